Context: an optimization exercise on an open-source flow, tuned for small area. The choices shown serve that exercise and are no tape-out recipe. Where RTL was checked, it was by simulation tests only, not by an equivalence proof against the original. Order is by start time. A run may have started before the one above it ended, and the first run may already hold edits. The series may have gaps, and a smaller design here may also do less where the tests do not look. Function not checked in run 2: the RTL went through the layout flow alone.

## design/flow/run.sh

```bash
#!/bin/bash
# synth_recipe.tcl (not shown) runs the flow's synth.tcl, then flattens the netlist and writes it again
# the make line also repeats each setting of config.mk as NAME=value (left out here)
make -C /OpenROAD-flow-scripts/flow DESIGN_CONFIG=/design/flow/config.mk WORK_HOME=/design/flow/orfs CLKGATE_MAP_FILE= SYNTH_SCRIPT=/design/flow/synth_recipe.tcl finish
```

## design/flow/config.mk

```make
export PLATFORM = sky130hd
export DESIGN_NAME = viterbi_decoder
export DESIGN_NICKNAME = viterbi_decoder
export VERILOG_FILES = /design/flow/design.v
export SDC_FILE = /design/flow/constraint.sdc
export NUM_CORES = 4
export LEC_CHECK = 0
export CAP_MARGIN = 20
export CORE_MARGIN = 2
export CORE_UTILIZATION = 40
export SLEW_MARGIN = 20
```

## design/flow/constraint.sdc

```tcl
create_clock -name core_clock -period 4.5 [get_ports {clk}]
set_input_delay 0.9000 -clock core_clock [delete_from_list [all_inputs] [get_ports {clk}]]
set_output_delay 0.9000 -clock core_clock [all_outputs]
set_load 0.01 [all_outputs]
```

## design/flow/design.v

```verilog
`timescale 1ns / 1ps
module ACS(
    input  logic       rst,
    input  logic       clk,
    input  logic       enable,
    input  logic [3:0] MB0,
    input  logic [3:0] MB1,
    input  logic [6:0] MN0,
    input  logic [6:0] MN1,
    output logic [6:0] MN_out,
    output logic       decision
    );
    logic [6:0] MN_0_new, MN_1_new;
    logic [6:0] next_MN;
    assign MN_0_new = MN0 + MB0;
    assign MN_1_new = MN1 + MB1;
    always_comb
    begin
        if(MN_0_new < MN_1_new) begin 
            decision = '0;
            next_MN = MN_0_new;
        end
        else begin
            decision = '1;
            next_MN = MN_1_new;
        end
    end
    always_ff @(posedge clk, posedge rst)
    begin
        if(rst)
            MN_out <= '0;
        else if (enable)
            MN_out <= next_MN;
    end
endmodule
`timescale 1ns / 1ps
module branch_metric_unit(
    input  logic       rst,
    input  logic       clk,
    input  logic       enable,
    input  logic [2:0] y1,
    input  logic [2:0] y2,
    output logic [3:0] MB00,
    output logic [3:0] MB01,
    output logic [3:0] MB10,
    output logic [3:0] MB11
    );
    logic [5:0] address;
    logic [3:0] rMB00, rMB01, rMB10, rMB11;
    assign address = {y2, y1};
    always_comb
    begin
        case (address)
            6'd0: begin rMB00 = 4'b0000; rMB01 = 4'b0111; rMB10 = 4'b0111; rMB11 = 4'b1001; end
            6'd1: begin rMB00 = 4'b0001; rMB01 = 4'b0111; rMB10 = 4'b0110; rMB11 = 4'b1001; end
            6'd2: begin rMB00 = 4'b0010; rMB01 = 4'b0111; rMB10 = 4'b0101; rMB11 = 4'b1000; end
            6'd3: begin rMB00 = 4'b0011; rMB01 = 4'b0111; rMB10 = 4'b0100; rMB11 = 4'b1000; end
            6'd4: begin rMB00 = 4'b0100; rMB01 = 4'b1000; rMB10 = 4'b0011; rMB11 = 4'b0111; end
            6'd5: begin rMB00 = 4'b0101; rMB01 = 4'b1000; rMB10 = 4'b0010; rMB11 = 4'b0111; end
            6'd6: begin rMB00 = 4'b0110; rMB01 = 4'b1001; rMB10 = 4'b0001; rMB11 = 4'b0111; end
            6'd7: begin rMB00 = 4'b0111; rMB01 = 4'b1001; rMB10 = 4'b0000; rMB11 = 4'b0111; end
            6'd8: begin rMB00 = 4'b0001; rMB01 = 4'b0110; rMB10 = 4'b0111; rMB11 = 4'b1001; end
            6'd9: begin rMB00 = 4'b0001; rMB01 = 4'b0110; rMB10 = 4'b0110; rMB11 = 4'b1000; end
            6'd10: begin rMB00 = 4'b0010; rMB01 = 4'b0110; rMB10 = 4'b0101; rMB11 = 4'b0111; end
            6'd11: begin rMB00 = 4'b0011; rMB01 = 4'b0110; rMB10 = 4'b0100; rMB11 = 4'b0111; end
            6'd12: begin rMB00 = 4'b0100; rMB01 = 4'b0111; rMB10 = 4'b0011; rMB11 = 4'b0110; end
            6'd13: begin rMB00 = 4'b0101; rMB01 = 4'b0111; rMB10 = 4'b0010; rMB11 = 4'b0110; end
            6'd14: begin rMB00 = 4'b0110; rMB01 = 4'b1000; rMB10 = 4'b0001; rMB11 = 4'b0110; end
            6'd15: begin rMB00 = 4'b0111; rMB01 = 4'b1001; rMB10 = 4'b0001; rMB11 = 4'b0110; end
            6'd16: begin rMB00 = 4'b0010; rMB01 = 4'b0101; rMB10 = 4'b0111; rMB11 = 4'b1000; end
            6'd17: begin rMB00 = 4'b0010; rMB01 = 4'b0101; rMB10 = 4'b0110; rMB11 = 4'b0111; end
            6'd18: begin rMB00 = 4'b0010; rMB01 = 4'b0101; rMB10 = 4'b0101; rMB11 = 4'b0111; end
            6'd19: begin rMB00 = 4'b0011; rMB01 = 4'b0101; rMB10 = 4'b0100; rMB11 = 4'b0110; end
            6'd20: begin rMB00 = 4'b0100; rMB01 = 4'b0110; rMB10 = 4'b0011; rMB11 = 4'b0101; end
            6'd21: begin rMB00 = 4'b0101; rMB01 = 4'b0111; rMB10 = 4'b0010; rMB11 = 4'b0101; end
            6'd22: begin rMB00 = 4'b0110; rMB01 = 4'b0111; rMB10 = 4'b0010; rMB11 = 4'b0101; end
            6'd23: begin rMB00 = 4'b0111; rMB01 = 4'b1000; rMB10 = 4'b0010; rMB11 = 4'b0101; end
            6'd24: begin rMB00 = 4'b0011; rMB01 = 4'b0100; rMB10 = 4'b0111; rMB11 = 4'b1000; end
            6'd25: begin rMB00 = 4'b0011; rMB01 = 4'b0100; rMB10 = 4'b0110; rMB11 = 4'b0111; end
            6'd26: begin rMB00 = 4'b0011; rMB01 = 4'b0100; rMB10 = 4'b0101; rMB11 = 4'b0110; end
            6'd27: begin rMB00 = 4'b0100; rMB01 = 4'b0101; rMB10 = 4'b0101; rMB11 = 4'b0101; end
            6'd28: begin rMB00 = 4'b0101; rMB01 = 4'b0101; rMB10 = 4'b0100; rMB11 = 4'b0101; end
            6'd29: begin rMB00 = 4'b0101; rMB01 = 4'b0110; rMB10 = 4'b0011; rMB11 = 4'b0100; end
            6'd30: begin rMB00 = 4'b0110; rMB01 = 4'b0111; rMB10 = 4'b0011; rMB11 = 4'b0100; end
            6'd31: begin rMB00 = 4'b0111; rMB01 = 4'b1000; rMB10 = 4'b0011; rMB11 = 4'b0100; end
            6'd32: begin rMB00 = 4'b0100; rMB01 = 4'b0011; rMB10 = 4'b1000; rMB11 = 4'b0111; end
            6'd33: begin rMB00 = 4'b0100; rMB01 = 4'b0011; rMB10 = 4'b0111; rMB11 = 4'b0110; end
            6'd34: begin rMB00 = 4'b0100; rMB01 = 4'b0011; rMB10 = 4'b0110; rMB11 = 4'b0101; end
            6'd35: begin rMB00 = 4'b0101; rMB01 = 4'b0100; rMB10 = 4'b0101; rMB11 = 4'b0101; end
            6'd36: begin rMB00 = 4'b0101; rMB01 = 4'b0101; rMB10 = 4'b0101; rMB11 = 4'b0100; end
            6'd37: begin rMB00 = 4'b0110; rMB01 = 4'b0101; rMB10 = 4'b0100; rMB11 = 4'b0011; end
            6'd38: begin rMB00 = 4'b0111; rMB01 = 4'b0110; rMB10 = 4'b0100; rMB11 = 4'b0011; end
            6'd39: begin rMB00 = 4'b1000; rMB01 = 4'b0111; rMB10 = 4'b0100; rMB11 = 4'b0011; end
            6'd40: begin rMB00 = 4'b0101; rMB01 = 4'b0010; rMB10 = 4'b1000; rMB11 = 4'b0111; end
            6'd41: begin rMB00 = 4'b0101; rMB01 = 4'b0010; rMB10 = 4'b0111; rMB11 = 4'b0110; end
            6'd42: begin rMB00 = 4'b0101; rMB01 = 4'b0010; rMB10 = 4'b0111; rMB11 = 4'b0101; end
            6'd43: begin rMB00 = 4'b0101; rMB01 = 4'b0011; rMB10 = 4'b0110; rMB11 = 4'b0100; end
            6'd44: begin rMB00 = 4'b0110; rMB01 = 4'b0100; rMB10 = 4'b0101; rMB11 = 4'b0011; end
            6'd45: begin rMB00 = 4'b0111; rMB01 = 4'b0101; rMB10 = 4'b0101; rMB11 = 4'b0010; end
            6'd46: begin rMB00 = 4'b0111; rMB01 = 4'b0110; rMB10 = 4'b0101; rMB11 = 4'b0010; end
            6'd47: begin rMB00 = 4'b1000; rMB01 = 4'b0111; rMB10 = 4'b0101; rMB11 = 4'b0010; end
            6'd48: begin rMB00 = 4'b0110; rMB01 = 4'b0001; rMB10 = 4'b1001; rMB11 = 4'b0111; end
            6'd49: begin rMB00 = 4'b0110; rMB01 = 4'b0001; rMB10 = 4'b1000; rMB11 = 4'b0110; end
            6'd50: begin rMB00 = 4'b0110; rMB01 = 4'b0010; rMB10 = 4'b0111; rMB11 = 4'b0101; end
            6'd51: begin rMB00 = 4'b0110; rMB01 = 4'b0011; rMB10 = 4'b0111; rMB11 = 4'b0100; end
            6'd52: begin rMB00 = 4'b0111; rMB01 = 4'b0100; rMB10 = 4'b0110; rMB11 = 4'b0011; end
            6'd53: begin rMB00 = 4'b0111; rMB01 = 4'b0101; rMB10 = 4'b0110; rMB11 = 4'b0010; end
            6'd54: begin rMB00 = 4'b1000; rMB01 = 4'b0110; rMB10 = 4'b0110; rMB11 = 4'b0001; end
            6'd55: begin rMB00 = 4'b1001; rMB01 = 4'b0111; rMB10 = 4'b0110; rMB11 = 4'b0001; end
            6'd56: begin rMB00 = 4'b0111; rMB01 = 4'b0000; rMB10 = 4'b1001; rMB11 = 4'b0111; end
            6'd57: begin rMB00 = 4'b0111; rMB01 = 4'b0001; rMB10 = 4'b1001; rMB11 = 4'b0110; end
            6'd58: begin rMB00 = 4'b0111; rMB01 = 4'b0010; rMB10 = 4'b1000; rMB11 = 4'b0101; end
            6'd59: begin rMB00 = 4'b0111; rMB01 = 4'b0011; rMB10 = 4'b1000; rMB11 = 4'b0100; end
            6'd60: begin rMB00 = 4'b1000; rMB01 = 4'b0100; rMB10 = 4'b0111; rMB11 = 4'b0011; end
            6'd61: begin rMB00 = 4'b1000; rMB01 = 4'b0101; rMB10 = 4'b0111; rMB11 = 4'b0010; end
            6'd62: begin rMB00 = 4'b1001; rMB01 = 4'b0110; rMB10 = 4'b0111; rMB11 = 4'b0001; end
            6'd63: begin rMB00 = 4'b1001; rMB01 = 4'b0111; rMB10 = 4'b0111; rMB11 = 4'b0000; end
            default: begin rMB00 = 4'b0000; rMB01 = 4'b0000; rMB10 = 4'b0000; rMB11 = 4'b0000; end
        endcase
    end
    always_ff @(posedge clk, posedge rst)
    begin
        if(rst) begin
            MB00 <= '0;
            MB01 <= '0;
            MB10 <= '0;
            MB11 <= '0;
        end
        else if (enable) begin
            MB00 <= rMB00;
            MB01 <= rMB01;
            MB10 <= rMB10;
            MB11 <= rMB11;
        end
    end
endmodule
`timescale 1ns / 1ps
module state_metric_unit(
    input logic rst,
    input logic clk,
    input logic enable,
    input logic [3:0] branch_metric0,
    input logic [3:0] branch_metric1,
    input logic [3:0] branch_metric2,
    input logic [3:0] branch_metric3,
    output logic [7:0] decision
    );
logic [6:0] state_metric_loopback0, state_metric_loopback1, state_metric_loopback2, state_metric_loopback3;
logic [6:0] state_metric_loopback4, state_metric_loopback5, state_metric_loopback6, state_metric_loopback7;
logic [6:0] state_metric_tmp0, state_metric_tmp1, state_metric_tmp2, state_metric_tmp3;
logic [6:0] state_metric_tmp4, state_metric_tmp5, state_metric_tmp6, state_metric_tmp7;
logic       clear_msb;
ACS acs0 (.rst(rst), .clk(clk), .enable(enable), .MB0(branch_metric0), .MB1(branch_metric3), .MN0(state_metric_loopback0), .MN1(state_metric_loopback1), .decision(decision[0]), .MN_out(state_metric_tmp0));
ACS acs1 (.rst(rst), .clk(clk), .enable(enable), .MB0(branch_metric1), .MB1(branch_metric2), .MN0(state_metric_loopback2), .MN1(state_metric_loopback3), .decision(decision[1]), .MN_out(state_metric_tmp1));
ACS acs2 (.rst(rst), .clk(clk), .enable(enable), .MB0(branch_metric2), .MB1(branch_metric1), .MN0(state_metric_loopback4), .MN1(state_metric_loopback5), .decision(decision[2]), .MN_out(state_metric_tmp2));
ACS acs3 (.rst(rst), .clk(clk), .enable(enable), .MB0(branch_metric3), .MB1(branch_metric0), .MN0(state_metric_loopback6), .MN1(state_metric_loopback7), .decision(decision[3]), .MN_out(state_metric_tmp3));
ACS acs4 (.rst(rst), .clk(clk), .enable(enable), .MB0(branch_metric3), .MB1(branch_metric0), .MN0(state_metric_loopback0), .MN1(state_metric_loopback1), .decision(decision[4]), .MN_out(state_metric_tmp4));
ACS acs5 (.rst(rst), .clk(clk), .enable(enable), .MB0(branch_metric2), .MB1(branch_metric1), .MN0(state_metric_loopback2), .MN1(state_metric_loopback3), .decision(decision[5]), .MN_out(state_metric_tmp5));
ACS acs6 (.rst(rst), .clk(clk), .enable(enable), .MB0(branch_metric1), .MB1(branch_metric2), .MN0(state_metric_loopback4), .MN1(state_metric_loopback5), .decision(decision[6]), .MN_out(state_metric_tmp6));
ACS acs7 (.rst(rst), .clk(clk), .enable(enable), .MB0(branch_metric0), .MB1(branch_metric3), .MN0(state_metric_loopback6), .MN1(state_metric_loopback7), .decision(decision[7]), .MN_out(state_metric_tmp7));
assign clear_msb = state_metric_tmp0[6] & state_metric_tmp1[6] & state_metric_tmp2[6] & state_metric_tmp3[6] &
                   state_metric_tmp4[6] & state_metric_tmp5[6] & state_metric_tmp6[6] & state_metric_tmp7[6];
assign state_metric_loopback0 = {state_metric_tmp0[6] & ~clear_msb, state_metric_tmp0[5:0]};
assign state_metric_loopback1 = {state_metric_tmp1[6] & ~clear_msb, state_metric_tmp1[5:0]};
assign state_metric_loopback2 = {state_metric_tmp2[6] & ~clear_msb, state_metric_tmp2[5:0]};
assign state_metric_loopback3 = {state_metric_tmp3[6] & ~clear_msb, state_metric_tmp3[5:0]};
assign state_metric_loopback4 = {state_metric_tmp4[6] & ~clear_msb, state_metric_tmp4[5:0]};
assign state_metric_loopback5 = {state_metric_tmp5[6] & ~clear_msb, state_metric_tmp5[5:0]};
assign state_metric_loopback6 = {state_metric_tmp6[6] & ~clear_msb, state_metric_tmp6[5:0]};
assign state_metric_loopback7 = {state_metric_tmp7[6] & ~clear_msb, state_metric_tmp7[5:0]};
endmodule
`timescale 1ns / 1ps
module survivor_path_stage
    (input  logic         rst,
     input  logic         clk,
     input  logic         enable,
     input  logic [7 : 0] data_in,
     input  logic [7 : 0] decision,
     output logic [7 : 0] data_out);
	logic [7:0] reg_data;
	always_ff @(posedge clk, posedge rst)
	begin
		if(rst)
			reg_data <= '0;
		else if(enable)
			reg_data <= data_in;
	end
	always_comb
	begin
		if(decision[0] == '0)
			data_out[0] = reg_data[0];
		else
			data_out[0] = reg_data[1];
		if(decision[1] == '0)
			data_out[1] = reg_data[2];
		else
			data_out[1] = reg_data[3];
		if(decision[2] == '0)
			data_out[2] = reg_data[4];
		else
			data_out[2] = reg_data[5];
		if(decision[3] == '0)
			data_out[3] = reg_data[6];
		else
			data_out[3] = reg_data[7];
		if(decision[4] == '0)
			data_out[4] = reg_data[0];
		else
			data_out[4] = reg_data[1];
		if(decision[5] == '0)
			data_out[5] = reg_data[2];
		else
			data_out[5] = reg_data[3];
		if(decision[6] == '0)
			data_out[6] = reg_data[4];
		else
			data_out[6] = reg_data[5];
		if(decision[7] == '0)
			data_out[7] = reg_data[6];
		else
			data_out[7] = reg_data[7];
	end
endmodule
`timescale 1ns / 1ps
module survivor_path
    (input  logic         rst,
     input  logic         clk,
     input  logic         enable,
     input  logic [7 : 0] data_in,
     output logic [7 : 0] data_out);
logic [7:0] st0_out, st1_out, st2_out, st3_out, st4_out, st5_out, st6_out, st7_out, st8_out, st9_out, st10_out, st11_out, st12_out, st13_out, st14_out, st15_out, st16_out, st17_out, st18_out, st19_out;
survivor_path_stage stage_0(.data_in(data_in),   .decision(data_in), .data_out(st0_out), .*);
survivor_path_stage stage_1(.data_in(st0_out),   .decision(data_in), .data_out(st1_out), .*);
survivor_path_stage stage_2(.data_in(st1_out),   .decision(data_in), .data_out(st2_out), .*);
survivor_path_stage stage_3(.data_in(st2_out),   .decision(data_in), .data_out(st3_out), .*);
survivor_path_stage stage_4(.data_in(st3_out),   .decision(data_in), .data_out(st4_out), .*);
survivor_path_stage stage_5(.data_in(st4_out),   .decision(data_in), .data_out(st5_out), .*);
survivor_path_stage stage_6(.data_in(st5_out),   .decision(data_in), .data_out(st6_out), .*);
survivor_path_stage stage_7(.data_in(st6_out),   .decision(data_in), .data_out(st7_out), .*);
survivor_path_stage stage_8(.data_in(st7_out),   .decision(data_in), .data_out(st8_out), .*);
survivor_path_stage stage_9(.data_in(st8_out),   .decision(data_in), .data_out(st9_out), .*);
survivor_path_stage stage_10(.data_in(st9_out),  .decision(data_in), .data_out(st10_out), .*);
survivor_path_stage stage_11(.data_in(st10_out), .decision(data_in), .data_out(st11_out), .*);
survivor_path_stage stage_12(.data_in(st11_out), .decision(data_in), .data_out(st12_out), .*);
survivor_path_stage stage_13(.data_in(st12_out), .decision(data_in), .data_out(st13_out), .*);
survivor_path_stage stage_14(.data_in(st13_out), .decision(data_in), .data_out(st14_out), .*);
survivor_path_stage stage_15(.data_in(st14_out), .decision(data_in), .data_out(st15_out), .*);
survivor_path_stage stage_16(.data_in(st15_out), .decision(data_in), .data_out(st16_out), .*);
survivor_path_stage stage_17(.data_in(st16_out), .decision(data_in), .data_out(st17_out), .*);
survivor_path_stage stage_18(.data_in(st17_out), .decision(data_in), .data_out(st18_out), .*);
survivor_path_stage stage_19(.data_in(st18_out), .decision(data_in), .data_out(data_out), .*);
endmodule
`timescale 1ns / 1ps
module viterbi_decoder(
    input  logic       rst,
    input  logic       clk,
    input  logic       enable,
    input  logic [2:0] y1,
    input  logic [2:0] y2,
    output logic       decoded_bit
    );
logic       enable_dly1, enable_dly2, enable_dly3, enable_dly4;
logic [3:0] MB00, MB01, MB10, MB11;
logic [7:0] decision, final_decision;
always_ff @(posedge clk, posedge rst)
begin
    if(rst) begin
        enable_dly1 <= 1'b0;
        enable_dly2 <= 1'b0;
        enable_dly3 <= 1'b0;
        enable_dly4 <= 1'b0;
    end
    else begin
        enable_dly1 <= enable;
        enable_dly2 <= enable_dly1;
        enable_dly3 <= enable_dly2;
        enable_dly4 <= enable_dly3;
    end
end
branch_metric_unit BMU (.rst(rst), .clk(clk), .enable(enable_dly2), .y1(y1), .y2(y2),
                        .MB00(MB00), .MB01(MB01), .MB10(MB10), .MB11(MB11));
state_metric_unit SMU (.rst(rst), .clk(clk), .enable(enable_dly3),
                       .branch_metric0(MB00), .branch_metric1(MB01),
                       .branch_metric2(MB10), .branch_metric3(MB11),
                       .decision(decision));
survivor_path survivor_path_unit (.rst(rst), .clk(clk), .enable(enable_dly3),
                                  .data_in(decision), .data_out(final_decision));
assign decoded_bit = final_decision[0];
endmodule
```

==> run notes, run 1 <==
* Fraction of layout instances using a drive strength above 1 at 8.12%
* Critical path launch point type: flip-flop
* Most frequent cells in the layout: dfrtp_1 (224), a21oi_1 (204), nor2_1 (185), mux2i_1 (145), ha_1 (116)
* Fraction of registers with async set/reset at 100%
* Post-Syn Area at 0.0147 mm^2
* Post-synth EDFFs at 0
* Post-synth top area share at 38.3%
* Crit share post-route at 96.7%
* Die height at 196 um
* Synth Area in Simple Gates at 12.7%
* Area delta synth->final at 11.2%
* Initial antenna violation count at 0
* DP Cell Count at 1957
* Antenna Nets Post-Route at 0
* RR Startpoint: BMU.MB01[0]
* Routability cong. at 0.865
* Core area at 0.0364 mm^2
* Status: finished clean
* Largest family of logic cells by synthesized area: compound AO/OA/AOI/OAI gates
* First-pass GRT wire length at 60300 um
* Worst-Margin Slew at 1.04 ns
* Yosys cell types at 61
* Clock slew at reported path FFs at 0.06 ns
* Worst EP required at 3.60 ns
* Total die area at 0.0383 mm^2
* Clock root cell: clkbuf_16
* Commonest non-fill, non-tap cell in the layout: dfrtp_1
* Worst R2R Setup Slack at 0.61 ns
* Vias per Instance at 5.57
* Synthesized flop and latch total at 225
* DRC at 0
* Largest cells by area after synthesis: dfrtp_1 (38%), ha_1 (10%), mux2i_1 (9.9%), a21oi_1 (7.1%), nor2_1 (4.7%)
* HPWL after DPL at 25900 um
* Antenna diode count at 0
* Min-Delay Endpoint: enable_dly2
* Post-synthesis mux area share at 11.0%
* Final Hold Viols at 0
* Ys Warns at 4
* Dominant synthesized flop cell: dfrtp_1
* Post-synthesis compound-gate area fraction at 16.9%
* Per-instance average area after synthesis at 9.58 um^2
* Initial DRC count at 717
* Die width at 196 um
* Top Ports at 10
* CP Max Fanout at 2
* Fin nets at 1663
* Worst skew pair latency at 0.57 ns
* Largest area contributor in the netlist: dfrtp_1
* Buffers on Ports at 9
* Largest net degree at the start of global routing at 113
* Initial core utilization at 40.4%
* Vias in the first global route at 11100
* Hold_sp: enable_dly1
* Vias at 11200
* Total track usage at 19.5%
* CTS Buffer Depth at 3
* FP Rows at 70
* R2r endpoint: survivor_path_unit.stage_5.reg_data[5]
* Cells after Synth at 1535
* Synth Area in XOR/XNOR at 4.76%
* Max transition margin at 30.4%
* Final max-slew violation count at 0
* CTS tree: built
* Hold Crit Class: flip-flop to flip-flop
* Drt wl/cell at 18.3 um
* Finished Layout Cells at 2008
* Max_cap viols at 0
* Seq/Total Area, Yosys at 38.3%
* R2r worst-path depth at 13
* Setup CP Type: flip-flop to primary output
* DR pass1 iterations at 5
* Final Skew at 0.0148 ns
* Synthesized net count at 1678
* Synth Area in Adders at 12.2%
* Maximum clock frequency at 230 MHz
* Final setup vio count at 0
* Crit path arrival time at 3.45 ns
* CTS buffer count at 27
* CP Capture Type: primary output
* CTS Sinks at 225
* Crit path time final at 4.35 ns
* # H-tree levels at 1
* Final WL at 36700 um
* GRT Residual Overflow at 0
* Min-Delay Path Depth at 0
[how the worst max path moves through the flow]
stage / start / to / slack (ns)
global route: BMU.MB11[0] / decoded_bit / -0.01
global placement: SMU.acs1.MN_out[0] / decoded_bit / 0.19
CTS: SMU.acs1.MN_out[0] / decoded_bit / 0.002
floorplan: rst / BMU.MB00[0] / 0.66
detailed placement: SMU.acs1.MN_out[0] / decoded_bit / 0.19
finish: BMU.MB11[0] / decoded_bit / 0.15
[routing by layer]
metal / vias to the layer above / wire length [um] / global-route usage [%]
met3: 44 / 1270 / 2.17
met5: - / 0 / 0
met1: 5455 / 17400 / 26.9
li1: 5505 / - / -
met4: 0 / 892 / 5.81
met2: 173 / 17200 / 32.4
[cells in the mapped netlist, drive strengths merged (16+ instances only)]
cell and instances:
nand2 72, a221o 33, clkbuf 48, xnor2 44, nor3 17, a21o 37, mux2i 145, xor2 36
o21ai 40, o221ai 24, nor2 187, dfrtp 225, nand4 21, fa 16, nand3 41, ha 118
nor2b 25, a21oi 213, inv 49, buf 42
[area by class of cell]
cell class	instances	area [um^2]
inverter	49	188
clock buffer	36	749
multi-input combinational	1171	8580
fill	3438	20100
sequential	225	5630
clock inverter	13	145
timing repair buffer	46	475
tap	468	586
[cell families (layout without fill, tap and decap cells)]
logic type                 Yosys count  count (layout)
AOI/OAI and AO/OA                  391             391
xor gates and xnor gates            80              80
adders and majority gates          134             134
buffers and inverters              139             144
DFF                                225             225
muxes                              158             158
and+or+nand+nor                    408             408
[worst max-delay path: stages (launching register included)]
cell and delay, ns:
dfrtp_1 0.38, ha_2 0.21, fa_2 0.40, a21o_1 0.18, a21oi_2 0.19, nor2_1 0.08
xor2_1 0.16, ha_1 0.36, a21oi_2 0.15, o21ai_2 0.08, a21oi_4 0.13, mux2_4 0.32
clkdlybuf4s15_1 0.25
[what timing repair did]
item	4_1_cts	5_1_grt
gates resized for setup	7	8
hold buffers	0	0
setup endpoints to repair	1	1
setup buffers	0	2
pin swaps	1	3
[through the flow]
step                      setup WS, ns  hold slack, ns  util (%)  TNS (ns)  instance area [um^2]
after detailed placement         0.190           0.385      42.3         0                 15400
final                            0.147           0.411      44.9         0                 16400
after global routing           -0.0110           0.419      44.9   -0.0110                 16400
after global placement           0.185           0.383      42.2         0                 15400
after CTS                      0.00176           0.410      44.8         0                 16300
after floorplan                  0.662           0.331         -         0                 14700
Power of run 1 is left out: the tool's default activity adds up to more than one toggle a clock period on the data nets, which glitch-free logic cannot reach.
==> run 2: changes to the inputs <==
==> design/flow/design.v (replaced) <==
`timescale 1ns / 1ps
module ACS(
    input  logic       rst,
    input  logic       clk,
    input  logic       enable,
    input  logic [5:0] cand0,
    input  logic [5:0] cand1,
    input  logic       add_pos,
    output logic [5:0] MN_out,
    output logic       decision
    );
    logic [5:0] r;
    logic       c;
    always_comb begin
        c = 1'b1;
        for (int i = 0; i < 6; i++) begin
            r[i] = cand0[i] ^ ~cand1[i] ^ c;
            c = (cand0[i] & ~cand1[i]) | (cand0[i] & c) | (~cand1[i] & c);
        end
    end
    assign decision = ~r[5] | ((r == 6'b100000) & add_pos);
    always_ff @(posedge clk, posedge rst)
    begin
        if (rst)
            MN_out <= '0;
        else if (enable)
            MN_out <= decision ? cand1 : cand0;
    end
endmodule
`timescale 1ns / 1ps
module branch_metric_unit(
    input  logic              rst,
    input  logic              clk,
    input  logic              enable,
    input  logic [2:0]        y1,
    input  logic [2:0]        y2,
    output logic signed [4:0] e,
    output logic signed [3:0] g,
    output logic signed [3:0] h,
    output logic              fneg
    );
    logic [5:0]        address;
    logic signed [4:0] e_n;
    logic signed [3:0] g_n, h_n;
    logic              fneg_n;
    assign address = {y2, y1};
    localparam logic [63:0] E0 = 64'h9a657ab5ad5ea659;
    localparam logic [63:0] E1 = 64'hb62ce99364c99234;
    localparam logic [63:0] E2 = 64'h8e1c1870e3c78e0c;
    localparam logic [63:0] E3 = 64'h7efcf8f0e0c08103;
    localparam logic [63:0] E4 = 64'hfefcf8f0e0c08000;
    localparam logic [63:0] G0 = 64'h651bc7efefc71b65;
    localparam logic [63:0] G1 = 64'h86e3f8ef003ff8e3;
    localparam logic [63:0] G2 = 64'hf8fcffef0000071f;
    localparam logic [63:0] G3 = 64'hffffffef00000000;
    localparam logic [63:0] H0 = 64'h3cbd99425abd7eff;
    localparam logic [63:0] H1 = 64'hf37377263694d555;
    localparam logic [63:0] H2 = 64'hf0f0f0e1f1733333;
    localparam logic [63:0] H3 = 64'hf0f0f0e0f0f0f0f0;
    localparam logic [63:0] FNEG0 = 64'h0080c0e0f0f8fcfe;
    assign e_n = {E4[address], E3[address], E2[address], E1[address], E0[address]};
    assign g_n = {G3[address], G2[address], G1[address], G0[address]};
    assign h_n = {H3[address], H2[address], H1[address], H0[address]};
    assign fneg_n = FNEG0[address];
    always_ff @(posedge clk)
    begin
        if (enable) begin
            e    <= e_n;
            g    <= g_n;
            h    <= h_n;
            fneg <= fneg_n;
        end
    end
endmodule
`timescale 1ns / 1ps
module state_metric_unit(
    input  logic              rst,
    input  logic              clk,
    input  logic              enable,
    input  logic signed [4:0] e,
    input  logic              fneg,
    input  logic signed [3:0] g,
    input  logic signed [3:0] h,
    output logic [7:0]        decision
    );
    function automatic logic [5:0] add6(input logic [5:0] a, input logic [5:0] b);
        logic       c;
        logic [5:0] s;
        c = 1'b0;
        for (int i = 0; i < 6; i++) begin
            s[i] = a[i] ^ b[i] ^ c;
            c = (a[i] & b[i]) | (a[i] & c) | (b[i] & c);
        end
        add6 = s;
    endfunction
    logic [5:0] M0, M1, M2, M3, M4, M5, M6, M7;
    logic [5:0] e6, g6, h6;
    logic [5:0] M0e, M1e, M6e, M7e;
    logic [5:0] M2g, M2h, M3g, M3h, M4g, M4h, M5g, M5h;
    logic [7:0] dec;
    logic [5:0] delta0;
    assign e6 = {e[4], e};
    assign g6 = {{2{g[3]}}, g};
    assign h6 = {{2{h[3]}}, h};
    assign M0e = add6(M0, e6);
    assign M1e = add6(M1, e6);
    assign M6e = add6(M6, e6);
    assign M7e = add6(M7, e6);
    assign M2g = add6(M2, g6);
    assign M2h = add6(M2, h6);
    assign M3g = add6(M3, g6);
    assign M3h = add6(M3, h6);
    assign M4g = add6(M4, g6);
    assign M4h = add6(M4, h6);
    assign M5g = add6(M5, g6);
    assign M5h = add6(M5, h6);
    ACS acs0 (.rst, .clk, .enable, .cand0(M0),  .cand1(M1e), .add_pos(e[4]),  .MN_out(M0), .decision(dec[0]));
    ACS acs1 (.rst, .clk, .enable, .cand0(M2g), .cand1(M3h), .add_pos(fneg),  .MN_out(M1), .decision(dec[1]));
    ACS acs2 (.rst, .clk, .enable, .cand0(M4h), .cand1(M5g), .add_pos(~fneg), .MN_out(M2), .decision(dec[2]));
    ACS acs3 (.rst, .clk, .enable, .cand0(M6e), .cand1(M7),  .add_pos(~e[4]), .MN_out(M3), .decision(dec[3]));
    ACS acs4 (.rst, .clk, .enable, .cand0(M0e), .cand1(M1),  .add_pos(~e[4]), .MN_out(M4), .decision(dec[4]));
    ACS acs5 (.rst, .clk, .enable, .cand0(M2h), .cand1(M3g), .add_pos(~fneg), .MN_out(M5), .decision(dec[5]));
    ACS acs6 (.rst, .clk, .enable, .cand0(M4g), .cand1(M5h), .add_pos(fneg),  .MN_out(M6), .decision(dec[6]));
    ACS acs7 (.rst, .clk, .enable, .cand0(M6),  .cand1(M7e), .add_pos(e[4]),  .MN_out(M7), .decision(dec[7]));
    assign delta0 = M0 - M1;
    assign decision = {dec[7:1], $signed(delta0) >= e};
endmodule
`timescale 1ns / 1ps
module survivor_path_stage
    (input  logic         rst,
     input  logic         clk,
     input  logic         hold,
     input  logic [7 : 0] take1,
     input  logic [7 : 0] take0,
     input  logic [7 : 0] data_in,
     output logic [7 : 0] reg_data);
    logic [7:0] next_data;
    always_comb
        for (int s = 0; s < 8; s++)
            next_data[s] = ~((take1[s] & data_in[2*(s%4)+1]) |
                             (take0[s] & data_in[2*(s%4)]) |
                             (hold & reg_data[s]));
    always_ff @(posedge clk)
    begin
        reg_data <= next_data;
    end
endmodule
`timescale 1ns / 1ps
module survivor_path
    (input  logic         rst,
     input  logic         clk,
     input  logic         enable,
     input  logic [7 : 0] data_in,
     output logic [7 : 0] data_out);
    logic       pol, hold;
    logic [7:0] take1, take0;
    logic [7:0] r0, stage0_next;
    logic [7:0] st [0:19];
    always_ff @(posedge clk, posedge rst)
    begin
        if (rst)
            pol <= 1'b0;
        else
            pol <= ~pol;
    end
    assign hold  = ~enable;
    assign take1 = {8{enable}} & data_in;
    assign take0 = {8{enable}} & ~data_in;
    assign stage0_next = ~(({8{enable}} & (data_in ^ {8{pol}})) | ({8{hold}} & r0));
    always_ff @(posedge clk)
    begin
        r0 <= stage0_next;
    end
    assign st[0] = r0;
    for (genvar k = 1; k < 20; k++) begin : stage
        survivor_path_stage u (.rst, .clk, .hold, .take1, .take0, .data_in(st[k-1]), .reg_data(st[k]));
    end
    always_comb
        for (int s = 0; s < 8; s++)
            data_out[s] = pol ^ (data_in[s] ? st[19][2*(s%4)+1] : st[19][2*(s%4)]);
endmodule
`timescale 1ns / 1ps
module viterbi_decoder(
    input  logic       rst,
    input  logic       clk,
    input  logic       enable,
    input  logic [2:0] y1,
    input  logic [2:0] y2,
    output logic       decoded_bit
    );
logic       enable_dly1, enable_dly2, enable_dly3;
logic signed [4:0] e;
logic              fneg;
logic signed [3:0] g, h;
logic [7:0] decision, final_decision;
always_ff @(posedge clk, posedge rst)
begin
    if(rst) begin
        enable_dly1 <= 1'b0;
        enable_dly2 <= 1'b0;
        enable_dly3 <= 1'b0;
    end
    else begin
        enable_dly1 <= enable;
        enable_dly2 <= enable_dly1;
        enable_dly3 <= enable_dly2;
    end
end
logic [4:0] advances;
logic       full;
assign full = (advances == 5'd20);
always_ff @(posedge clk, posedge rst)
begin
    if (rst)
        advances <= '0;
    else if (enable_dly3 && !full)
        advances <= advances + 5'd1;
end
branch_metric_unit BMU (.rst(rst), .clk(clk), .enable(enable_dly2), .y1(y1), .y2(y2),
                        .e(e), .g(g), .h(h), .fneg(fneg));
state_metric_unit SMU (.rst(rst), .clk(clk), .enable(enable_dly3),
                       .e(e), .g(g), .h(h), .fneg(fneg), .decision(decision));
survivor_path survivor_path_unit (.rst(rst), .clk(clk), .enable(enable_dly3),
                                  .data_in(decision), .data_out(final_decision));
assign decoded_bit = full & final_decision[0];
endmodule
--- a/design/flow/config.mk
+++ b/design/flow/config.mk
@@ -11 +11,2 @@
 export SLEW_MARGIN = 20
+export SYNTH_HIERARCHICAL = 1
==> run notes, run 2 <==
* Final Hold Viols at 0
* Fraction of layout instances using a drive strength above 1 at 16.9%
* DR WL met2 at 13700 um
* Placed cell areas at 0.0128 mm^2
* Post-Syn Area at 0.0122 mm^2
* Clock slew at reported path FFs at 0.06 ns
* CTS Buffer Depth at 3
* Initial DRC count at 1121
* Worst skew pair latency at 0.54 ns
* Vias at 9015
* Hold slack final at 0.356 ns
* Worst R2R Setup Slack at 0.14 ns
* Hold Crit Class: flip-flop to flip-flop
* Top Registers: survivor_path_unit.stage.u.reg_data x142, survivor_path_unit.r0 x8
* M1 WL at 14400 um
* CTS buffer count at 25
* Drt wl/cell at 20.7 um
* CP Max Fanout at 9
* Fin area at 0.0139 mm^2
* Crit path arrival time at 4.78 ns
* GRT Residual Overflow at 0
* R2r endpoint: survivor_path_unit.stage[1].u.reg_data[2]
* Setup TNS at 0 ns
* Worst EP required at 4.92 ns
* Setup CP Type: flip-flop to flip-flop
* Antenna Nets Post-Route at 0
* CTS Sinks at 221
* Max_cap viols at 0
* Core area at 0.0299 mm^2
* Crit path time final at 4.36 ns
* HPWL after DPL at 20500 um
* DR top layer: met4
* DR pass1 iterations at 8
* R2r worst-path depth at 12
* RR Startpoint: BMU.h[0]
* Area delta synth->final at 13.9%
* FP Rows at 63
* Total track usage at 19.2%
* Antenna diode count at 0
* CTS tree: built
* Final WL at 30600 um
* Final Skew at 0.0163 ns
* Vias in the first global route at 8890
* Buffers on Ports at 9
* Final setup vio count at 0
* Cells after Synth at 1031
* Critical path launch point type: flip-flop
* Hold_sp: enable_dly1
* Routability cong. at 0.872
* Die height at 179 um
* Top Ports at 10
* Total die area at 0.0319 mm^2
* Worst-Margin Slew at 1.07 ns
* RSZ-0062 raised after global routing: true
* CP Capture Type: flip-flop
* Status: finished clean
* Biggest register: survivor_path_unit.stage.u.reg_data
* Synthesized net count at 1168
* Crit share post-route at 96.9%
* Commonest non-fill, non-tap cell in the layout: dfxtp_1
* Max transition margin at 28.9%
* Vias per Instance at 6.10
* Initial antenna violation count at 0
* Final core occ at 46.5%
* Final max-slew violation count at 0
* Clock root cell: clkbuf_16
* Per-instance average area after synthesis at 11.8 um^2
* Die width at 179 um
* Min-Delay Endpoint: enable_dly2
* Largest net degree at the start of global routing at 111
* Min-Delay Path Depth at 0
* Maximum clock frequency at 229 MHz
* First-pass GRT wire length at 48700 um
* Initial core utilization at 40.8%
* Wire length on met3 at 1820 um
* # H-tree levels at 1
* Ys Warns at 14
* Largest register FFs at 142
* Most frequent cells in the layout: dfxtp_1 (150), a222oi_1 (142), fa_1 (77), inv_1 (73), dfrtp_1 (56)
* Hold_buf cts at 0
* DRC at 0
* Fin nets at 1205
run 2: repair_timing:
action | 4_1_cts | 5_1_grt
pin swaps | 0 | 20
gates resized for setup | 7 | 19
setup endpoints to repair | 18 | 76
gates cloned | 0 | 4
setup buffers | 0 | 13
run 2: worst max path at each step:
stage | start | endpoint | cells past startpoint
global placement | BMU.e[0] | survivor_path_unit.stage[14].u.reg_data[7] | 10
detailed placement | BMU.e[0] | survivor_path_unit.stage[14].u.reg_data[7] | 10
global route | BMU.h[0] | survivor_path_unit.stage[18].u.reg_data[2] | 12
finish | BMU.h[0] | survivor_path_unit.stage[1].u.reg_data[2] | 12
floorplan | BMU.g[0] | survivor_path_unit.stage[10].u.reg_data[1] | 12
CTS | SMU.acs0.MN_out[1] | decoded_bit | 13
run 2: metal layers:
metal  up-vias  track usage, %
met3        48            2.20
met1      4543            28.2
met4         0            5.35
met5         -               0
met2       294            29.8
li1       4130               -
run 2: through the flow:
step,worst slack (ns),instances
floorplan,0.169,1031
global placement,0.0242,1414
detailed placement,-0.0793,1414
CTS,0.0413,1460
global route,-0.0168,1477
finish,0.140,1477
run 2: cell type report:
cell class	count	area, um^2
fillers	2691	16000
multi-input cells	675	6760
flip-flops and latches	221	4850
clock buffers	37	772
repair buffers	69	634
well taps	390	488
inverters	76	288
clock inverters	9	98.8
run 2: worst max-delay path: stages, from the launching register on:
cell	delay, ns
edfxtp_1	0.49
ha_1	0.26
fa_1	0.38
fa_1	0.56
inv_1	0.10
fa_1	0.44
fa_1	0.39
fa_1	0.49
nand4_1	0.12
o21ai_2	0.26
nor2_1	0.13
buf_2	0.29
a222oi_1	0.31
Power of run 2 is left out for the same reason.
==> run 3: changes to the inputs <==
--- a/design/flow/design.v
+++ b/design/flow/design.v
@@ -46,20 +46,3 @@
     assign address = {y2, y1};
-    localparam logic [63:0] E0 = 64'h9a657ab5ad5ea659;
-    localparam logic [63:0] E1 = 64'hb62ce99364c99234;
-    localparam logic [63:0] E2 = 64'h8e1c1870e3c78e0c;
-    localparam logic [63:0] E3 = 64'h7efcf8f0e0c08103;
-    localparam logic [63:0] E4 = 64'hfefcf8f0e0c08000;
-    localparam logic [63:0] G0 = 64'h651bc7efefc71b65;
-    localparam logic [63:0] G1 = 64'h86e3f8ef003ff8e3;
-    localparam logic [63:0] G2 = 64'hf8fcffef0000071f;
-    localparam logic [63:0] G3 = 64'hffffffef00000000;
-    localparam logic [63:0] H0 = 64'h3cbd99425abd7eff;
-    localparam logic [63:0] H1 = 64'hf37377263694d555;
-    localparam logic [63:0] H2 = 64'hf0f0f0e1f1733333;
-    localparam logic [63:0] H3 = 64'hf0f0f0e0f0f0f0f0;
-    localparam logic [63:0] FNEG0 = 64'h0080c0e0f0f8fcfe;
-    assign e_n = {E4[address], E3[address], E2[address], E1[address], E0[address]};
-    assign g_n = {G3[address], G2[address], G1[address], G0[address]};
-    assign h_n = {H3[address], H2[address], H1[address], H0[address]};
-    assign fneg_n = FNEG0[address];
+    bm_table table_lookup (.address(address), .e_n(e_n), .g_n(g_n), .h_n(h_n), .fneg_n(fneg_n));
     always_ff @(posedge clk)
@@ -73,2 +56,159 @@
     end
+endmodule
+module bm_table(address, e_n, g_n, h_n, fneg_n);
+  input [5:0] address;
+  output [4:0] e_n;
+  output [3:0] g_n;
+  output [3:0] h_n;
+  output fneg_n;
+  wire _000_, _001_, _002_, _003_, _004_, _005_, _006_, _007_, _008_, _009_, _010_, _011_, _012_, _013_, _014_, _015_, _016_, _017_, _018_, _019_, _020_, _021_, _022_, _023_, _024_, _025_, _026_, _027_, _028_, _029_, _030_, _031_, _032_, _033_, _034_, _035_, _036_, _037_, _038_, _039_, _040_, _041_, _042_, _043_, _044_, _045_, _046_, _047_, _048_, _049_, _050_, _051_, _052_, _053_, _054_, _055_, _056_, _057_, _058_, _059_, _060_, _061_, _062_, _063_, _064_, _065_, _066_, _067_, _068_, _069_, _070_, _071_, _072_, _073_, _074_, _075_, _076_, _077_, _078_, _079_, _080_, _081_, _082_, _083_, _084_, _085_, _086_, _087_, _088_, _089_, _090_, _091_, _092_, _093_, _094_, _095_, _096_, _097_, _098_, _099_, _100_, _101_, _102_, _103_, _104_, _105_, _106_, _107_, _108_, _109_, _110_, _111_, _112_, _113_, _114_, _115_, _116_, _117_, _118_, _119_, _120_, _121_, _122_, _123_, _124_, _125_, _126_, _127_, _128_, _129_, _130_, _131_, _132_, _133_, _134_;
+  assign _061_ = address[0] & address[3];
+  assign _062_ = ~(address[4] | address[1]);
+  assign _063_ = _062_ | ~(_061_);
+  assign _064_ = address[2] & ~(address[5]);
+  assign _065_ = _063_ | ~(_064_);
+  assign _066_ = address[1] & ~(address[4]);
+  assign _067_ = ~_066_;
+  assign _068_ = ~(address[5] | address[2]);
+  assign _069_ = address[0] | ~(address[3]);
+  assign _070_ = _069_ | ~(_068_);
+  assign _071_ = _067_ & ~(_070_);
+  assign _072_ = _065_ & ~(_071_);
+  assign _073_ = address[4] & ~(address[3]);
+  assign _074_ = address[5] & address[1];
+  assign _075_ = address[5] & address[2];
+  assign _076_ = _075_ | _066_;
+  assign _077_ = _076_ & ~(_074_);
+  assign _078_ = ~(_077_ | _073_);
+  assign _079_ = address[4] & address[2];
+  assign _080_ = address[1] & ~(address[0]);
+  assign _081_ = address[0] & ~(address[1]);
+  assign _082_ = _079_ ? _080_ : _081_;
+  assign _083_ = _082_ & ~(_078_);
+  assign _084_ = _072_ & ~(_083_);
+  assign _085_ = ~(address[0] | address[3]);
+  assign _086_ = _085_ & ~(address[1]);
+  assign _087_ = address[2] & ~(_086_);
+  assign _088_ = _085_ | ~(address[1]);
+  assign _089_ = ~(_088_ & _087_);
+  assign _090_ = address[0] & ~(address[3]);
+  assign _091_ = address[2] | ~(address[1]);
+  assign _092_ = _091_ & ~(_090_);
+  assign _093_ = _067_ & ~(_092_);
+  assign _094_ = _062_ & ~(_069_);
+  assign _095_ = _066_ & _061_;
+  assign _096_ = ~address[5];
+  assign _097_ = _073_ | _096_;
+  assign _098_ = _097_ | _095_;
+  assign _099_ = _098_ | _094_;
+  assign _100_ = _099_ | _093_;
+  assign _101_ = _089_ & ~(_100_);
+  assign h_n[0] = _084_ & ~(_101_);
+  assign _102_ = address[5] & ~(address[1]);
+  assign _103_ = address[4] & ~(address[1]);
+  assign _104_ = _103_ & _061_;
+  assign _105_ = ~(address[4] | address[0]);
+  assign _106_ = _105_ ? address[3] : _102_;
+  assign _107_ = ~(_106_ | _104_);
+  assign _108_ = _107_ & _102_;
+  assign h_n[3] = address[2] & ~(_108_);
+  assign _109_ = address[5] & ~(address[2]);
+  assign _110_ = ~(_109_ | _064_);
+  assign _111_ = address[4] & address[1];
+  assign _112_ = _111_ | ~(_063_);
+  assign _113_ = _112_ & ~(_110_);
+  assign e_n[4] = _113_ | _075_;
+  assign _114_ = _068_ & ~(_062_);
+  assign _115_ = _075_ & ~(_111_);
+  assign _116_ = _115_ | _114_;
+  assign _117_ = _069_ & ~(_090_);
+  assign _118_ = ~(_103_ | _066_);
+  assign _119_ = _118_ | ~(_110_);
+  assign e_n[0] = _117_ ? _119_ : _116_;
+  assign _120_ = _074_ & _069_;
+  assign _121_ = address[4] & ~(_120_);
+  assign _122_ = ~(_121_ | _087_);
+  assign _123_ = _075_ & ~(_122_);
+  assign g_n[3] = _123_ | _109_;
+  assign _124_ = _085_ | _075_;
+  assign _125_ = _085_ & ~(_068_);
+  assign _126_ = _125_ | _118_;
+  assign _127_ = _124_ & ~(_126_);
+  assign _128_ = ~_061_;
+  assign _129_ = _118_ & ~(_110_);
+  assign _130_ = _061_ & ~(_114_);
+  assign _131_ = _129_ ? _128_ : _130_;
+  assign _132_ = _131_ | _127_;
+  assign _133_ = _116_ & ~(_117_);
+  assign _134_ = ~address[4];
+  assign _000_ = ~(address[1] | address[2]);
+  assign _001_ = _000_ | _134_;
+  assign _002_ = _133_ & ~(_001_);
+  assign _003_ = _002_ | _108_;
+  assign e_n[1] = _003_ | _132_;
+  assign _004_ = _073_ & ~(e_n[4]);
+  assign _005_ = _061_ | ~(_062_);
+  assign _006_ = _075_ & ~(_005_);
+  assign _007_ = _006_ | _113_;
+  assign _008_ = _087_ | ~(_121_);
+  assign _009_ = _007_ & ~(_008_);
+  assign _010_ = _087_ & ~(_121_);
+  assign _011_ = ~address[3];
+  assign _012_ = ~(_074_ & _134_);
+  assign _013_ = _000_ | _081_;
+  assign _014_ = _012_ & ~(_013_);
+  assign _015_ = _011_ & ~(_014_);
+  assign _016_ = _015_ | _095_;
+  assign _017_ = _016_ | _010_;
+  assign _018_ = _017_ | _009_;
+  assign g_n[1] = _018_ | _004_;
+  assign _019_ = _068_ & ~(_118_);
+  assign _020_ = _019_ | _007_;
+  assign _021_ = _061_ & ~(_129_);
+  assign _022_ = _116_ ? _085_ : _021_;
+  assign e_n[2] = _022_ | _020_;
+  assign _023_ = _090_ | _066_;
+  assign _024_ = _109_ | _103_;
+  assign _025_ = _023_ & ~(_024_);
+  assign fneg_n = _025_ | _064_;
+  assign _026_ = _000_ & _107_;
+  assign _027_ = _079_ | _062_;
+  assign _028_ = address[1] & ~(address[5]);
+  assign _029_ = _028_ & _090_;
+  assign _030_ = _029_ | address[5];
+  assign _031_ = _027_ & ~(_030_);
+  assign _032_ = _031_ | _123_;
+  assign h_n[2] = _032_ | _026_;
+  assign _033_ = ~(_028_ & _061_);
+  assign _034_ = ~(_122_ ^ _075_);
+  assign g_n[2] = _033_ & ~(_034_);
+  assign _035_ = _061_ | ~(_068_);
+  assign _036_ = ~(_113_ | _062_);
+  assign _037_ = _036_ | ~(_090_);
+  assign _038_ = _104_ | ~(address[2]);
+  assign _039_ = _012_ & ~(_038_);
+  assign _040_ = ~(_039_ | _113_);
+  assign _041_ = _037_ & ~(_040_);
+  assign _042_ = _035_ & ~(_041_);
+  assign _043_ = _011_ & ~(_074_);
+  assign _044_ = _043_ | _078_;
+  assign _045_ = address[1] | ~(address[2]);
+  assign _046_ = _045_ | _106_;
+  assign _047_ = _046_ & ~(address[0]);
+  assign _048_ = _084_ & ~(_047_);
+  assign _049_ = _044_ & ~(_048_);
+  assign g_n[0] = _049_ | _042_;
+  assign _050_ = _116_ | ~(_021_);
+  assign _051_ = _114_ | ~(_110_);
+  assign _052_ = _050_ & ~(_051_);
+  assign e_n[3] = _052_ | _007_;
+  assign _053_ = _080_ & ~(e_n[4]);
+  assign _054_ = _134_ & ~(_072_);
+  assign _055_ = _028_ ^ _090_;
+  assign _056_ = _079_ & ~(_055_);
+  assign _057_ = ~(_105_ & _096_);
+  assign _058_ = ~(_057_ & _107_);
+  assign _059_ = _058_ | _056_;
+  assign _060_ = _059_ | _054_;
+  assign h_n[1] = _060_ | _053_;
 endmodule
@@ -100,3 +240,3 @@
     logic [7:0] dec;
-    logic [5:0] delta0;
+    logic signed [5:0] delta0;
     assign e6 = {e[4], e};
@@ -125,3 +265,3 @@
     assign delta0 = M0 - M1;
-    assign decision = {dec[7:1], $signed(delta0) >= e};
+    assign decision = {dec[7:1], delta0 >= e};
 endmodule
==> run notes, run 3 <==
* Finished Layout Cells at 1393
* CP top delay family: adder cells
* Max_cap viols at 0
* Grt peak-use layer: met2
* Final Skew at 0.0127 ns
* Clock slew at reported path FFs at 0.06 ns
* Fin nets at 1131
* CP Max Fanout at 17
* Final setup vio count at 0
* CP Capture Type: flip-flop
* Largest net degree at the start of global routing at 126
* Area delta synth->final at 15.1%
* Crit path arrival time at 4.74 ns
* Grt met2 use at 29.0%
* Cell Chain, Critical Path: buf_4 > ha_1 > fa_1 > fa_2 > inv_1 > fa_1 > fa_1 > fa_1 > nand4_1 > o21ai_4 > buf_4 > and2_1 > buf_12 > a222oi_1
* Vias in the first global route at 8245
* Critical path launch point type: flip-flop
* Top Ports at 10
* Ys Warns at 14
* Cells after Synth at 941
* Cell at the slowest stage of the critical path: fa_2
* Die height at 175 um
* Fraction of layout instances using a drive strength above 1 at 17.7%
* Setup CP Type: flip-flop to flip-flop
* Clock root cell: clkbuf_16
* Min-Delay Path Depth at 0
* Initial core utilization at 40.7%
* CTS Buffer Depth at 3
* Per-instance average area after synthesis at 12.4 um^2
* Vias at 8446
* Fin area at 0.0134 mm^2
* CTS tree: built
* Max transition margin at 28.7%
* Most frequent cells in the layout: dfxtp_1 (150), a222oi_1 (142), inv_1 (76), fa_1 (71), dfrtp_1 (54)
* Die width at 175 um
* FP Rows at 62
* Worst-Margin Slew at 1.07 ns
* Top Registers: survivor_path_unit.stage.u.reg_data x142, survivor_path_unit.r0 x8
* First-pass GRT wire length at 46300 um
* CTS buffer count at 23
* Met3 global-route usage at 1.83%
* Synthesized net count at 1079
* HPWL after DPL at 19400 um
* Crit share post-route at 97.4%
* Buf+Inv Stages, Crit Path at 4
* Total track usage at 18.7%
* RR Startpoint: BMU.g[0]
* R2r worst-path depth at 14
* Worst skew pair latency at 0.53 ns
* R2r endpoint: survivor_path_unit.stage[12].u.reg_data[6]
* Met1 Resource Use GR at 28.2%
* Total die area at 0.0306 mm^2
* Hold_buf cts at 0
* DRC at 0
* Crit path time final at 4.39 ns
* Critical Path Max Stage Delay at 0.56 ns
* Status: finished clean
* Antenna diode count at 0
* Min-Delay Endpoint: enable_dly2
* Vias per Instance at 6.06
* Most frequent CP cell: fa_1
* Final Hold Viols at 0
* Routability cong. at 0.871
* Final WL at 29200 um
* Hold_sp: enable_dly1
* Initial antenna violation count at 0
* DP Cell Count at 1324
* Initial DRC count at 1226
* DR pass1 iterations at 10
* Commonest non-fill, non-tap cell in the layout: dfxtp_1
* Buffers on Ports at 9
* Placed cell areas at 0.0124 mm^2
* Hold slack final at 0.350 ns
* CTS Sinks at 221
* Hold Crit Class: flip-flop to flip-flop
* Post-Syn Area at 0.0117 mm^2
* Maximum clock frequency at 228 MHz
* # H-tree levels at 1
* Biggest register: survivor_path_unit.stage.u.reg_data
* Worst EP required at 4.85 ns
* Final max-slew violation count at 0
* Drt wl/cell at 21.0 um
* Antenna Nets Post-Route at 0
* Largest register FFs at 142
* Core area at 0.0287 mm^2
* GRT Residual Overflow at 0
* Worst R2R Setup Slack at 0.11 ns
==> run 3: worst register-to-register path: stages, from the launching register on <==
cell and delay [ns]:
edfxtp_1 0.42, buf_4 0.17, ha_1 0.20, fa_1 0.43, fa_2 0.56, inv_1 0.06, fa_1 0.44, fa_1 0.39
fa_1 0.50, nand4_1 0.21, o21ai_4 0.25, buf_4 0.14, and2_1 0.16, buf_12 0.16, a222oi_1 0.12
==> run 3: metal layers <==
metal	vias up	wire, um
li1	3839	-
met1	4266	13600
met2	303	13200
met3	38	1870
met4	0	548
met5	-	0
==> run 3: layout make-up <==
cell class / count / area (um^2)
clock buffers: 36 / 684
repair buffers: 72 / 702
well taps: 384 / 480
clock inverters: 5 / 70.1
flip-flops and latches: 221 / 4860
inverters: 77 / 292
multi-input cells: 598 / 6360
fillers: 2663 / 15300
==> run 3: stage by stage <==
stage	setup WS [ns]	setup TNS, ns	util, %
after floorplan	0.169	0	-
after global placement	0.116	0	43.1
after detailed placement	0.0894	0	43.1
after CTS	0.0217	0	45.8
after global routing	-0.0137	-0.0584	46.9
final	0.115	0	46.9
==> run 3: how the worst max path moves through the flow <==
| stage | from | to | cells after the start |
|---|---|---|---|
| after floorplan | BMU.g[0] | survivor_path_unit.stage[10].u.reg_data[1] | 12 |
| after global placement | BMU.h[0] | survivor_path_unit.stage[9].u.reg_data[2] | 12 |
| after detailed placement | BMU.g[0] | survivor_path_unit.stage[12].u.reg_data[6] | 12 |
| after CTS | SMU.acs0.MN_out[0] | decoded_bit | 15 |
| after global routing | BMU.g[0] | survivor_path_unit.stage[13].u.reg_data[6] | 14 |
| final | BMU.g[0] | survivor_path_unit.stage[12].u.reg_data[6] | 14 |
==> run 3: what timing repair did <==
action	in CTS	in global routing
cloned	0	8
resized for setup	6	39
endpoints found under the setup margin	1	62
pin swaps	1	19
buffers inserted	0	20
Power of run 3 is left out for the same reason.
==> run 4: changes to the inputs <==
--- a/design/flow/config.mk
+++ b/design/flow/config.mk
@@ -10,2 +10,4 @@
 export CORE_UTILIZATION = 40
+export CTS_BUF_LIST = sky130_fd_sc_hd__clkbuf_4 sky130_fd_sc_hd__clkbuf_8
+export CTS_CLUSTER_SIZE = 30
 export SLEW_MARGIN = 20
==> run notes, run 4 <==
* Critical Path Max Stage Delay at 0.56 ns
* Hold Crit Class: flip-flop to flip-flop
* DRC at 0
* Setup CP Type: flip-flop to flip-flop
* Placed cell areas at 0.0124 mm^2
* Worst-Margin Slew at 1.11 ns
* Min-Delay Path Depth at 0
* DP Cell Count at 1324
* Buffers on Ports at 9
* First-pass GRT wire length at 46500 um
* Antenna Nets Post-Route at 0
* Buf+Inv Stages, Crit Path at 4
* Initial antenna violation count at 0
* CP Capture Type: flip-flop
* Clock root cell: clkbuf_8
* Initial DRC count at 1229
* Final max-slew violation count at 0
* Largest register FFs at 142
* Commonest non-fill, non-tap cell in the layout: dfxtp_1
* Vias per Instance at 6.05
* Setup crit start: BMU.g[0]
* Fraction of layout instances using a drive strength above 1 at 20.8%
* Cell at the slowest stage of the critical path: fa_2
* Status: finished clean
* Top Ports at 10
* Initial core utilization at 40.7%
* HPWL after DPL at 19400 um
* Fin nets at 1148
* Total die area at 0.0306 mm^2
* Final WL at 30000 um
* # H-tree levels at 2
* Worst R2R Setup Slack at 0.10 ns
* Cells after Synth at 941
* Most frequent cells in the layout: dfxtp_1 (150), a222oi_1 (142), inv_1 (76), fa_1 (70), dfrtp_1 (54)
* Clock slew at reported path FFs at 0.06 ns
* Area delta synth->final at 15.9%
* Die height at 175 um
* Worst EP required at 4.85 ns
* CP top delay family: adder cells
* Cell Chain, Critical Path: buf_4 > ha_1 > fa_1 > fa_2 > inv_1 > fa_1 > fa_1 > fa_1 > nand4_1 > o21ai_4 > buf_4 > and2_1 > buf_12 > a222oi_1
* Crit path arrival time at 4.75 ns
* Vias at 8605
* Ys Warns at 14
* CP Max Fanout at 17
* Post-Syn Area at 0.0117 mm^2
* GRT Residual Overflow at 0
* RR Startpoint: BMU.g[0]
* Drt wl/cell at 21.1 um
* Largest net degree at the start of global routing at 126
* R2r worst-path depth at 14
* Final Hold Viols at 0
* Die width at 175 um
* R2r endpoint: survivor_path_unit.stage[1].u.reg_data[6]
* Core area at 0.0287 mm^2
* CTS tree: built
* Antenna diode count at 0
* Final core occ at 47.2%
* Final setup vio count at 0
* Vias in the first global route at 8356
* Worst skew pair latency at 0.55 ns
* Critical path launch point type: flip-flop
* Routability cong. at 0.871
* Total track usage at 18.9%
* Top Registers: survivor_path_unit.stage.u.reg_data x142, survivor_path_unit.r0 x8
* Crit path time final at 4.40 ns
* Per-instance average area after synthesis at 12.4 um^2
* Fin area at 0.0135 mm^2
* Setup TNS at 0 ns
* Max_cap viols at 0
* Setup crit end: survivor_path_unit.stage[1].u.reg_data[6]
* DR pass1 iterations at 11
* CTS Buffer Depth at 3
* Most frequent CP cell: fa_1
* Cell depth of the worst setup path at 14
* Maximum clock frequency at 227 MHz
* Crit share post-route at 97.7%
* CTS buffer count at 38
* Max transition margin at 26.2%
* CTS Sinks at 221
* Synthesized net count at 1079
* Finished Layout Cells at 1422
* Biggest register: survivor_path_unit.stage.u.reg_data
* FP Rows at 62
* Final Skew at 0.0182 ns
* Hold_buf cts at 0
## run 4: cell count changes in the layout (fill, tap and decap cells not counted), sizes merged
cell,delta
buf,+1
clkdlybuf4s15,-1
clkinv,+3
inv,+2
clkbuf,+27
bufinv,-1
clkinvlp,-2
## run 4: repair_timing
item / in CTS / in global routing
pin swaps: 1 / 23
setup endpoints to repair: 1 / 74
setup buffers: 1 / 19
gates resized for setup: 6 / 46
cloned: 0 / 10
## run 4: cell type report
| type | count | area [um^2] |
|---|---|---|
| clock buffers | 61 | 739 |
| multi-input cells | 598 | 6370 |
| flip-flops and latches | 221 | 4860 |
| fillers | 2669 | 15200 |
| inverters | 77 | 292 |
| repair buffers | 74 | 749 |
| well taps | 384 | 480 |
| clock inverters | 7 | 50.0 |
## run 4: per-layer routing
metal	up-vias	part of all wire (%)	GRT usage, %
li1	3889	-	-
met1	4314	46	28.1
met2	358	45	28.8
met3	44	7.3	2.42
met4	0	2.2	5.73
met5	-	0	0
## run 4: worst min path at each step
stage | startpoint | endpoint | slack, ns
after global routing | enable_dly1 | enable_dly2 | 0.36
after CTS | enable_dly1 | enable_dly2 | 0.35
after detailed placement | enable_dly1 | enable_dly2 | 0.34
final | enable_dly1 | enable_dly2 | 0.35
after floorplan | enable_dly1 | enable_dly2 | 0.33
after global placement | enable_dly1 | enable_dly2 | 0.33
## run 4: per-stage QoR
stage               setup slack [ns]  hold WS, ns
global placement               0.116        0.333
CTS                           0.0255        0.353
finish                         0.104        0.348
detailed placement            0.0894        0.340
floorplan                      0.169        0.331
global route                 -0.0284        0.364
Power of run 4 is left out for the same reason.
==> run 5: changes to the inputs <==
--- a/design/flow/design.v
+++ b/design/flow/design.v
@@ -9,2 +9,3 @@
     output logic [5:0] MN_out,
+    output logic [5:0] MN_out_n,
     output logic       decision
@@ -21,2 +22,16 @@
     assign decision = ~r[5] | ((r == 6'b100000) & add_pos);
+    metric_register state_metric (.rst, .clk, .take1(enable & decision), .take0(enable & ~decision),
+                                  .hold(~enable), .cand1, .cand0, .MN(MN_out), .MN_n(MN_out_n));
+endmodule
+module metric_register(
+    input  logic       rst,
+    input  logic       clk,
+    input  logic       take1,
+    input  logic       take0,
+    input  logic       hold,
+    input  logic [5:0] cand1,
+    input  logic [5:0] cand0,
+    output logic [5:0] MN,
+    output logic [5:0] MN_n
+    );
     always_ff @(posedge clk, posedge rst)
@@ -24,6 +39,17 @@
         if (rst)
-            MN_out <= '0;
-        else if (enable)
-            MN_out <= decision ? cand1 : cand0;
+            MN_n <= '0;
+        else
+            MN_n <= ~(({6{take1}} & cand1) | ({6{take0}} & cand0) | ({6{hold}} & MN));
     end
+    assign MN = ~MN_n;
+endmodule
+module decision_pair0(
+    input  logic [5:0]        M0_n,
+    input  logic [5:0]        M1_n,
+    input  logic signed [4:0] e,
+    output logic              decision
+    );
+    logic signed [5:0] delta;
+    assign delta = M1_n - M0_n;
+    assign decision = (delta >= e);
 endmodule
@@ -223,3 +249,4 @@
     input  logic signed [3:0] h,
-    output logic [7:0]        decision
+    output logic [7:0]        decision,
+    output logic              decision0_out
     );
@@ -236,2 +263,3 @@
     logic [5:0] M0, M1, M2, M3, M4, M5, M6, M7;
+    logic [5:0] M0_n, M1_n;
     logic [5:0] e6, g6, h6;
@@ -239,4 +267,4 @@
     logic [5:0] M2g, M2h, M3g, M3h, M4g, M4h, M5g, M5h;
-    logic [7:0] dec;
-    logic signed [5:0] delta0;
+    logic [7:1] dec;
+    logic       d0;
     assign e6 = {e[4], e};
@@ -256,12 +284,14 @@
     assign M5h = add6(M5, h6);
-    ACS acs0 (.rst, .clk, .enable, .cand0(M0),  .cand1(M1e), .add_pos(e[4]),  .MN_out(M0), .decision(dec[0]));
-    ACS acs1 (.rst, .clk, .enable, .cand0(M2g), .cand1(M3h), .add_pos(fneg),  .MN_out(M1), .decision(dec[1]));
-    ACS acs2 (.rst, .clk, .enable, .cand0(M4h), .cand1(M5g), .add_pos(~fneg), .MN_out(M2), .decision(dec[2]));
-    ACS acs3 (.rst, .clk, .enable, .cand0(M6e), .cand1(M7),  .add_pos(~e[4]), .MN_out(M3), .decision(dec[3]));
-    ACS acs4 (.rst, .clk, .enable, .cand0(M0e), .cand1(M1),  .add_pos(~e[4]), .MN_out(M4), .decision(dec[4]));
-    ACS acs5 (.rst, .clk, .enable, .cand0(M2h), .cand1(M3g), .add_pos(~fneg), .MN_out(M5), .decision(dec[5]));
-    ACS acs6 (.rst, .clk, .enable, .cand0(M4g), .cand1(M5h), .add_pos(fneg),  .MN_out(M6), .decision(dec[6]));
-    ACS acs7 (.rst, .clk, .enable, .cand0(M6),  .cand1(M7e), .add_pos(e[4]),  .MN_out(M7), .decision(dec[7]));
-    assign delta0 = M0 - M1;
-    assign decision = {dec[7:1], delta0 >= e};
+    decision_pair0 dp0     (.M0_n, .M1_n, .e, .decision(d0));
+    assign decision0_out = d0;
+    metric_register acs0 (.rst, .clk, .take1(enable & d0), .take0(enable & ~d0), .hold(~enable),
+                          .cand1(M1e), .cand0(M0), .MN(M0), .MN_n(M0_n));
+    ACS acs1 (.rst, .clk, .enable, .cand0(M2g), .cand1(M3h), .add_pos(fneg),  .MN_out(M1), .MN_out_n(M1_n), .decision(dec[1]));
+    ACS acs2 (.rst, .clk, .enable, .cand0(M4h), .cand1(M5g), .add_pos(~fneg), .MN_out(M2), .MN_out_n(), .decision(dec[2]));
+    ACS acs3 (.rst, .clk, .enable, .cand0(M6e), .cand1(M7),  .add_pos(~e[4]), .MN_out(M3), .MN_out_n(), .decision(dec[3]));
+    ACS acs4 (.rst, .clk, .enable, .cand0(M0e), .cand1(M1),  .add_pos(~e[4]), .MN_out(M4), .MN_out_n(), .decision(dec[4]));
+    ACS acs5 (.rst, .clk, .enable, .cand0(M2h), .cand1(M3g), .add_pos(~fneg), .MN_out(M5), .MN_out_n(), .decision(dec[5]));
+    ACS acs6 (.rst, .clk, .enable, .cand0(M4g), .cand1(M5h), .add_pos(fneg),  .MN_out(M6), .MN_out_n(), .decision(dec[6]));
+    ACS acs7 (.rst, .clk, .enable, .cand0(M6),  .cand1(M7e), .add_pos(e[4]),  .MN_out(M7), .MN_out_n(), .decision(dec[7]));
+    assign decision = {dec[7:1], d0};
 endmodule
@@ -292,4 +322,6 @@
      input  logic         enable,
+     input  logic         full,
      input  logic [7 : 0] data_in,
-     output logic [7 : 0] data_out);
+     output logic         out0,
+     output logic         out1);
     logic       pol, hold;
@@ -317,5 +349,4 @@
     end
-    always_comb
-        for (int s = 0; s < 8; s++)
-            data_out[s] = pol ^ (data_in[s] ? st[19][2*(s%4)+1] : st[19][2*(s%4)]);
+    assign out0 = full & (pol ^ st[19][0]);
+    assign out1 = full & (pol ^ st[19][1]);
 endmodule
@@ -334,3 +365,4 @@
 logic signed [3:0] g, h;
-logic [7:0] decision, final_decision;
+logic [7:0] decision;
+logic       decision0_out, out0, out1;
 always_ff @(posedge clk, posedge rst)
@@ -361,6 +393,7 @@
 state_metric_unit SMU (.rst(rst), .clk(clk), .enable(enable_dly3),
-                       .e(e), .g(g), .h(h), .fneg(fneg), .decision(decision));
-survivor_path survivor_path_unit (.rst(rst), .clk(clk), .enable(enable_dly3),
-                                  .data_in(decision), .data_out(final_decision));
-assign decoded_bit = full & final_decision[0];
+                       .e(e), .g(g), .h(h), .fneg(fneg), .decision(decision),
+                       .decision0_out(decision0_out));
+survivor_path survivor_path_unit (.rst(rst), .clk(clk), .enable(enable_dly3), .full(full),
+                                  .data_in(decision), .out0(out0), .out1(out1));
+assign decoded_bit = decision0_out ? out1 : out0;
 endmodule
--- a/design/flow/config.mk
+++ b/design/flow/config.mk
@@ -10,4 +10,2 @@
 export CORE_UTILIZATION = 40
-export CTS_BUF_LIST = sky130_fd_sc_hd__clkbuf_4 sky130_fd_sc_hd__clkbuf_8
-export CTS_CLUSTER_SIZE = 30
 export SLEW_MARGIN = 20
==> run notes, run 5 <==
* Status: finished clean
* Setup crit start: BMU.h[0]
* Clock root cell: clkbuf_16
* Antenna diode count at 0
* R2r worst-path depth at 13
* R2r endpoint: survivor_path_unit.stage[13].u.reg_data[5]
* DR WL met2 at 12300 um
* Buf+Inv Stages, Crit Path at 3
* Setup CP Type: flip-flop to flip-flop
* Top Ports at 10
* Area delta synth->final at 12.3%
* Die height at 172 um
* Buffers on Ports at 9
* Fin area at 0.0126 mm^2
* RSZ-0062 raised after global routing: true
* Critical Path Max Stage Delay at 0.53 ns
* Critical path launch point type: flip-flop
* M1 WL at 12600 um
* Per-instance average area after synthesis at 12.5 um^2
* Final WL at 27300 um
* Cell Chain, Critical Path: buf_4 > ha_1 > fa_1 > fa_1 > fa_1 > fa_1 > inv_1 > fa_1 > nand4_1 > o21ai_2 > nor2_1 > buf_4 > a222oi_1
* Final core occ at 45.5%
* Filler cell count at 2509
* Vias in the first global route at 7914
* Antenna Nets Post-Route at 0
* Commonest non-fill, non-tap cell in the layout: a222oi_1
* HPWL after DPL at 18800 um
* Top Registers: survivor_path_unit.stage.u.reg_data x142, survivor_path_unit.r0 x8
* Final Hold Viols at 0
* Final max-slew violation count at 0
* Synthesized net count at 1034
* Worst R2R Setup Slack at 0.19 ns
* CP Capture Type: flip-flop
* CTS Sinks at 221
* Worst skew pair latency at 0.53 ns
* GRT Residual Overflow at 0
* Final Skew at 0.0148 ns
* CTS buffer count at 24
* Clock slew at reported path FFs at 0.06 ns
* Largest register FFs at 142
* CTS Buffer Depth at 3
* Wire length on met3 at 1930 um
* Core area at 0.0277 mm^2
* Maximum clock frequency at 232 MHz
* Cell at the slowest stage of the critical path: fa_1
* Fraction of layout instances using a drive strength above 1 at 8.66%
* # H-tree levels at 1
* Vias at 8011
* Most frequent cells in the layout: a222oi_1 (190), dfxtp_1 (150), inv_1 (127), fa_1 (77), dfrtp_1 (57)
* Initial DRC count at 1413
* Total die area at 0.0295 mm^2
* Total track usage at 19.1%
* RR Startpoint: BMU.h[0]
* Placed cell areas at 0.0118 mm^2
* Largest net degree at the start of global routing at 104
* DR top layer: met4
* CP Max Fanout at 17
* Hold Crit Class: flip-flop to flip-flop
* Hold_buf cts at 0
* Cell depth of the worst setup path at 13
* Initial antenna violation count at 0
* Setup crit end: survivor_path_unit.stage[13].u.reg_data[5]
* Routability cong. at 0.898
* First-pass GRT wire length at 44600 um
* Area of the multi-input gates at 0.00576 mm^2
* Worst EP required at 4.91 ns
* Biggest register: survivor_path_unit.stage.u.reg_data
* Vias per Instance at 6.05
* Cells after Synth at 901
* DRC at 0
* Final setup vio count at 0
* Most frequent CP cell: fa_1
* FP Rows at 61
* Post-Syn Area at 0.0112 mm^2
* Crit path arrival time at 4.73 ns
* Crit share post-route at 95.9%
* DR pass1 iterations at 10
* CP top delay family: adder cells
* Ys Warns at 15
* CTS tree: built
* Crit path time final at 4.31 ns
* Max transition margin at 32.3%
* Drt wl/cell at 20.6 um
* Initial core utilization at 40.6%
* Register area at 0.00485 mm^2
* Die width at 172 um
* Worst-Margin Slew at 1.02 ns
* Fin nets at 1063
* Max_cap viols at 0
run 5: per-layer routing:
layer,track usage [%],vias up
li1,-,3632
met4,4.53,0
met3,2.78,30
met1,28.4,4010
met2,29.3,339
met5,0,-
run 5: layout make-up:
cell class	count	area share [%]
clock buffers	37	5.88
clock inverters	6	0.357
repair buffers	31	2.07
inverters	129	3.86
multi-input cells	523	45.7
flip-flops and latches	221	38.4
well taps	378	3.75
run 5: per-stage QoR:
step	hold slack [ns]	TNS, ns	std cells	setup slack (ns)
floorplan	0.331	0	901	0.390
global placement	0.334	-0.243	1281	-0.0196
detailed placement	0.344	-0.890	1281	-0.0632
CTS	0.357	0	1324	0.0157
global route	0.373	-0.0111	1325	-0.0111
finish	0.356	0	1325	0.186
run 5: worst min path at each step:
stage	from	endpoint	cells past startpoint
after detailed placement	enable_dly1	enable_dly2	0
final	enable_dly1	enable_dly2	0
after global placement	enable_dly1	enable_dly2	0
after floorplan	enable_dly1	enable_dly2	0
after CTS	enable_dly1	enable_dly2	0
after global routing	enable_dly1	enable_dly2	0
run 5: repair_timing:
item	in CTS	in global routing
buffers inserted	0	1
resized for setup	2	6
cloned	0	0
setup endpoints to repair	19	25
run 5: worst reg2reg max path, delay by kind of cell, from the launching register on:
family / cells / cell delay, ns
buf+inv: 3 / 0.52
simple gates: 2 / 0.20
compound gates: 2 / 0.59
fa+ha+maj: 6 / 2.44
flops: 1 / 0.47
Power of run 5 is left out for the same reason.
==> run 6: changes to the inputs <==
--- a/design/flow/design.v
+++ b/design/flow/design.v
@@ -88,153 +88,141 @@
   output [3:0] h_n;
-  output fneg_n;
-  wire _000_, _001_, _002_, _003_, _004_, _005_, _006_, _007_, _008_, _009_, _010_, _011_, _012_, _013_, _014_, _015_, _016_, _017_, _018_, _019_, _020_, _021_, _022_, _023_, _024_, _025_, _026_, _027_, _028_, _029_, _030_, _031_, _032_, _033_, _034_, _035_, _036_, _037_, _038_, _039_, _040_, _041_, _042_, _043_, _044_, _045_, _046_, _047_, _048_, _049_, _050_, _051_, _052_, _053_, _054_, _055_, _056_, _057_, _058_, _059_, _060_, _061_, _062_, _063_, _064_, _065_, _066_, _067_, _068_, _069_, _070_, _071_, _072_, _073_, _074_, _075_, _076_, _077_, _078_, _079_, _080_, _081_, _082_, _083_, _084_, _085_, _086_, _087_, _088_, _089_, _090_, _091_, _092_, _093_, _094_, _095_, _096_, _097_, _098_, _099_, _100_, _101_, _102_, _103_, _104_, _105_, _106_, _107_, _108_, _109_, _110_, _111_, _112_, _113_, _114_, _115_, _116_, _117_, _118_, _119_, _120_, _121_, _122_, _123_, _124_, _125_, _126_, _127_, _128_, _129_, _130_, _131_, _132_, _133_, _134_;
-  assign _061_ = address[0] & address[3];
-  assign _062_ = ~(address[4] | address[1]);
-  assign _063_ = _062_ | ~(_061_);
-  assign _064_ = address[2] & ~(address[5]);
-  assign _065_ = _063_ | ~(_064_);
-  assign _066_ = address[1] & ~(address[4]);
-  assign _067_ = ~_066_;
-  assign _068_ = ~(address[5] | address[2]);
-  assign _069_ = address[0] | ~(address[3]);
-  assign _070_ = _069_ | ~(_068_);
-  assign _071_ = _067_ & ~(_070_);
-  assign _072_ = _065_ & ~(_071_);
-  assign _073_ = address[4] & ~(address[3]);
-  assign _074_ = address[5] & address[1];
-  assign _075_ = address[5] & address[2];
-  assign _076_ = _075_ | _066_;
-  assign _077_ = _076_ & ~(_074_);
-  assign _078_ = ~(_077_ | _073_);
-  assign _079_ = address[4] & address[2];
-  assign _080_ = address[1] & ~(address[0]);
-  assign _081_ = address[0] & ~(address[1]);
-  assign _082_ = _079_ ? _080_ : _081_;
-  assign _083_ = _082_ & ~(_078_);
-  assign _084_ = _072_ & ~(_083_);
-  assign _085_ = ~(address[0] | address[3]);
-  assign _086_ = _085_ & ~(address[1]);
-  assign _087_ = address[2] & ~(_086_);
-  assign _088_ = _085_ | ~(address[1]);
-  assign _089_ = ~(_088_ & _087_);
-  assign _090_ = address[0] & ~(address[3]);
-  assign _091_ = address[2] | ~(address[1]);
-  assign _092_ = _091_ & ~(_090_);
-  assign _093_ = _067_ & ~(_092_);
-  assign _094_ = _062_ & ~(_069_);
-  assign _095_ = _066_ & _061_;
-  assign _096_ = ~address[5];
-  assign _097_ = _073_ | _096_;
-  assign _098_ = _097_ | _095_;
-  assign _099_ = _098_ | _094_;
-  assign _100_ = _099_ | _093_;
-  assign _101_ = _089_ & ~(_100_);
-  assign h_n[0] = _084_ & ~(_101_);
-  assign _102_ = address[5] & ~(address[1]);
-  assign _103_ = address[4] & ~(address[1]);
-  assign _104_ = _103_ & _061_;
-  assign _105_ = ~(address[4] | address[0]);
-  assign _106_ = _105_ ? address[3] : _102_;
-  assign _107_ = ~(_106_ | _104_);
-  assign _108_ = _107_ & _102_;
-  assign h_n[3] = address[2] & ~(_108_);
-  assign _109_ = address[5] & ~(address[2]);
-  assign _110_ = ~(_109_ | _064_);
-  assign _111_ = address[4] & address[1];
-  assign _112_ = _111_ | ~(_063_);
-  assign _113_ = _112_ & ~(_110_);
-  assign e_n[4] = _113_ | _075_;
-  assign _114_ = _068_ & ~(_062_);
-  assign _115_ = _075_ & ~(_111_);
-  assign _116_ = _115_ | _114_;
-  assign _117_ = _069_ & ~(_090_);
-  assign _118_ = ~(_103_ | _066_);
-  assign _119_ = _118_ | ~(_110_);
-  assign e_n[0] = _117_ ? _119_ : _116_;
-  assign _120_ = _074_ & _069_;
-  assign _121_ = address[4] & ~(_120_);
-  assign _122_ = ~(_121_ | _087_);
-  assign _123_ = _075_ & ~(_122_);
-  assign g_n[3] = _123_ | _109_;
-  assign _124_ = _085_ | _075_;
-  assign _125_ = _085_ & ~(_068_);
-  assign _126_ = _125_ | _118_;
-  assign _127_ = _124_ & ~(_126_);
-  assign _128_ = ~_061_;
-  assign _129_ = _118_ & ~(_110_);
-  assign _130_ = _061_ & ~(_114_);
-  assign _131_ = _129_ ? _128_ : _130_;
-  assign _132_ = _131_ | _127_;
-  assign _133_ = _116_ & ~(_117_);
-  assign _134_ = ~address[4];
-  assign _000_ = ~(address[1] | address[2]);
-  assign _001_ = _000_ | _134_;
-  assign _002_ = _133_ & ~(_001_);
-  assign _003_ = _002_ | _108_;
-  assign e_n[1] = _003_ | _132_;
-  assign _004_ = _073_ & ~(e_n[4]);
-  assign _005_ = _061_ | ~(_062_);
-  assign _006_ = _075_ & ~(_005_);
-  assign _007_ = _006_ | _113_;
-  assign _008_ = _087_ | ~(_121_);
-  assign _009_ = _007_ & ~(_008_);
-  assign _010_ = _087_ & ~(_121_);
-  assign _011_ = ~address[3];
-  assign _012_ = ~(_074_ & _134_);
-  assign _013_ = _000_ | _081_;
-  assign _014_ = _012_ & ~(_013_);
-  assign _015_ = _011_ & ~(_014_);
-  assign _016_ = _015_ | _095_;
-  assign _017_ = _016_ | _010_;
-  assign _018_ = _017_ | _009_;
-  assign g_n[1] = _018_ | _004_;
-  assign _019_ = _068_ & ~(_118_);
-  assign _020_ = _019_ | _007_;
-  assign _021_ = _061_ & ~(_129_);
-  assign _022_ = _116_ ? _085_ : _021_;
-  assign e_n[2] = _022_ | _020_;
-  assign _023_ = _090_ | _066_;
-  assign _024_ = _109_ | _103_;
-  assign _025_ = _023_ & ~(_024_);
-  assign fneg_n = _025_ | _064_;
-  assign _026_ = _000_ & _107_;
-  assign _027_ = _079_ | _062_;
-  assign _028_ = address[1] & ~(address[5]);
-  assign _029_ = _028_ & _090_;
-  assign _030_ = _029_ | address[5];
-  assign _031_ = _027_ & ~(_030_);
-  assign _032_ = _031_ | _123_;
-  assign h_n[2] = _032_ | _026_;
-  assign _033_ = ~(_028_ & _061_);
-  assign _034_ = ~(_122_ ^ _075_);
-  assign g_n[2] = _033_ & ~(_034_);
-  assign _035_ = _061_ | ~(_068_);
-  assign _036_ = ~(_113_ | _062_);
-  assign _037_ = _036_ | ~(_090_);
-  assign _038_ = _104_ | ~(address[2]);
-  assign _039_ = _012_ & ~(_038_);
-  assign _040_ = ~(_039_ | _113_);
-  assign _041_ = _037_ & ~(_040_);
-  assign _042_ = _035_ & ~(_041_);
-  assign _043_ = _011_ & ~(_074_);
-  assign _044_ = _043_ | _078_;
-  assign _045_ = address[1] | ~(address[2]);
-  assign _046_ = _045_ | _106_;
-  assign _047_ = _046_ & ~(address[0]);
-  assign _048_ = _084_ & ~(_047_);
-  assign _049_ = _044_ & ~(_048_);
-  assign g_n[0] = _049_ | _042_;
-  assign _050_ = _116_ | ~(_021_);
-  assign _051_ = _114_ | ~(_110_);
-  assign _052_ = _050_ & ~(_051_);
-  assign e_n[3] = _052_ | _007_;
-  assign _053_ = _080_ & ~(e_n[4]);
-  assign _054_ = _134_ & ~(_072_);
-  assign _055_ = _028_ ^ _090_;
-  assign _056_ = _079_ & ~(_055_);
-  assign _057_ = ~(_105_ & _096_);
-  assign _058_ = ~(_057_ & _107_);
-  assign _059_ = _058_ | _056_;
-  assign _060_ = _059_ | _054_;
-  assign h_n[1] = _060_ | _053_;
+  output [0:0] fneg_n;
+  wire _000_, _001_, _002_, _003_, _004_, _005_, _006_, _007_, _008_, _009_, _010_, _011_, _012_, _013_, _014_, _015_, _016_, _017_, _018_, _019_, _020_, _021_, _022_, _023_, _024_, _025_, _026_, _027_, _028_, _029_, _030_, _031_, _032_, _033_, _034_, _035_, _036_, _037_, _038_, _039_, _040_, _041_, _042_, _043_, _044_, _045_, _046_, _047_, _048_, _049_, _050_, _051_, _052_, _053_, _054_, _055_, _056_, _057_, _058_, _059_, _060_, _061_, _062_, _063_, _064_, _065_, _066_, _067_, _068_, _069_, _070_, _071_, _072_, _073_, _074_, _075_, _076_, _077_, _078_, _079_, _080_, _081_, _082_, _083_, _084_, _085_, _086_, _087_, _088_, _089_, _090_, _091_, _092_, _093_, _094_, _095_, _096_, _097_, _098_, _099_, _100_, _101_, _102_, _103_, _104_, _105_, _106_, _107_, _108_, _109_, _110_, _111_, _112_, _113_, _114_, _115_, _116_, _117_, _118_, _119_, _120_, _121_, _122_;
+  assign _051_ = address[0] & address[3];
+  assign _052_ = address[4] ^ address[3];
+  assign _053_ = address[0] & ~(_052_);
+  assign _054_ = _053_ | address[1];
+  assign _055_ = address[0] & ~(address[3]);
+  assign _056_ = address[4] & ~(_055_);
+  assign _057_ = _054_ & ~(_056_);
+  assign _058_ = ~(address[0] | address[3]);
+  assign _059_ = ~(address[5] | address[2]);
+  assign _060_ = _059_ & ~(_058_);
+  assign _061_ = _057_ | ~(_060_);
+  assign _062_ = address[5] & address[2];
+  assign _063_ = ~(address[4] | address[1]);
+  assign _064_ = address[4] & address[1];
+  assign _065_ = ~(_064_ | _063_);
+  assign _066_ = ~(_065_ | _051_);
+  assign _067_ = ~(_066_ | _058_);
+  assign _068_ = _062_ & ~(_067_);
+  assign _069_ = ~address[5];
+  assign _070_ = address[4] | ~(address[1]);
+  assign _071_ = _070_ | _069_;
+  assign _072_ = ~(_071_ | _068_);
+  assign _073_ = _061_ & ~(_072_);
+  assign _074_ = ~(_073_ | _051_);
+  assign _075_ = address[2] & ~(_051_);
+  assign _076_ = _063_ | address[5];
+  assign _077_ = _076_ | _075_;
+  assign _078_ = address[2] & ~(_077_);
+  assign _079_ = ~address[2];
+  assign _080_ = _064_ & ~(_079_);
+  assign _081_ = _063_ & ~(_069_);
+  assign _082_ = _081_ | _080_;
+  assign _083_ = ~(_058_ | _051_);
+  assign _084_ = _082_ & ~(_083_);
+  assign _085_ = _084_ | _078_;
+  assign _086_ = ~(_085_ | _074_);
+  assign _087_ = _062_ & ~(_052_);
+  assign _088_ = _087_ & ~(_065_);
+  assign _089_ = address[3] & ~(address[0]);
+  assign _090_ = address[1] & ~(_089_);
+  assign _091_ = ~address[4];
+  assign _092_ = address[2] | ~(address[5]);
+  assign _093_ = _092_ | _091_;
+  assign _094_ = ~(_093_ | _090_);
+  assign _095_ = _094_ & _067_;
+  assign _096_ = _095_ | _088_;
+  assign h_n[0] = _086_ & ~(_096_);
+  assign _097_ = _088_ & _058_;
+  assign h_n[3] = address[2] & ~(_097_);
+  assign _098_ = ~(_064_ & _060_);
+  assign _099_ = ~(_062_ | _059_);
+  assign _100_ = _098_ & ~(_099_);
+  assign _101_ = _064_ ? _060_ : _077_;
+  assign _102_ = _059_ ? _051_ : _058_;
+  assign _103_ = _065_ & ~(_083_);
+  assign _104_ = _102_ ? _063_ : _103_;
+  assign _105_ = _081_ | address[2];
+  assign _106_ = _104_ & ~(_105_);
+  assign _107_ = _101_ & ~(_106_);
+  assign e_n[2] = ~(_107_ ^ _068_);
+  assign _108_ = e_n[2] & ~(_100_);
+  assign e_n[4] = _108_ | _062_;
+  assign _109_ = ~_083_;
+  assign _110_ = ~_103_;
+  assign _111_ = _079_ ? _063_ : _064_;
+  assign _112_ = _111_ | _099_;
+  assign e_n[0] = _112_ ? _109_ : _110_;
+  assign g_n[3] = address[5] & ~(_097_);
+  assign _113_ = _067_ & _062_;
+  assign _114_ = _066_ & ~(_100_);
+  assign _115_ = _114_ | _104_;
+  assign e_n[1] = _115_ | _113_;
+  assign _116_ = address[3] & ~(address[4]);
+  assign _117_ = _062_ | _116_;
+  assign _118_ = ~(_117_ & _090_);
+  assign _119_ = address[2] & ~(address[4]);
+  assign _120_ = _119_ & ~(_104_);
+  assign _121_ = _118_ & ~(_120_);
+  assign _122_ = ~address[1];
+  assign _000_ = address[4] & ~(address[5]);
+  assign _001_ = _000_ | _122_;
+  assign _002_ = _071_ & ~(_001_);
+  assign _003_ = ~(address[0] | address[2]);
+  assign _004_ = _003_ & ~(_002_);
+  assign _005_ = _094_ & ~(_004_);
+  assign _006_ = ~(_000_ | address[0]);
+  assign _007_ = _122_ & ~(_006_);
+  assign _008_ = _007_ | _079_;
+  assign _009_ = _002_ | address[3];
+  assign _010_ = _008_ & ~(_009_);
+  assign _011_ = _010_ | _005_;
+  assign _012_ = _121_ & ~(_011_);
+  assign g_n[1] = ~_012_;
+  assign _013_ = ~(_099_ | _057_);
+  assign fneg_n = _092_ & ~(_013_);
+  assign _014_ = address[5] | ~(address[1]);
+  assign _015_ = _014_ | _056_;
+  assign _016_ = ~(address[1] | address[2]);
+  assign _017_ = _069_ & ~(_051_);
+  assign _018_ = address[5] & ~(_058_);
+  assign _019_ = _091_ & ~(_018_);
+  assign _020_ = ~(_019_ | _017_);
+  assign _021_ = _020_ | ~(_016_);
+  assign _022_ = _021_ & ~(h_n[3]);
+  assign h_n[2] = _015_ & ~(_022_);
+  assign _023_ = _121_ | address[5];
+  assign _024_ = _000_ | _094_;
+  assign _025_ = _024_ | _097_;
+  assign g_n[2] = _023_ & ~(_025_);
+  assign _026_ = _013_ | _063_;
+  assign _027_ = e_n[0] | _079_;
+  assign _028_ = _026_ & ~(_027_);
+  assign _029_ = _063_ & ~(address[2]);
+  assign _030_ = _029_ & ~(_083_);
+  assign _031_ = _058_ & ~(_014_);
+  assign _032_ = _055_ & ~(_092_);
+  assign _033_ = _032_ | _031_;
+  assign _034_ = _033_ | _030_;
+  assign _035_ = _034_ | _004_;
+  assign _036_ = _035_ | _028_;
+  assign _037_ = _054_ & ~(_002_);
+  assign _038_ = _079_ & ~(_012_);
+  assign _039_ = _038_ ^ _037_;
+  assign g_n[0] = _039_ | _036_;
+  assign _040_ = _107_ | _068_;
+  assign e_n[3] = _100_ ? _040_ : e_n[2];
+  assign _041_ = _103_ & ~(_086_);
+  assign _042_ = ~(_016_ & address[4]);
+  assign _043_ = address[5] & ~(_116_);
+  assign _044_ = ~(_043_ | address[0]);
+  assign _045_ = ~(_044_ & _042_);
+  assign _046_ = _080_ ? _015_ : _045_;
+  assign _047_ = _020_ & ~(address[1]);
+  assign _048_ = _062_ & _056_;
+  assign _049_ = ~(_048_ | _047_);
+  assign _050_ = ~(_049_ & _046_);
+  assign h_n[1] = _050_ | _041_;
 endmodule
--- a/design/flow/config.mk
+++ b/design/flow/config.mk
@@ -10,2 +10,4 @@
 export CORE_UTILIZATION = 40
+export CTS_CLUSTER_DIAMETER = 100
+export CTS_CLUSTER_SIZE = 30
 export SLEW_MARGIN = 20
==> run notes, run 6 <==
* Status: finished clean
* CTS tree: built
* DP Cell Count at 1278
* Grt peak-use layer: met2
* Commonest non-fill, non-tap cell in the layout: a222oi_1
* Antenna Nets Post-Route at 0
* Register area at 0.00485 mm^2
* Max transition margin at 30.7%
* Final Hold Viols at 0
* Clock root cell: clkbuf_16
* Hold Crit Class: flip-flop to flip-flop
* Initial core utilization at 40.5%
* Fin area at 0.0123 mm^2
* Met3 global-route usage at 2.67%
* Crit share post-route at 97.3%
* Fraction of layout instances using a drive strength above 1 at 7.75%
* RSZ-0062 raised after global routing: true
* CP Max Fanout at 6
* Setup CP Type: flip-flop to flip-flop
* Finished Layout Cells at 1307
* Top Registers: survivor_path_unit.stage.u.reg_data x142, survivor_path_unit.r0 x8
* CTS Buffer Depth at 3
* Clock slew at reported path FFs at 0.11 ns
* Vias in the first global route at 7822
* FP Rows at 61
* Routability cong. at 0.900
* Maximum clock frequency at 228 MHz
* Largest register FFs at 142
* Initial DRC count at 1289
* Final Skew at 0.0282 ns
* Placement Setup Slack at 0.0125 ns
* GRT Residual Overflow at 0
* Vias per Instance at 6.09
* Area of the multi-input gates at 0.00574 mm^2
* Antenna diode count at 0
* CTS buffer count at 12
* Setup TNS at 0 ns
* Area delta synth->final at 9.71%
* Most frequent cells in the layout: a222oi_1 (191), dfxtp_1 (150), inv_1 (127), fa_1 (77), dfrtp_1 (57)
* Top Ports at 10
* Drt wl/cell at 20.8 um
* Initial antenna violation count at 0
* Post-route setup slack at 0.122 ns
* Fin nets at 1056
* Core area at 0.0277 mm^2
* Ys Warns at 15
* Filler cell count at 2560
* Worst EP required at 4.85 ns
* Total die area at 0.0294 mm^2
* Final setup vio count at 0
* CP Capture Type: flip-flop
* Largest net degree at the start of global routing at 108
* Buffers on Ports at 9
* Crit path time final at 4.38 ns
* HPWL after DPL at 18900 um
* Crit path arrival time at 4.73 ns
* First-pass GRT wire length at 43700 um
* DR pass1 iterations at 8
* Die height at 171 um
* Die width at 171 um
* Synthesized net count at 1027
* Met1 Resource Use GR at 27.6%
* # H-tree levels at 1
* Per-instance average area after synthesis at 12.5 um^2
* Final max-slew violation count at 0
* Biggest register: survivor_path_unit.stage.u.reg_data
* Worst skew pair latency at 0.49 ns
* Vias at 7960
* DRC at 0
* Cells after Synth at 897
* Critical path launch point type: flip-flop
* Worst-Margin Slew at 1.04 ns
* Final WL at 27200 um
* Grt met2 use at 29.1%
* Post-Syn Area at 0.0112 mm^2
* Total track usage at 18.7%
* Max_cap viols at 0
* CTS Sinks at 221
* Placed cell areas at 0.0118 mm^2
## run 6: final cells by class
class,instances,area share [%]
well taps,378,3.84
multi-input cells,519,46.6
inverters,129,3.95
clock buffers,14,2.67
clock inverters,3,0.468
repair buffers,43,3.06
flip-flops and latches,221,39.4
## run 6: repair_timing
item	in CTS	in global routing
pin swaps	0	5
endpoints found under the setup margin	14	17
gates cloned	0	1
setup buffers	0	11
resized for setup	2	9
hold buffers	0	0
## run 6: final timing paths
| kind | from | end | slack, ns | cells after the start |
|---|---|---|---|---|
| worst max-delay path | BMU.e[0] | SMU.acs3.state_metric.MN_n[2] | 0.12 | 13 |
| worst min-delay path | enable_dly1 | enable_dly2 | 0.36 | 0 |
| worst max register to register | BMU.e[0] | SMU.acs3.state_metric.MN_n[2] | 0.12 | 13 |
| worst min register to register | enable_dly1 | enable_dly2 | 0.36 | 0 |
| max in group asynchronous | rst | advances[3] | 3.04 | 2 |
| min in group asynchronous | rst | survivor_path_unit.pol | 1.01 | 2 |
## run 6: critical path: stages (launching register included)
cell and delay [ns]:
edfxtp_1 0.49, buf_4 0.20, ha_1 0.20, fa_1 0.50, inv_1 0.07, fa_1 0.45, fa_1 0.43, fa_1 0.40
fa_1 0.47, nand4_1 0.14, o21ai_2 0.09, buf_4 0.15, and2_1 0.22, a222oi_1 0.41
## run 6: per-stage QoR
stage	utilization [%]	hold slack, ns
6_report	44.4	0.358
5_1_grt	44.4	0.381
4_1_cts	44.0	0.361
3_5_place_dp	42.6	0.337
3_3_place_gp	42.6	0.331
2_1_floorplan	-	0.331
## run 6: per-layer routing
layer / vias to the layer above / wire length [um]
li1: 3586 / -
met1: 4059 / 12800
met2: 282 / 12200
met3: 33 / 1680
met4: 0 / 458
met5: - / 0
Power of run 6 is left out for the same reason.
==> run 7: changes to the inputs <==
--- a/design/flow/config.mk
+++ b/design/flow/config.mk
@@ -8,2 +8,3 @@
 export CAP_MARGIN = 20
+export CELL_PAD_IN_SITES_DETAIL_PLACEMENT = 1
 export CORE_MARGIN = 2
@@ -12,2 +13,3 @@
 export CTS_CLUSTER_SIZE = 30
+export PLACE_DENSITY = 0.5
 export SLEW_MARGIN = 20
==> run notes, run 7 <==
* Post-Syn Area at 0.0112 mm^2
* Routability cong. at 0.863
* Die width at 171 um
* DRC at 0
* Hold Crit Class: flip-flop to flip-flop
* CP Capture Type: flip-flop
* Total track usage at 21.2%
* Crit path time final at 4.30 ns
* Initial DRC count at 1287
* CTS buffer count at 12
* Critical path launch point type: flip-flop
* Biggest register: survivor_path_unit.stage.u.reg_data
* Vias in the first global route at 8187
* Initial core utilization at 40.5%
* Final WL at 30600 um
* # H-tree levels at 1
* Final Skew at 0.0352 ns
* CP Max Fanout at 5
* Fin nets at 1054
* Max transition margin at 30.8%
* Final max-slew violation count at 0
* Vias per Instance at 6.11
* Largest net degree at the start of global routing at 104
* Commonest non-fill, non-tap cell in the layout: a222oi_1
* Antenna Nets Post-Route at 0
* DR pass1 iterations at 9
* DP Cell Count at 1279
* Top Ports at 10
* CTS tree: built
* Worst EP required at 4.87 ns
* Per-instance average area after synthesis at 12.5 um^2
* Setup CP Type: flip-flop to flip-flop
* FP Rows at 61
* Maximum clock frequency at 233 MHz
* Final Hold Viols at 0
* Drt wl/cell at 23.4 um
* Worst-Margin Slew at 1.04 ns
* Status: finished clean
* Die height at 171 um
* CTS Sinks at 221
* Finished Layout Cells at 1307
* Vias at 7987
* Crit path arrival time at 4.67 ns
* CTS Buffer Depth at 3
* Cells after Synth at 897
* GRT Residual Overflow at 0
* Buffers on Ports at 9
* Synthesized net count at 1027
* Ys Warns at 15
* First-pass GRT wire length at 48500 um
* Final setup vio count at 0
* Setup TNS at 0 ns
* Area delta synth->final at 10.1%
* HPWL after DPL at 21300 um
* Initial antenna violation count at 0
* Crit share post-route at 95.5%
* Clock slew at reported path FFs at 0.11 ns
* Filler cell count at 2844
* Total die area at 0.0294 mm^2
* Worst skew pair latency at 0.50 ns
* Top Registers: survivor_path_unit.stage.u.reg_data x142, survivor_path_unit.r0 x8
* Core area at 0.0277 mm^2
* Fraction of layout instances using a drive strength above 1 at 8.19%
* Clock root cell: clkbuf_16
* Most frequent cells in the layout: a222oi_1 (191), dfxtp_1 (150), inv_1 (127), fa_1 (75), dfrtp_1 (57)
* Largest register FFs at 142
* Max_cap viols at 0
## run 7: changes by cell type in the layout (fill, tap and decap cells not counted), sizes merged
cell,change
buf,-2
clkbuf,+1
clkinv,-1
diode,+1
dlygate4sd2,+1
dlymetal6s2s,-1
inv,+1
## run 7: repair_timing
item,CTS,global route
hold endpoints to repair,0,0
cloned,0,4
hold buffers,0,0
endpoints found under the setup margin,1,45
buffers inserted,0,5
resized for setup,3,23
pin swaps,0,10
## run 7: path summary, 6_finish.rpt
path | to | from | cells past startpoint | slack (ns)
setup / recovery | survivor_path_unit.stage[4].u.reg_data[2] | BMU.h[0] | 12 | 0.20
setup reg to reg | survivor_path_unit.stage[4].u.reg_data[2] | BMU.h[0] | 12 | 0.20
min in group asynchronous | survivor_path_unit.pol | rst | 2 | 1.11
hold / removal | enable_dly2 | enable_dly1 | 0 | 0.35
max in group asynchronous | enable_dly1 | rst | 2 | 2.88
hold reg to reg | enable_dly2 | enable_dly1 | 0 | 0.35
## run 7: area by class of cell
cell class	instances	area (um^2)	area share, %
Sequential cell	221	4850	39.3
Clock inverter	3	56.3	0.456
Tap cell	378	473	3.83
Inverter	129	487	3.94
Antenna cell	1	2.50	0.0203
Clock buffer	15	343	2.77
Multi-Input combinational cell	519	5760	46.6
Timing Repair Buffer	41	385	3.12
## run 7: metrics by stage
stage               area, um^2  utilization, %  hold WS [ns]  worst slack (ns)
global route             12400            44.6         0.361           -0.0214
detailed placement       11800            42.7         0.336             0.140
floorplan                11200               -         0.331             0.390
CTS                      12200            44.1         0.355             0.127
finish                   12400            44.6         0.351             0.202
global placement         11800            42.7         0.332             0.199
## run 7: metal layers
metal / GRT usage, % / vias to the layer above / wire length (um)
met5: 0 / - / 0
met4: 2.84 / 0 / 296
met3: 2.02 / 21 / 1370
met2: 32.3 / 198 / 13600
met1: 33.3 / 4161 / 15400
li1: - / 3607 / -
## run 7: worst max-delay path, stage by stage, from the launching register on
cell      delay (ns)
edfxtp_1        0.50
ha_2            0.24
fa_1            0.43
fa_1            0.43
fa_1            0.43
fa_1            0.53
inv_1           0.06
fa_1            0.54
nand4_1         0.16
o21ai_4         0.24
nor2_2          0.11
buf_6           0.22
a222oi_1        0.31
Power of run 7 is left out for the same reason.
==> run 8: changes to the inputs <==
--- a/design/flow/config.mk
+++ b/design/flow/config.mk
@@ -7,4 +7,3 @@
 export LEC_CHECK = 0
-export CAP_MARGIN = 20
-export CELL_PAD_IN_SITES_DETAIL_PLACEMENT = 1
+export CAP_MARGIN = 5
 export CORE_MARGIN = 2
@@ -13,4 +12,3 @@
 export CTS_CLUSTER_SIZE = 30
-export PLACE_DENSITY = 0.5
-export SLEW_MARGIN = 20
+export SLEW_MARGIN = 5
 export SYNTH_HIERARCHICAL = 1
==> run notes, run 8 <==
* Status: finished clean
* RSZ-0062 raised after global routing: true
* Final max-slew violation count at 0
* Largest register FFs at 142
* Drt wl/cell at 20.8 um
* Most frequent cells in the layout: a222oi_1 (191), dfxtp_1 (150), inv_1 (127), fa_1 (77), dfrtp_1 (57)
* Synthesized net count at 1027
* First-pass GRT wire length at 43700 um
* Vias in the first global route at 7822
* # H-tree levels at 1
* Final WL at 27200 um
* Per-instance average area after synthesis at 12.5 um^2
* Cells after Synth at 897
* Crit path arrival time at 4.73 ns
* Filler cell count at 2560
* Min-Delay Path Depth at 0
* Placed cell areas at 0.0118 mm^2
* Setup CP Type: flip-flop to flip-flop
* Final core occ at 44.4%
* Setup crit end: SMU.acs3.state_metric.MN_n[2]
* Buffers on Ports at 9
* Vias at 7960
* CTS buffer count at 12
* DRC at 0
* CP Capture Type: flip-flop
* Worst EP required at 4.85 ns
* Worst skew pair latency at 0.49 ns
* Hold_buf cts at 0
* Area delta synth->final at 9.71%
* Fin nets at 1056
* Fraction of layout instances using a drive strength above 1 at 7.75%
* Critical path launch point type: flip-flop
* Antenna diode count at 0
* Commonest non-fill, non-tap cell in the layout: a222oi_1
* Hold Crit Class: flip-flop to flip-flop
* GRT Residual Overflow at 0
* CTS tree: built
* Crit path time final at 4.38 ns
* Initial antenna violation count at 0
* Largest net degree at the start of global routing at 108
* CTS Buffer Depth at 3
* Fin area at 0.0123 mm^2
* Clock root cell: clkbuf_16
* Worst R2R Setup Slack at 0.12 ns
* Initial DRC count at 1289
* Core area at 0.0277 mm^2
* HPWL after DPL at 18900 um
* Max transition margin at 30.7%
* Die height at 171 um
* Final setup vio count at 0
* R2r endpoint: SMU.acs3.state_metric.MN_n[2]
* R2r worst-path depth at 13
* Total die area at 0.0294 mm^2
* Initial core utilization at 40.5%
* FP Rows at 61
* Hold slack final at 0.358 ns
* Total track usage at 18.7%
* Die width at 171 um
* DR pass1 iterations at 8
* Max_cap viols at 0
* Top Ports at 10
* Routability cong. at 0.900
* RR Startpoint: BMU.e[0]
* Setup crit start: BMU.e[0]
* Biggest register: survivor_path_unit.stage.u.reg_data
* Clock slew at reported path FFs at 0.11 ns
* Final Hold Viols at 0
* Post-Syn Area at 0.0112 mm^2
* Crit share post-route at 97.3%
* Ys Warns at 15
* Worst-Margin Slew at 1.04 ns
* Maximum clock frequency at 228 MHz
* Top Registers: survivor_path_unit.stage.u.reg_data x142, survivor_path_unit.r0 x8
* CP Max Fanout at 6
* Final Skew at 0.0282 ns
* CTS Sinks at 221
* Antenna Nets Post-Route at 0
* Vias per Instance at 6.09
run 8: per-layer routing:
layer	track usage [%]	vias up	part of all wire, %
met3	2.67	33	6.2
li1	-	3586	-
met2	29.1	282	45
met1	27.6	4059	47
met5	0	-	0
met4	4.31	0	1.7
run 8: stage by stage:
stage	TNS (ns)	worst slack [ns]	std cells
6_report	0	0.122	1307
5_1_grt	-0.452	-0.0745	1307
4_1_cts	0	0.0116	1295
3_5_place_dp	0	0.0125	1278
3_3_place_gp	0	0.0557	1278
2_1_floorplan	0	0.390	897
run 8: cell type report:
type / instances / area [um^2] / share of cell area (%)
multi-input cells: 519 / 5740 / 46.6
flip-flops and latches: 221 / 4850 / 39.4
inverters: 129 / 487 / 3.95
well taps: 378 / 473 / 3.84
repair buffers: 43 / 377 / 3.06
clock buffers: 14 / 329 / 2.67
clock inverters: 3 / 57.6 / 0.468
run 8: how the worst min path moves through the flow:
stage	startpoint	to	slack, ns
2_1_floorplan	enable_dly1	enable_dly2	0.33
3_3_place_gp	enable_dly1	enable_dly2	0.33
3_5_place_dp	enable_dly1	enable_dly2	0.34
4_1_cts	enable_dly1	enable_dly2	0.36
5_1_grt	enable_dly1	enable_dly2	0.38
6_report	enable_dly1	enable_dly2	0.36
run 8: repair_timing:
| item | in CTS | in global routing |
|---|---|---|
| setup buffers | 0 | 11 |
| gates cloned | 0 | 1 |
| endpoints found under the setup margin | 14 | 17 |
| resized for setup | 2 | 9 |
| pin swaps | 0 | 5 |
run 8: worst max-delay path, stage by stage (launching register included):
cell      delay [ns]
edfxtp_1        0.49
buf_4           0.20
ha_1            0.20
fa_1            0.50
inv_1           0.07
fa_1            0.45
fa_1            0.43
fa_1            0.40
fa_1            0.47
nand4_1         0.14
o21ai_2         0.09
buf_4           0.15
and2_1          0.22
a222oi_1        0.41
Power of run 8 is left out for the same reason.
==> run 9: changes to the inputs <==
--- a/design/flow/design.v
+++ b/design/flow/design.v
@@ -73,5 +73,11 @@
     bm_table table_lookup (.address(address), .e_n(e_n), .g_n(g_n), .h_n(h_n), .fneg_n(fneg_n));
-    always_ff @(posedge clk)
+    always_ff @(posedge clk, posedge rst)
     begin
-        if (enable) begin
+        if (rst) begin
+            e    <= '0;
+            g    <= '0;
+            h    <= '0;
+            fneg <= 1'b0;
+        end
+        else if (enable) begin
             e    <= e_n;
@@ -300,5 +306,8 @@
                              (hold & reg_data[s]));
-    always_ff @(posedge clk)
+    always_ff @(posedge clk, posedge rst)
     begin
-        reg_data <= next_data;
+        if (rst)
+            reg_data <= '0;
+        else
+            reg_data <= next_data;
     end
@@ -310,3 +319,2 @@
      input  logic         enable,
-     input  logic         full,
      input  logic [7 : 0] data_in,
@@ -329,5 +337,8 @@
     assign stage0_next = ~(({8{enable}} & (data_in ^ {8{pol}})) | ({8{hold}} & r0));
-    always_ff @(posedge clk)
+    always_ff @(posedge clk, posedge rst)
     begin
-        r0 <= stage0_next;
+        if (rst)
+            r0 <= '0;
+        else
+            r0 <= stage0_next;
     end
@@ -337,4 +348,4 @@
     end
-    assign out0 = full & (pol ^ st[19][0]);
-    assign out1 = full & (pol ^ st[19][1]);
+    assign out0 = pol ^ st[19][0];
+    assign out1 = pol ^ st[19][1];
 endmodule
@@ -368,12 +379,2 @@
 end
-logic [4:0] advances;
-logic       full;
-assign full = (advances == 5'd20);
-always_ff @(posedge clk, posedge rst)
-begin
-    if (rst)
-        advances <= '0;
-    else if (enable_dly3 && !full)
-        advances <= advances + 5'd1;
-end
 branch_metric_unit BMU (.rst(rst), .clk(clk), .enable(enable_dly2), .y1(y1), .y2(y2),
@@ -383,3 +384,3 @@
                        .decision0_out(decision0_out));
-survivor_path survivor_path_unit (.rst(rst), .clk(clk), .enable(enable_dly3), .full(full),
+survivor_path survivor_path_unit (.rst(rst), .clk(clk), .enable(enable_dly3),
                                   .data_in(decision), .out0(out0), .out1(out1));
--- a/design/flow/config.mk
+++ b/design/flow/config.mk
@@ -7,3 +7,3 @@
 export LEC_CHECK = 0
-export CAP_MARGIN = 5
+export CAP_MARGIN = 20
 export CORE_MARGIN = 2
@@ -12,3 +12,3 @@
 export CTS_CLUSTER_SIZE = 30
-export SLEW_MARGIN = 5
+export SLEW_MARGIN = 20
 export SYNTH_HIERARCHICAL = 1
==> run notes, run 9 <==
* Vias per Instance at 6.24
* Largest register FFs at 142
* Max_cap viols at 0
* FP Rows at 63
* Hold_sp: enable_dly1
* RSZ-0062 raised after global routing: false
* Most frequent CP cell: fa_1
* Final Skew at 0.0208 ns
* Status: finished clean
* Crit path time final at 4.33 ns
* Fin nets at 1054
* Setup TNS at 0 ns
* CTS Buffer Depth at 3
* Placement Setup Slack at 0.0250 ns
* Fraction of layout instances using a drive strength above 1 at 7.87%
* R2r worst-path depth at 13
* Hold Crit Class: flip-flop to flip-flop
* Setup crit start: BMU.g[0]
* R2r endpoint: survivor_path_unit.stage[7].u.reg_data[6]
* Per-instance average area after synthesis at 13.2 um^2
* Area delta synth->final at 6.90%
* Clock slew at reported path FFs at 0.11 ns
* # H-tree levels at 1
* Ys Warns at 15
* Post-route setup slack at 0.170 ns
* Crit share post-route at 96.2%
* Die width at 177 um
* Clock root cell: clkbuf_16
* CP Max Fanout at 17
* Cell at the slowest stage of the critical path: fa_1
* Final max-slew violation count at 0
* Initial core utilization at 40.5%
* Antenna Nets Post-Route at 0
* Total track usage at 19.6%
* CP Capture Type: flip-flop
* Largest net degree at the start of global routing at 110
* Biggest register: survivor_path_unit.stage.u.reg_data
* Worst R2R Setup Slack at 0.17 ns
* Cell Chain, Critical Path: ha_1 > fa_1 > fa_1 > fa_1 > fa_1 > inv_1 > fa_1 > nand4_1 > o21ai_2 > buf_4 > nor2_1 > buf_4 > a222oi_1
* Final Hold Viols at 0
* Worst EP required at 4.85 ns
* CTS tree: built
* Total die area at 0.0313 mm^2
* Crit path arrival time at 4.68 ns
* Cells after Synth at 907
* Critical Path Max Stage Delay at 0.55 ns
* Initial antenna violation count at 0
* CTS buffer count at 11
* Worst-Margin Slew at 1.10 ns
* Final setup vio count at 0
* RR Startpoint: BMU.g[0]
* Commonest non-fill, non-tap cell in the layout: dfrtp_1
* Post-Syn Area at 0.0120 mm^2
* Synthesized net count at 1035
* DR pass1 iterations at 9
* Top Registers: survivor_path_unit.stage.u.reg_data x142, survivor_path_unit.r0 x8
* Buffers on Ports at 9
* Setup CP Type: flip-flop to flip-flop
* Routability cong. at 0.896
* Maximum clock frequency at 231 MHz
* Die height at 177 um
* First-pass GRT wire length at 48100 um
* GRT Residual Overflow at 0
* Worst skew pair latency at 0.48 ns
* Final WL at 29800 um
* Fin area at 0.0128 mm^2
* Antenna diode count at 0
* HPWL after DPL at 20900 um
* Critical path launch point type: flip-flop
* DRC at 0
* Initial DRC count at 1413
* Top Ports at 10
* Setup crit end: survivor_path_unit.stage[7].u.reg_data[6]
* CTS Sinks at 216
* Core area at 0.0296 mm^2
* Vias at 8229
* Placed cell areas at 0.0125 mm^2
* Final core occ at 43.3%
* Most frequent cells in the layout: dfrtp_1 (215), a222oi_1 (191), inv_1 (145), fa_1 (77), ha_1 (42)
* Max transition margin at 26.4%
* Drt wl/cell at 22.6 um
* Vias in the first global route at 8232
[run 9: area by class of cell]
cell class / count / area, um^2
sequential: 216 / 5410
timing repair buffer: 34 / 297
inverter: 146 / 551
clock inverter: 3 / 25.0
fill: 2697 / 16800
tap: 390 / 488
clock buffer: 12 / 289
multi-input combinational: 517 / 5740
[run 9: through the flow]
step                std cells  hold slack [ns]
CTS                      1318            0.371
finish                   1318            0.364
global route             1318            0.392
detailed placement       1303            0.346
floorplan                 907            0.331
global placement         1303            0.338
[run 9: worst min-delay path by stage]
stage	to	slack, ns	cells past startpoint
finish	enable_dly2	0.36	0
global route	enable_dly2	0.39	0
CTS	enable_dly2	0.37	0
detailed placement	enable_dly2	0.35	0
global placement	enable_dly2	0.34	0
floorplan	enable_dly2	0.33	0
[run 9: routing by layer]
layer	GRT usage, %	vias up	part of all wire (%)
met5	0	-	0
met4	4.65	0	2.2
met3	2.88	42	7.8
met2	29.4	387	45
met1	29.8	4219	45
li1	-	3581	-
[run 9: timing repair]
action                     4_1_cts  5_1_grt
resized for setup                0        8
setup endpoints to repair        0       37
setup buffers                    0        0
hold buffers                     0        0
[run 9: worst max-delay path, delay by kind of cell (launching register included)]
| family | cells | cell delay (ns) |
|---|---|---|
| flip-flops | 1 | 0.47 |
| adder cells (fa/ha/maj) | 6 | 2.61 |
| buffers and inverters | 3 | 0.47 |
| AND/OR/NAND/NOR | 2 | 0.15 |
| AO/OA/AOI/OAI | 2 | 0.51 |
Power of run 9 is left out for the same reason.
==> run 10: changes to the inputs <==
--- a/design/flow/design.v
+++ b/design/flow/design.v
@@ -73,11 +73,5 @@
     bm_table table_lookup (.address(address), .e_n(e_n), .g_n(g_n), .h_n(h_n), .fneg_n(fneg_n));
-    always_ff @(posedge clk, posedge rst)
+    always_ff @(posedge clk)
     begin
-        if (rst) begin
-            e    <= '0;
-            g    <= '0;
-            h    <= '0;
-            fneg <= 1'b0;
-        end
-        else if (enable) begin
+        if (enable) begin
             e    <= e_n;
@@ -306,8 +300,5 @@
                              (hold & reg_data[s]));
-    always_ff @(posedge clk, posedge rst)
+    always_ff @(posedge clk)
     begin
-        if (rst)
-            reg_data <= '0;
-        else
-            reg_data <= next_data;
+        reg_data <= next_data;
     end
@@ -319,2 +310,3 @@
      input  logic         enable,
+     input  logic         full,
      input  logic [7 : 0] data_in,
@@ -337,8 +329,5 @@
     assign stage0_next = ~(({8{enable}} & (data_in ^ {8{pol}})) | ({8{hold}} & r0));
-    always_ff @(posedge clk, posedge rst)
+    always_ff @(posedge clk)
     begin
-        if (rst)
-            r0 <= '0;
-        else
-            r0 <= stage0_next;
+        r0 <= stage0_next;
     end
@@ -348,4 +337,4 @@
     end
-    assign out0 = pol ^ st[19][0];
-    assign out1 = pol ^ st[19][1];
+    assign out0 = full & (pol ^ st[19][0]);
+    assign out1 = full & (pol ^ st[19][1]);
 endmodule
@@ -379,2 +368,12 @@
 end
+logic [4:0] advances;
+logic       full;
+assign full = (advances == 5'd20);
+always_ff @(posedge clk, posedge rst)
+begin
+    if (rst)
+        advances <= '0;
+    else if (enable_dly3 && !full)
+        advances <= advances + 5'd1;
+end
 branch_metric_unit BMU (.rst(rst), .clk(clk), .enable(enable_dly2), .y1(y1), .y2(y2),
@@ -384,3 +383,3 @@
                        .decision0_out(decision0_out));
-survivor_path survivor_path_unit (.rst(rst), .clk(clk), .enable(enable_dly3),
+survivor_path survivor_path_unit (.rst(rst), .clk(clk), .enable(enable_dly3), .full(full),
                                   .data_in(decision), .out0(out0), .out1(out1));
--- a/design/flow/config.mk
+++ b/design/flow/config.mk
@@ -9,3 +9,3 @@
 export CORE_MARGIN = 2
-export CORE_UTILIZATION = 40
+export CORE_UTILIZATION = 55
 export CTS_CLUSTER_DIAMETER = 100
==> run notes, run 10 <==
* Initial antenna violation count at 0
* Per-instance average area after synthesis at 12.5 um^2
* Register area at 0.00485 mm^2
* Area of the multi-input gates at 0.00576 mm^2
* CP Max Fanout at 17
* Antenna diode count at 0
* Ys Warns at 15
* Fin nets at 1053
* Vias per Instance at 6.74
* Worst-Margin Slew at 1.05 ns
* CP Capture Type: flip-flop
* Most frequent CP cell: fa_1
* Hold Crit Class: flip-flop to flip-flop
* Largest net degree at the start of global routing at 108
* Max transition margin at 29.7%
* Vias at 8066
* Setup TNS at 0 ns
* Area delta synth->final at 7.96%
* CTS tree: built
* Crit path time final at 4.39 ns
* Worst skew pair latency at 0.48 ns
* Cells after Synth at 897
* Initial DRC count at 1616
* Buf+Inv Stages, Crit Path at 3
* Final Hold Viols at 0
* Total track usage at 26.5%
* Top Registers: survivor_path_unit.stage.u.reg_data x142, survivor_path_unit.r0 x8
* Status: finished clean
* DRC at 0
* Critical path launch point type: flip-flop
* Cell at the slowest stage of the critical path: fa_1
* Buffers on Ports at 9
* Max_cap viols at 0
* Die height at 147 um
* Hold_buf cts at 0
* Biggest register: survivor_path_unit.stage.u.reg_data
* Final Skew at 0.0209 ns
* Commonest non-fill, non-tap cell in the layout: a222oi_1
* Drt wl/cell at 23.8 um
* GRT Residual Overflow at 0
* Antenna Nets Post-Route at 0
* CP top delay family: adder cells
* Die width at 147 um
* DR pass1 iterations at 14
* Total die area at 0.0216 mm^2
* First-pass GRT wire length at 45300 um
* Cell Chain, Critical Path: buf_4 > ha_1 > fa_1 > fa_1 > fa_1 > fa_1 > inv_1 > fa_1 > nand4_1 > o21ai_2 > nor2_1 > buf_4 > a222oi_1
* Critical Path Max Stage Delay at 0.54 ns
* Largest register FFs at 142
* HPWL after DPL at 20200 um
* Fraction of layout instances using a drive strength above 1 at 7.77%
* # H-tree levels at 1
* Vias in the first global route at 8121
* Initial core utilization at 55.8%
* CTS Sinks at 221
* Clock slew at reported path FFs at 0.11 ns
* Final WL at 28400 um
* Filler cell count at 1651
* Clock root cell: clkbuf_16
* Core area at 0.0201 mm^2
* CTS buffer count at 11
* Setup CP Type: flip-flop to flip-flop
* Routability cong. at 0.902
* FP Rows at 52
* Synthesized net count at 1027
* Top Ports at 10
* Final setup vio count at 0
* RSZ-0062 raised after global routing: true
* Post-Syn Area at 0.0112 mm^2
* Worst EP required at 4.86 ns
* Maximum clock frequency at 228 MHz
* Crit path arrival time at 4.75 ns
* Most frequent cells in the layout: a222oi_1 (191), dfxtp_1 (150), inv_1 (127), fa_1 (76), dfrtp_1 (57)
* CTS Buffer Depth at 3
* Crit share post-route at 97.6%
* Final max-slew violation count at 0
## run 10: cell count changes in the layout (fill, tap and decap cells not counted), sizes merged, moves of 7 or more
cell,delta
mux2,-13
inv,-17
dfrtp,-159
dfxtp,+150
edfxtp,+14
buf,+7
## run 10: layer usage
layer	track usage (%)	vias up	wire length, um
met2	41.0	411	13000
met1	38.7	4032	12300
met4	5.92	0	437
met5	0	-	0
met3	5.84	32	2690
li1	-	3591	-
## run 10: area by class of cell
class                      instances  area share, %
clock buffer                      14           2.37
clock inverter                     3          0.227
inverter                         129           4.02
multi-input combinational        519           47.5
sequential                       221           40.0
tap                              270           2.79
timing repair buffer              41           3.03
## run 10: repair_timing
item,in CTS,in global routing
gates resized for setup,2,15
pin swaps,0,13
endpoints found under the setup margin,1,36
setup buffers,0,6
gates cloned,0,2
## run 10: worst reg2reg max path: stages (launching register included)
cell and delay [ns]:
edfxtp_1 0.46, buf_4 0.16, ha_1 0.20, fa_1 0.38, fa_1 0.39, fa_1 0.42, fa_1 0.54, inv_1 0.07
fa_1 0.54, nand4_1 0.14, o21ai_2 0.26, nor2_1 0.07, buf_4 0.27, a222oi_1 0.35
## run 10: worst paths after layout
| kind | slack [ns] | end | cells past startpoint | startpoint |
|---|---|---|---|---|
| max | 0.11 | survivor_path_unit.stage[17].u.reg_data[5] | 13 | BMU.h[0] |
| min | 0.36 | enable_dly2 | 0 | enable_dly1 |
| max reg2reg | 0.11 | survivor_path_unit.stage[17].u.reg_data[5] | 13 | BMU.h[0] |
| min reg2reg | 0.36 | enable_dly2 | 0 | enable_dly1 |
| max in group asynchronous | 2.94 | advances[4] | 2 | rst |
| min in group asynchronous | 1.09 | survivor_path_unit.pol | 2 | rst |
## run 10: metrics by stage
| stage | std cells | util, % | worst slack [ns] | hold WS (ns) | area, um^2 |
|---|---|---|---|---|---|
| floorplan | 897 | - | 0.390 | 0.331 | 11200 |
| global route | 1197 | 60.2 | -0.0343 | 0.373 | 12100 |
| finish | 1197 | 60.2 | 0.109 | 0.363 | 12100 |
| detailed placement | 1172 | 58.1 | 0.135 | 0.342 | 11700 |
| CTS | 1189 | 59.7 | 0.0250 | 0.367 | 12000 |
| global placement | 1172 | 58.1 | 0.171 | 0.337 | 11700 |
Power of run 10 is left out for the same reason.
==> run 11: changes to the inputs <==
--- a/design/flow/config.mk
+++ b/design/flow/config.mk
@@ -9,3 +9,3 @@
 export CORE_MARGIN = 2
-export CORE_UTILIZATION = 55
+export CORE_UTILIZATION = 65
 export CTS_CLUSTER_DIAMETER = 100
==> run notes, run 11 <==
* Status: finished clean
* Clock root cell: clkbuf_16
* Antenna Nets Post-Route at 0
* Fraction of layout instances using a drive strength above 1 at 7.49%
* Largest net degree at the start of global routing at 90
* Routability cong. at 0.918
* Top Ports at 10
* Setup TNS at 0 ns
* Die height at 135 um
* Maximum clock frequency at 232 MHz
* Final max-slew violation count at 0
* M1 WL at 11500 um
* GRT Residual Overflow at 0
* Vias per Instance at 7.14
* Antenna diode count at 0
* Wire length on met3 at 2910 um
* Biggest register: survivor_path_unit.stage.u.reg_data
* Ys Warns at 15
* Final Skew at 0.0260 ns
* RR Startpoint: BMU.g[0]
* Crit path arrival time at 4.67 ns
* Initial antenna violation count at 0
* Final Hold Viols at 0
* Cells after Synth at 897
* Hold_sp: enable_dly1
* Finished Layout Cells at 1146
* Per-instance average area after synthesis at 12.5 um^2
* Total die area at 0.0183 mm^2
* Top Registers: survivor_path_unit.stage.u.reg_data x142, survivor_path_unit.r0 x8
* Synthesized net count at 1027
* Register area at 0.00485 mm^2
* Setup crit start: BMU.g[0]
* Final WL at 27900 um
* HPWL after DPL at 20000 um
* Hold_buf cts at 0
* CTS Buffer Depth at 3
* Worst skew pair latency at 0.48 ns
* First-pass GRT wire length at 45200 um
* CP Capture Type: flip-flop
* Core area at 0.0171 mm^2
* Commonest non-fill, non-tap cell in the layout: a222oi_1
* Buf+Inv Stages, Crit Path at 3
* Total track usage at 31.5%
* Crit path time final at 4.32 ns
* CP Max Fanout at 17
* Filler cell count at 1244
* Max_cap viols at 0
* Worst-Margin Slew at 0.866 ns
* Most frequent cells in the layout: a222oi_1 (191), dfxtp_1 (150), inv_1 (127), fa_1 (72), dfrtp_1 (57)
* Crit share post-route at 95.9%
* Worst EP required at 4.86 ns
* Placed cell areas at 0.0116 mm^2
* Cell at the slowest stage of the critical path: fa_1
* DR WL met2 at 12900 um
* Fin nets at 1048
* Vias in the first global route at 8175
* Post-route setup slack at 0.183 ns
* Drt wl/cell at 24.3 um
* CTS Sinks at 221
* Area delta synth->final at 7.10%
* Placement Setup Slack at 0.0464 ns
* Post-Syn Area at 0.0112 mm^2
* Area of the multi-input gates at 0.00576 mm^2
* Most frequent CP cell: fa_1
* DP Cell Count at 1128
* FP Rows at 48
* RSZ-0062 raised after global routing: false
* DR top layer: met4
* Critical path launch point type: flip-flop
* Vias at 8188
* Final setup vio count at 0
* DR pass1 iterations at 11
* CTS tree: built
* CP top delay family: adder cells
* Largest register FFs at 142
* Clock slew at reported path FFs at 0.11 ns
* Hold Crit Class: flip-flop to flip-flop
* Buffers on Ports at 9
* Critical Path Max Stage Delay at 0.54 ns
* Die width at 135 um
* Fin area at 0.0120 mm^2
* Initial core utilization at 65.8%
* DRC at 0
* Max transition margin at 42.3%
* Cell Chain, Critical Path: ha_1 > fa_1 > fa_1 > fa_1 > fa_1 > inv_1 > fa_1 > xor3_1 > o21ai_2 > buf_4 > and2_1 > buf_4 > a222oi_1
* CTS buffer count at 11
* # H-tree levels at 1
* Initial DRC count at 1493
* Setup CP Type: flip-flop to flip-flop
-- run 11: cell count changes in the layout (fill, tap and decap cells not counted), moves of 2 or more --
cell     change
o21ai_2      +2
o21ai_4      -2
buf_6        -2
buf_4        -2
nor2_4       +2
nor2_1       -3
fa_1         -4
fa_2         +4
-- run 11: metal layers --
layer	vias up	track usage, %
met5	-	0
met2	501	49.2
met3	38	5.95
met4	0	6.66
met1	4069	46.7
li1	3580	-
-- run 11: repair_timing --
| action | in CTS | in global routing |
|---|---|---|
| gates resized for setup | 1 | 14 |
| pin swaps | 0 | 7 |
| setup buffers | 0 | 2 |
| setup endpoints to repair | 1 | 76 |
-- run 11: final timing paths --
check / to / slack [ns] / depth (start not counted)
max: survivor_path_unit.stage[4].u.reg_data[6] / 0.18 / 13
min: enable_dly2 / 0.36 / 0
max reg2reg: survivor_path_unit.stage[4].u.reg_data[6] / 0.18 / 13
min reg2reg: enable_dly2 / 0.36 / 0
max in group asynchronous: enable_dly2 / 3.01 / 2
min in group asynchronous: survivor_path_unit.pol / 1.01 / 2
-- run 11: worst reg2reg max path: cells and delay by family (launching register included) --
family	cells	cell delay (ns)
compound gates	2	0.47
buf+inv	3	0.42
fa+ha+maj	6	2.50
xor+xnor	1	0.22
simple gates	1	0.13
flops	1	0.47
-- run 11: through the flow --
stage / hold WS (ns) / utilization [%]
finish: 0.356 / 70.4
global route: 0.379 / 70.4
CTS: 0.356 / 70.1
detailed placement: 0.335 / 68.3
global placement: 0.335 / 68.2
floorplan: 0.331 / -
-- run 11: final cells by class --
| cell class | count | area share [%] |
|---|---|---|
| multi-input cells | 519 | 48.0 |
| flip-flops and latches | 221 | 40.4 |
| inverters | 129 | 4.05 |
| repair buffers | 36 | 2.70 |
| clock buffers | 15 | 2.42 |
| well taps | 225 | 2.34 |
| clock inverters | 1 | 0.167 |
Power of run 11 is left out for the same reason.
==> run 12: changes to the inputs <==
--- a/design/flow/design.v
+++ b/design/flow/design.v
@@ -73,5 +73,11 @@
     bm_table table_lookup (.address(address), .e_n(e_n), .g_n(g_n), .h_n(h_n), .fneg_n(fneg_n));
-    always_ff @(posedge clk)
+    always_ff @(posedge clk, posedge rst)
     begin
-        if (enable) begin
+        if (rst) begin
+            e    <= '0;
+            g    <= '0;
+            h    <= '0;
+            fneg <= 1'b0;
+        end
+        else if (enable) begin
             e    <= e_n;
@@ -300,5 +306,8 @@
                              (hold & reg_data[s]));
-    always_ff @(posedge clk)
+    always_ff @(posedge clk, posedge rst)
     begin
-        reg_data <= next_data;
+        if (rst)
+            reg_data <= '0;
+        else
+            reg_data <= next_data;
     end
@@ -310,3 +319,2 @@
      input  logic         enable,
-     input  logic         full,
      input  logic [7 : 0] data_in,
@@ -329,5 +337,8 @@
     assign stage0_next = ~(({8{enable}} & (data_in ^ {8{pol}})) | ({8{hold}} & r0));
-    always_ff @(posedge clk)
+    always_ff @(posedge clk, posedge rst)
     begin
-        r0 <= stage0_next;
+        if (rst)
+            r0 <= '0;
+        else
+            r0 <= stage0_next;
     end
@@ -337,4 +348,4 @@
     end
-    assign out0 = full & (pol ^ st[19][0]);
-    assign out1 = full & (pol ^ st[19][1]);
+    assign out0 = pol ^ st[19][0];
+    assign out1 = pol ^ st[19][1];
 endmodule
@@ -368,12 +379,2 @@
 end
-logic [4:0] advances;
-logic       full;
-assign full = (advances == 5'd20);
-always_ff @(posedge clk, posedge rst)
-begin
-    if (rst)
-        advances <= '0;
-    else if (enable_dly3 && !full)
-        advances <= advances + 5'd1;
-end
 branch_metric_unit BMU (.rst(rst), .clk(clk), .enable(enable_dly2), .y1(y1), .y2(y2),
@@ -383,3 +384,3 @@
                        .decision0_out(decision0_out));
-survivor_path survivor_path_unit (.rst(rst), .clk(clk), .enable(enable_dly3), .full(full),
+survivor_path survivor_path_unit (.rst(rst), .clk(clk), .enable(enable_dly3),
                                   .data_in(decision), .out0(out0), .out1(out1));
--- a/design/flow/config.mk
+++ b/design/flow/config.mk
@@ -9,3 +9,3 @@
 export CORE_MARGIN = 2
-export CORE_UTILIZATION = 65
+export CORE_UTILIZATION = 55
 export CTS_CLUSTER_DIAMETER = 100
==> run notes, run 12 <==
* Largest register FFs at 142
* Hold slack final at 0.365 ns
* Cell at the slowest stage of the critical path: fa_1
* CTS Buffer Depth at 3
* RR Startpoint: BMU.g[0]
* R2r worst-path depth at 12
* Max transition margin at 34.6%
* Area delta synth->final at 5.83%
* Buffers on Ports at 9
* Vias in the first global route at 8891
* Largest net degree at the start of global routing at 100
* GRT Residual Overflow at 0
* Synthesized net count at 1035
* Biggest register: survivor_path_unit.stage.u.reg_data
* # H-tree levels at 1
* Routability cong. at 0.877
* Worst skew pair latency at 0.48 ns
* R2r endpoint: survivor_path_unit.stage[4].u.reg_data[6]
* First-pass GRT wire length at 50500 um
* Postcts setup bufs at 0
* Setup CP Type: flip-flop to flip-flop
* Min-Delay Endpoint: enable_dly2
* Critical Path Max Stage Delay at 0.56 ns
* Filler cell count at 1725
* Final Hold Viols at 0
* Worst EP required at 4.85 ns
* Total track usage at 28.8%
* Final WL at 31700 um
* HPWL after DPL at 21900 um
* Commonest non-fill, non-tap cell in the layout: dfrtp_1
* Post-Syn Area at 0.0120 mm^2
* CTS tree: built
* Fin nets at 1054
* DRC at 0
* Final Skew at 0.0205 ns
* CP Max Fanout at 17
* Critical path launch point type: flip-flop
* CTS Sinks at 216
* Fraction of layout instances using a drive strength above 1 at 7.55%
* Hold_sp: enable_dly1
* Core area at 0.0212 mm^2
* Antenna Nets Post-Route at 0
* Area of the multi-input gates at 0.00573 mm^2
* Clock root cell: clkbuf_16
* Max_cap viols at 0
* Top Registers: survivor_path_unit.stage.u.reg_data x142, survivor_path_unit.r0 x8
* CP Capture Type: flip-flop
* Crit path time final at 4.30 ns
* Die width at 152 um
* Maximum clock frequency at 233 MHz
* Cell Chain, Critical Path: ha_1 > fa_1 > fa_1 > fa_1 > fa_1 > inv_1 > fa_1 > nand4_1 > o21ai_2 > nor2_1 > buf_4 > a222oi_1
* RSZ-0062 raised after global routing: false
* Initial core utilization at 56.4%
* Most frequent cells in the layout: dfrtp_1 (215), a222oi_1 (191), inv_1 (145), fa_1 (76), ha_1 (42)
* Register area at 0.00541 mm^2
* Antenna diode count at 0
* Worst-Margin Slew at 0.981 ns
* Cells after Synth at 907
* Vias at 8574
* Final max-slew violation count at 0
* Top Ports at 10
* Initial antenna violation count at 1
* Most frequent CP cell: fa_1
* Worst R2R Setup Slack at 0.20 ns
* Min-Delay Path Depth at 0
* Per-instance average area after synthesis at 13.2 um^2
* Post-route setup slack at 0.203 ns
* Final setup vio count at 0
* Clock slew at reported path FFs at 0.12 ns
* Hold Crit Class: flip-flop to flip-flop
* Crit share post-route at 95.5%
* CTS buffer count at 11
* Placement Setup Slack at -0.0298 ns
* Total die area at 0.0230 mm^2
* Drt wl/cell at 26.4 um
* Initial DRC count at 1633
* Die height at 152 um
* Status: finished clean
* DR pass1 iterations at 12
* FP Rows at 53
* Vias per Instance at 7.13
* Crit path arrival time at 4.65 ns
* Ys Warns at 15
* Setup TNS at 0 ns
==> run 12: routing by layer <==
metal / vias to the layer above / GRT usage (%) / wire, um
met5: - / 0 / 0
met4: 0 / 6.81 / 571
met3: 53 / 7.10 / 3490
met2: 537 / 43.8 / 14200
met1: 4401 / 42.5 / 13400
li1: 3583 / - / -
==> run 12: worst max-delay path by stage <==
stage	from	to	slack (ns)
after CTS	SMU.acs1.state_metric.MN_n[0]	decoded_bit	0.1
after detailed placement	BMU.h[0]	survivor_path_unit.stage[1].u.reg_data[2]	-0.03
after floorplan	BMU.h[0]	survivor_path_unit.stage[10].u.reg_data[2]	0.41
final	BMU.g[0]	survivor_path_unit.stage[4].u.reg_data[6]	0.20
after global routing	BMU.g[0]	survivor_path_unit.stage[4].u.reg_data[1]	0.0003
after global placement	BMU.h[0]	survivor_path_unit.stage[18].u.reg_data[2]	0.09
==> run 12: timing repair <==
item / CTS / global route
cloned: 0 / 0
endpoints found under the setup margin: 18 / 19
hold endpoints to repair: 0 / 0
hold buffers: 0 / 0
pin swaps: 0 / 2
resized for setup: 1 / 4
==> run 12: worst max-delay path, delay by kind of cell, from the launching register on <==
kind	cells	cell delay (ns)
adder cells (fa/ha/maj)	6	2.64
AO/OA/AOI/OAI	2	0.55
flip-flops	1	0.47
buffers and inverters	2	0.33
AND/OR/NAND/NOR	2	0.18
==> run 12: final cells by class <==
cell class	count	share of cell area (%)
Clock inverter	2	0.217
Tap cell	275	2.72
Inverter	146	4.35
Timing Repair Buffer	34	2.54
Multi-Input combinational cell	517	45.2
Sequential cell	216	42.7
Clock buffer	12	2.28
==> run 12: metrics by stage <==
step | utilization (%) | cell area (um^2) | std cells
floorplan | - | 12000 | 907
global placement | 58.1 | 12300 | 1188
detailed placement | 58.1 | 12300 | 1188
CTS | 59.6 | 12700 | 1202
global route | 59.7 | 12700 | 1202
finish | 59.7 | 12700 | 1202
Power of run 12 is left out for the same reason.

==> port drivers added, routing unchanged <==
Ports are ideal in the flow. The routed layouts listed here were re-timed in OpenROAD.
Step 1, drivers: a clkbuf_16 drives clk and a buf_2 each remaining input, both assumed.
Step 2 also shifts input and output timing later by t, the mid clock arrival at the registers, as if the neighbouring blocks saw the same clock.
Slacks: no drivers / after step 1 / after step 2; pairs: no drivers / after step 1.
| run | shift t [ns] | setup WS [ns] | hold WS [ns] | pins driven straight from the clock port |
|---|---|---|---|---|
| run 1 | 0.611 | 0.147 / 0.095 / 0.609 | 0.411 / 0.411 / 0.411 | 1 |
| run 2 | 0.581 | 0.140 / 0.127 / 0.140 | 0.356 / 0.356 / 0.356 | 1 |
| run 3 | 0.569 | 0.115 / 0.098 / 0.115 | 0.350 / 0.350 / 0.350 | 1 |
| run 4 | 0.579 | 0.104 / 0.104 / 0.104 | 0.348 / 0.348 / 0.348 | 1 |
| run 5 | 0.565 | 0.186 / 0.186 / 0.186 | 0.356 / 0.356 / 0.356 | 1 |
| run 6 | 0.520 | 0.122 / 0.122 / 0.122 | 0.358 / 0.358 / 0.358 | 1 |
| run 7 | 0.528 | 0.202 / 0.202 / 0.202 | 0.351 / 0.351 / 0.351 | 1 |
| run 8 | 0.520 | 0.122 / 0.122 / 0.122 | 0.358 / 0.358 / 0.358 | 1 |
| run 9 | 0.522 | 0.170 / 0.170 / 0.170 | 0.364 / 0.364 / 0.364 | 1 |
| run 10 | 0.512 | 0.109 / 0.109 / 0.109 | 0.363 / 0.363 / 0.363 | 1 |
| run 11 | 0.509 | 0.183 / 0.183 / 0.183 | 0.356 / 0.356 / 0.356 | 1 |
| run 12 | 0.514 | 0.203 / 0.203 / 0.203 | 0.365 / 0.365 / 0.365 | 1 |
After both steps every run listed still meets setup and hold.
